What follows belongs to an exercise in optimizing a design on an open flow for small area and a short achievable clock period; a production flow would make more cautious choices.
Function was checked by simulation only, so behaviour that the tests miss may differ from the original.
Runs are listed by start time; runs that overlapped did not see each other's results, and the first one shown may already differ from the original design.
Not every run is shown, and edits may drop behaviour that the tests do not exercise.
Power figures rest on the tool's default switching activity, not on a simulated workload.

--- flow/constraint.sdc ---
create_clock -name core_clock -period 14.0 [get_ports {clk}]
set_input_delay 2.8000 -clock core_clock [delete_from_list [all_inputs] [get_ports {clk}]]
set_output_delay 2.8000 -clock core_clock [all_outputs]
set_load 0.01 [all_outputs]
--- flow/run.sh ---
#!/bin/bash
# synth_recipe.tcl (not shown) runs the flow's synth.tcl, then flattens the netlist and writes it again
# the make line also repeats each setting of config.mk as NAME=value (left out here)
make -C /OpenROAD-flow-scripts/flow DESIGN_CONFIG=/design/flow/config.mk WORK_HOME=/design/flow/orfs CLKGATE_MAP_FILE= SYNTH_SCRIPT=/design/flow/synth_recipe.tcl finish
--- flow/config.mk ---
export PLATFORM = sky130hd
export DESIGN_NAME = singlecycle
export DESIGN_NICKNAME = singlecycle
export VERILOG_FILES = /design/flow/design.v
export SDC_FILE = /design/flow/constraint.sdc
export NUM_CORES = 4
export LEC_CHECK = 0
export CAP_MARGIN = 20
export CORE_MARGIN = 2
export CORE_UTILIZATION = 45
export PLACE_DENSITY = 0.6
export SETUP_SLACK_MARGIN = 0.7
export SLEW_MARGIN = 20
--- flow/design.v ---
module alu (
  input  logic [31:0] a, b,
  input  logic [3:0]  op,
  output logic [31:0] res
);
  always_comb begin
    logic [31:0] tmp;
    res = '0;
    tmp = '0;
    case (op)
      4'b0000: res = a + b;
      4'b1000: res = a + (~b + 1);
      4'b0010: {res[0], tmp} = {a[31], a} + (~{b[31], b} + 1);
      4'b0011: {res[0], tmp} = {1'b0, a} + (~{1'b0, b} + 1);
      4'b0100: res = a ^ b;
      4'b0110: res = a | b;	
      4'b0111: res = a & b;
      4'b0001: begin
        res = a;
        res = b[0] ? {res[30:0], 1'b0} : res;
        res = b[1] ? {res[29:0], 2'b0} : res;
        res = b[2] ? {res[27:0], 4'b0} : res;
        res = b[3] ? {res[23:0], 8'b0} : res;
        res = b[4] ? {res[15:0], 16'b0} : res;
      end
      4'b0101,
      4'b1101: begin
        res = a;
        if (op[3] && a[31]) tmp = '1;
        else tmp = '0;
        res = b[0] ? {tmp[0:0], res[31:1]} : res;
        res = b[1] ? {tmp[1:0], res[31:2]} : res;
        res = b[2] ? {tmp[3:0], res[31:4]} : res;
        res = b[3] ? {tmp[7:0], res[31:8]} : res;
        res = b[4] ? {tmp[15:0], res[31:16]} : res;
      end
      4'b1001: res = b;
      default: res = '0;
    endcase
  end
endmodule
module brcmp (
  input [31:0] a, b,
  input        brun,
  output       brlt,
  output       breq
);
  logic signed [31:0] tmp;
  assign {brlt, tmp} = brun ? {1'b0, a} + (~{1'b0, b} + 1) : {a[31], a} + (~{b[31], b} + 1);
  assign breq = ~(|tmp);
endmodule
module ctrlunit (
  input  logic [31:0] instr,
  input  logic        brlt, breq,
  output logic        pcsel, asel, bsel, brun, regwen, wren,
  output logic [4:0]  immsel,
  output logic [3:0]  op,
  output logic [2:0]  rwsel,
  output logic [1:0]  wbsel
);
  logic [4:0] opcode;
  logic [2:0] funct3;
  logic       funct7, brTrue;
  assign opcode = instr[6:2];
  assign funct3 = instr[14:12];
  assign funct7 = instr[30];
  assign brTrue = (funct3 == 3'b000 & breq) |                          
                  (funct3 == 3'b001 & ~breq) |                         
                  ({funct3[2], funct3[0]} == 2'b10 & brlt) |           
                  ({funct3[2], funct3[0]} == 2'b11 & (breq | ~brlt));  
  logic Rtype, Itype, Stype, Btype, Jtype, JItype, Utype, Ltype;
  assign Rtype  = (opcode == 5'b01100);
  assign Itype  = ({opcode[4:3], opcode[1:0]} == 4'b0000);
  assign Stype  = (opcode == 5'b01000);
  assign Btype  = (opcode == 5'b11000);
  assign Jtype  = (opcode == 5'b11011);                      
  assign Utype  = ({opcode[4], opcode[2:0]} == 4'b0101);     
  assign JItype = (opcode == 5'b11001);                      
  assign Ltype  = ~(|opcode);                                
  assign pcsel  = Jtype | JItype | (Btype & brTrue);
  assign immsel = {Jtype, Utype, Btype, Stype, Itype | JItype};
  assign brun   = funct3[1];
  assign asel   = Btype | Jtype | Utype;
  assign bsel   = ~Rtype;
  assign wren   = Stype;
  assign regwen = ~Btype & ~Stype;
  assign wbsel  = Ltype ? 2'b00 : (Jtype | JItype) ? 2'b10 : 2'b01;
  assign rwsel  = funct3;
  assign op     = (Rtype) ? {funct7, funct3} :
                  ((Itype & ~Ltype) ? ((funct3 == 3'b101) ? {funct7, funct3} : {1'b0, funct3}) :
                  ((opcode == 5'b01101) ? 4'b1001 : 4'b0000));
endmodule
module immgen (
  input  [31:7] instr,
  input  [4:0]	immsel,
  output logic [31:0] imm
);
  logic [31:11] sign;
  always_comb begin
    if (instr[31]) sign = '1; else sign = '0;
         if (immsel[0])	imm = {sign[31:11], instr[30:20]};                                 
    else if (immsel[1])	imm = {sign[31:11], instr[30:25], instr[11:7]};                    
    else if (immsel[2])	imm = {sign[31:12], instr[7], instr[30:25], instr[11:8], 1'b0};    
    else if (immsel[3])	imm = {instr[31:12], 12'b0};                                       
    else if (immsel[4])	imm = {sign[31:20], instr[19:12], instr[20], instr[30:21], 1'b0};  
    else								imm = '0;
  end
endmodule
module outperiph (
  input  logic        clk,
  input  logic        rst,
  input  logic [7:0]  addr,
  input  logic [31:0] sdata,
  input  logic        wren,
  output logic [31:0] ldata,
  output logic [31:0] hex0, hex1, hex2, hex3, hex4, hex5, hex6, hex7, ledr, ledg, lcd
);
  always_ff @(posedge clk or negedge rst) begin
    if (~rst) begin
      hex0 <= 32'b0;
      hex1 <= 32'b0;
      hex2 <= 32'b0;
      hex3 <= 32'b0;
      hex4 <= 32'b0;
      hex5 <= 32'b0;
      hex6 <= 32'b0;
      hex7 <= 32'b0;
      ledr <= 32'b0;
      ledg <= 32'b0;
      lcd  <= 32'b0;
    end else if (wren) begin
      case (addr)
        8'h00: hex0 <= sdata;
        8'h10: hex1 <= sdata;
        8'h20: hex2 <= sdata;
        8'h30: hex3 <= sdata;
        8'h40: hex4 <= sdata;
        8'h50: hex5 <= sdata;
        8'h60: hex6 <= sdata;
        8'h70: hex7 <= sdata;
        8'h80: ledr <= sdata;
        8'h90: ledg <= sdata;
        8'hA0: lcd  <= sdata;
        default: begin
          hex0 <= hex0;
          hex1 <= hex1;
          hex2 <= hex2;
          hex3 <= hex3;
          hex4 <= hex4;
          hex5 <= hex5;
          hex6 <= hex6;
          hex7 <= hex7;
          ledr <= ledr;
          ledg <= ledg;
          lcd  <= lcd;
        end
      endcase
    end
  end
  always_comb begin
    case (addr)
      8'h00: ldata = hex0;
      8'h10: ldata = hex1;
      8'h20: ldata = hex2;
      8'h30: ldata = hex3;
      8'h40: ldata = hex4;
      8'h50: ldata = hex5;
      8'h60: ldata = hex6;
      8'h70: ldata = hex7;
      8'h80: ldata = ledr;
      8'h90: ldata = ledg;
      8'hA0: ldata = lcd;
      default: ldata = 32'd0;
    endcase
  end
endmodule
module regfile (
  input  logic        clk, rst,
  input  logic [4:0]  addr1, addr2, waddr,
  input  logic [31:0] wdata,
  input  logic        regwen,
  output logic [31:0] reg1, reg2
);
  logic [31:0] rs [31:0];
  always_ff @(posedge clk or negedge rst) begin
    if (~rst) for (int i = 0; i < 32; i++) rs[i] <= '0;
    else if (regwen & (|waddr)) rs[waddr] <= wdata;
  end
  always_comb begin
    reg1 = |addr1 ? rs[addr1] : '0;
    reg2 = |addr2 ? rs[addr2] : '0;
  end
endmodule
module lsu (
  input  logic        clk,
  input  logic        rst,
  input  logic [11:0] addr,
  input  logic [31:0] sdata,
  input  logic        wren,
  input  logic [31:0] sw, btn,
  input  logic [31:0] dmem_rdata,
  output logic [8:0]  dmem_addr,
  output logic [31:0] dmem_wdata,
  output logic        dmem_we,
  input  logic [2:0]  rwsel,
  output logic [31:0] ldata,
  output logic [31:0] hex0, hex1, hex2, hex3, hex4, hex5, hex6, hex7, ledr, ledg, lcd
);
  logic mwren, periphen;
  logic [31:0] idata, odata, newdata, mrdata, periphrdata;
  assign mwren = ~addr[11] & wren;
  assign periphen = (addr[11:8] == 4'b1000) & wren;
  assign idata = (addr[7:0] == 8'h00) ? sw : (addr[7:0] == 8'h10) ? btn : 32'd0;
  always_comb begin
    casez(rwsel)
      3'b000  : newdata = {odata[31:8], sdata[7:0]};     
      3'b001  : newdata = {odata[31:16], sdata[15:0]};   
      3'b010  : newdata = sdata;                         
      default : newdata = 32'd0;
    endcase
  end
  assign dmem_addr  = addr[10:2];
  assign dmem_wdata = newdata;
  assign dmem_we    = mwren;
  assign mrdata     = dmem_rdata;
  outperiph output_peripherals (
    .clk  (clk),
    .rst  (rst),
    .addr (addr[7:0]),
    .sdata(newdata),
    .wren (periphen),
    .ldata(periphrdata),
    .hex0 (hex0),
    .hex1 (hex1),
    .hex2 (hex2),
    .hex3 (hex3),
    .hex4 (hex4),
    .hex5 (hex5),
    .hex6 (hex6),
    .hex7 (hex7),
    .ledr (ledr),
    .ledg (ledg),
    .lcd  (lcd)
  );
  assign odata = (~addr[11]) ? mrdata :
                 (addr[10:8] == 3'b000) ? periphrdata :
                 (addr[10:8] == 3'b001) ? idata : 32'd0;
  always_comb begin
    casez(rwsel)
      3'b000 : ldata = {{24{odata[7]}}, odata[7:0]};     
      3'b001 : ldata = {{16{odata[15]}}, odata[15:0]};   
      3'b010 : ldata = odata;                            
      3'b100 : ldata = {24'd0, odata[7:0]};              
      3'b101 : ldata = {16'd0, odata[15:0]};             
      default: ldata = 32'd0;
    endcase
  end
endmodule
module singlecycle (
  input  logic  clk, rst,
  input  logic [31:0] sw, btn,
  input  logic [31:0] instr,
  input  logic [31:0] dmem_rdata,
  output logic [8:0]  dmem_addr,
  output logic [31:0] dmem_wdata,
  output logic        dmem_we,
  output logic [31:0] hex0, hex1, hex2, hex3, hex4, hex5, hex6, hex7, ledr, ledg, lcd,
  output logic [31:0] pcdebug
);
  logic        pcsel, asel, bsel, brun, brlt, breq, regwen, wren;
  logic [4:0]  immsel;
  logic [3:0]  op;
  logic [2:0]  rwsel;
  logic [1:0]  wbsel;
  logic [31:0] pc, reg1, reg2, imm, a, b, res, ldata, wdata;
  assign wdata = (wbsel == 2'b01) ? res : (wbsel == 2'b10) ? pc + 32'd4 : ldata;
  assign a = asel ? pc : reg1;
  assign b = bsel ? imm : reg2;
  assign pcdebug = pc;
  regfile reg_file (
    .clk   (clk),
    .rst   (rst),
    .addr1 (instr[19:15]),
    .addr2 (instr[24:20]),
    .waddr (instr[11:7]),
    .wdata (wdata),
    .regwen(regwen),
    .reg1  (reg1),
    .reg2  (reg2)
  );
  brcmp branch_comp (
    .a   (reg1),
    .b   (reg2),
    .brun(brun),
    .brlt(brlt),
    .breq(breq)
  );
  ctrlunit control_unit (
    .instr (instr),
    .brlt  (brlt),
    .breq  (breq),
    .immsel(immsel),
    .op    (op),
    .pcsel (pcsel),
    .regwen(regwen),
    .brun  (brun),
    .asel  (asel),
    .bsel  (bsel),
    .wren  (wren),
    .wbsel (wbsel),
    .rwsel (rwsel)
  );
  immgen imm_gen (
    .instr (instr[31:7]),
    .immsel(immsel),
    .imm   (imm)
  );
  alu alu (
    .a  (a),
    .b  (b),
    .op (op),
    .res(res)
  );
  lsu lsu (
    .clk  (clk),
    .rst  (rst),
    .addr (res[11:0]),
    .sdata(reg2),
    .wren (wren),
    .sw   (sw),
    .btn  (btn),
    .dmem_rdata(dmem_rdata),
    .dmem_addr (dmem_addr),
    .dmem_wdata(dmem_wdata),
    .dmem_we   (dmem_we),
    .rwsel(rwsel),
    .ldata(ldata),
    .hex0 (hex0),
    .hex1 (hex1),
    .hex2 (hex2),
    .hex3 (hex3),
    .hex4 (hex4),
    .hex5 (hex5),
    .hex6 (hex6),
    .hex7 (hex7),
    .ledr (ledr),
    .ledg (ledg),
    .lcd  (lcd)
  );
  always_ff @(posedge clk or negedge rst) begin
    if(~rst) pc <= 32'd0; else pc <= pcsel ? res : pc + 32'd4;
  end
endmodule
==> notes.md, run 1 <==
- Outcome: finished clean
- Synthesized flop and latch total: 1376
- Drt via density: around 7.2
- GRT Overall Usage: 0.545
- Met2 usage: 0.761
- Multi-input logic area: 0.0441 mm²
- Top Usage Layer GRT: met2
- Avg Cell Area, Syn: slightly below 9 µm²
- TritonRoute pass-1 iters: 10
- Clock skew: 0.0663 ns
- Final core occ: 0.569
- Worst path cell trace: buf_6 -> buf_4 -> nor2_4 -> buf_12 -> buf_4 -> and3_1 -> a2111oi_0 -> nand4_1 -> o31a_1 -> nand3_1 -> nand2_1 -> o21ai_1 -> o221ai_2 -> a211oi_4 -> o2111ai_4 -> or2_1 -> nor3_2 -> buf_4 -> a221oi_1 -> a41o_1 -> o31ai_2 -> nand2_2 -> inv_1 -> clkdlybuf4s50_1
- Cell family with most CP delay: compound AO/OA/AOI/OAI gates
- Grt met1 use: 0.640
- Buffers on Ports: 553
- CTS Root Cell: clkbuf_16
- Total Power: 18500 µW
- Initial antenna violation count: 50
- CTS sink cnt: 1376
- Hold Worst Slack: 0.495 ns
- Critical path's slowest cell: o31a_1
- CP endpoint kind: output pin
- Pleak: 0.0470 µW
- Most frequent CP cell: buf_4
- Core box area: 0.180 mm²
- Netlist Area Pre-Place: 0.0815 mm²
- Critical path start-end classification: primary input to output pin
- Unrepaired setup endpoints after global routing: true
- Ports: 556
- # DRC: 0
- Worst-Skew Late Latency: 0.88 ns
- Layout cell share with drive strength beyond 1: 0.188
- Global route overflow: 0
- Syn_nets: 9602
- Most used DFF post-synth: dfrtp_1
- Final estimated routing congestion in global placement: 1.08
- Min-delay worst type: register to register
- Yosys warnings: 7
- Rows: 156
- Initial Utilization: 0.452
- Final setup viols: 0
- GR Util met3: 0.224
- First-pass GRT wire length: 703 mm
- Fraction of registers with async set/reset: 1.00
- Worst slew margin: 0.260
- Endpoints failing hold: 0
- Worst path buffer plus inverter count: 7
- Clock slew at reported path FFs: 0.06 ns
- Htree depth: 4
- # fillers: 16400
- CTS tree: yes
- Cts-stage hold buffer count: 0
- Syn-to-layout area delta: 25.9%
- Routed Wire Length: between 500 and 600 mm
- 1st-iter DRT viols: 16700
- Worst ir drop on vdd: 0.000161 V
- Worst slew pin tran: about 1.1 ns
- Minimum clock period: between 10 and 15 ns
- Final net count: 10500
- Max-cap violations: 0
- Largest net degree at the start of global routing: 177
- Fmax: ~74 MHz
- Crit-path max FO: 88
- Synth unique cells: 121
- Register area: 0.0344 mm²
- Max Slew Vio Count: 0
- CP arrival: between 10 and 15 ns
- Final HPWL DP: 368 mm
- Setup crit start: instr[19]
- Hold Startpoint: reg_file.rs[6][4]$_DFFE_PN0P_
- DRT antenna net count: 0
- Seq/Total Area, Yosys: 0.422
- Die area: 0.185 mm²
- Crit share post-route: 0.963
- Wire length per cell: 40.7 µm
- CTS buffer count: 156
- PD cells: 180 mW/mm²
- Biggest cell delay along the critical path: 0.67 ns
- EDFF count, synth: 0
- CP Launch Type: primary input
- Die height: 430 µm
- Die W: 430 µm
- Via count: 91800
- Vias in the first global route: roughly 85000
- Worst Path Required: roughly 11 ns
- Bufs on Longest Clock Path: 3
- Mapped Cells: between 9000 and 10000
- Worst R2R Start: reg_file.rs[9][0]$_DFFE_PN0P_
## layout make-up
cell class	instances	share of cell area
Antenna cell	55	0.00134
Clock buffer	209	0.0435
Clock inverter	74	0.00931
Inverter	179	0.00659
Multi-Input combinational cell	6925	0.430
Sequential cell	1376	0.336
Tap cell	2370	0.0289
Timing Repair Buffer	1600	0.145
## per-stage QoR
step	setup slack, ns	setup TNS (ns)	std cells	instance area (µm²)
floorplan	1.38	0	9339	81500
finish	0.516	0	12800	103000
global placement	-0.331	-3.13	12300	95100
global route	0.476	0	12700	102000
detailed placement	-0.179	-0.782	12300	95200
CTS	0.644	0	12700	101000
## synth_stat cells (133+ instances only)
cell type / number / share of area
a2111oi_0: 164 / 0.018
a21oi_1: 383 / 0.024
a22oi_1: 437 / 0.040
and3_1: 681 / 0.052
buf_2: 157 / 0.0096
clkbuf_1: 608 / 0.028
dfrtp_1: 1376 / 0.42
inv_1: 170 / 0.0078
mux2_2: 262 / 0.036
nand2_1: 1409 / 0.065
nand3_1: 182 / 0.011
nand4_1: 133 / 0.010
nor2_1: 555 / 0.026
o21ai_0: 847 / 0.052
o21ai_1: 188 / 0.012
## cells by family after synthesis
family,count (synthesis),synth area share
AND/OR/NAND/NOR,3447,0.208
AO/OA/AOI/OAI,2902,0.237
flip-flops,1376,0.422
buffers and inverters,1039,0.0533
multiplexers,372,0.0511
adder cells (fa/ha/maj),133,0.0207
XOR/XNOR,70,0.00752
## state kept, by name (all words and copies together), names as in the netlist
register,cells
lsu.output_peripherals.hex5,32
lsu.output_peripherals.hex2,32
pc,32
lsu.output_peripherals.ledg,32
lsu.output_peripherals.hex6,32
lsu.output_peripherals.ledr,32
lsu.output_peripherals.lcd,32
lsu.output_peripherals.hex7,32
lsu.output_peripherals.hex1,32
lsu.output_peripherals.hex4,32
reg_file.rs,992
lsu.output_peripherals.hex3,32
lsu.output_peripherals.hex0,32
## layer usage
metal | wire length, µm | up-vias | share of wire
met5 | 265 | - | 0.00051
met4 | 59900 | 32 | 0.12
met3 | 75100 | 2657 | 0.14
met2 | 208000 | 8470 | 0.40
met1 | 176000 | 44300 | 0.34
li1 | - | 36300 | -
## cell usage in the layout, fill, tap and decap left out, types with 34 or more instances in the layout
| cell | count |
|---|---|
| and3_1 | 677 |
| xnor2_1 | 41 |
| nor2_1 | 500 |
| and2_1 | 34 |
| o21ai_0 | 833 |
| nand2_2 | 38 |
| nand2_1 | 1364 |
| mux2_2 | 262 |
| a211oi_1 | 48 |
| inv_1 | 169 |
| dfrtp_1 | 1376 |
| o31ai_1 | 100 |
| and4_1 | 42 |
| a2111o_1 | 41 |
| nor2_4 | 38 |
| buf_4 | 923 |
| nor3_1 | 68 |
| nand3_1 | 180 |
| o211ai_1 | 35 |
| nand3b_1 | 34 |
| nor4_1 | 49 |
| o21ai_1 | 190 |
| clkbuf_16 | 161 |
| a2111oi_0 | 145 |
| nand2b_1 | 41 |
| nand4_1 | 133 |
| buf_12 | 96 |
| diode_2 | 55 |
| clkdlybuf4s50_1 | 534 |
| a22o_1 | 56 |
| a21oi_1 | 374 |
| a221oi_1 | 121 |
| ha_1 | 127 |
| a22oi_1 | 427 |
| a31oi_1 | 86 |
| clkinv_2 | 36 |
| mux2i_1 | 100 |
## power by group
part	switching, µW	internal [µW]	leakage, µW
Sequential	1330	5200	0.0179
Clock	1900	2520	0.00267
Combinational	4870	2690	0.0264
## final timing paths
path / endpoint / slack, ns / depth (start not counted)
min in group asynchronous: pc[30]$_DFF_PN0_ / 1.90 / 1
setup / recovery: dmem_wdata[13] / 0.52 / 24
hold reg to reg: reg_file.rs[6][4]$_DFFE_PN0P_ / 0.49 / 2
max in group asynchronous: reg_file.rs[4][3]$_DFFE_PN0P_ / 8.93 / 4
hold / removal: reg_file.rs[6][4]$_DFFE_PN0P_ / 0.49 / 2
setup reg to reg: pc[7]$_DFF_PN0_ / 4.82 / 30
## worst min-delay path: cells and delay by family (launching register included)
| kind | cells | cell delay [ns] |
|---|---|---|
| AOI/OAI and AO/OA | 1 | 0.06 |
| and+or+nand+nor | 1 | 0.05 |
| DFF | 1 | 0.35 |
## timing repair
| item | 4_1_cts | 5_1_grt |
|---|---|---|
| pin swaps | 24 | 44 |
| endpoints found under the setup margin | 24 | 23 |
| buffers inserted | 46 | 54 |
| cloned | 5 | 3 |
| resized for setup | 92 | 106 |
==> run 2: changes to the inputs <==
==> flow/design.v (replaced) <==
module alu (
  input  logic [31:0] a, b,
  input  logic        sub,      
  input  logic        unsgn,    
  input  logic        arith,    
  input  logic [2:0]  funct3,
  output logic [31:0] res,
  output logic        lt, eq
);
  logic [32:0] diff;
  logic [31:0] sum, shin, shr, rev;
  logic        fill;
  assign diff = {1'b0, a} + {1'b0, b ^ {32{sub}}} + 33'(sub);
  assign sum  = diff[31:0];
  assign lt   = unsgn ? ~diff[32] : ((a[31] ^ b[31]) ? a[31] : diff[31]);
  assign eq   = (a == b);
  always_comb
    for (int i = 0; i < 32; i++) rev[i] = a[31 - i];
  assign shin = (funct3[2]) ? a : rev;
  assign fill = arith & a[31] & funct3[2];
  always_comb begin
    shr = shin;
    shr = b[0] ? {{ 1{fill}}, shr[31:1]}  : shr;
    shr = b[1] ? {{ 2{fill}}, shr[31:2]}  : shr;
    shr = b[2] ? {{ 4{fill}}, shr[31:4]}  : shr;
    shr = b[3] ? {{ 8{fill}}, shr[31:8]}  : shr;
    shr = b[4] ? {{16{fill}}, shr[31:16]} : shr;
  end
  always_comb begin
    case (funct3)
      3'b000: res = sum;
      3'b001: for (int i = 0; i < 32; i++) res[i] = shr[31 - i];
      3'b010: res = {31'd0, lt};
      3'b011: res = {31'd0, lt};
      3'b100: res = a ^ b;
      3'b101: res = shr;
      3'b110: res = a | b;
      default: res = a & b;
    endcase
  end
endmodule
module brcmp (
  input  logic [2:0] funct3,
  input  logic       lt, eq,
  output logic       taken
);
  always_comb
    case (funct3[2:1])
      2'b00:   taken = eq ^ funct3[0];    
      default: taken = lt ^ funct3[0];    
    endcase
endmodule
module ctrlunit (
  input  logic [31:0] instr,
  output logic        load, store, branch, jal, jalr, lui, auipc, opimm, op,
  output logic        regwen, sub, unsgn, arith, bsel
);
  logic [4:0] opc;
  logic [2:0] f3;
  assign opc = instr[6:2];
  assign f3  = instr[14:12];
  assign load   = (opc == 5'b00000);
  assign store  = (opc == 5'b01000);
  assign branch = (opc == 5'b11000);
  assign jal    = (opc == 5'b11011);
  assign jalr   = (opc == 5'b11001);
  assign lui    = (opc == 5'b01101);
  assign auipc  = (opc == 5'b00101);
  assign opimm  = (opc == 5'b00100);
  assign op     = (opc == 5'b01100);
  assign regwen = ~branch & ~store;
  assign bsel   = op | branch;
  assign sub    = branch | ((op | opimm) & (f3 == 3'b010 | f3 == 3'b011)) |
                  (op & f3 == 3'b000 & instr[30]);
  assign unsgn  = branch ? f3[1] : f3[0];
  assign arith  = instr[30];
endmodule
module immgen (
  input  logic [31:0] instr,
  input  logic        store, branch, jal,
  output logic [31:0] imm_alu,
  output logic [31:0] imm_pc
);
  logic [31:0] immI, immS, immB, immJ, immU;
  assign immI = {{21{instr[31]}}, instr[30:20]};
  assign immS = {{21{instr[31]}}, instr[30:25], instr[11:7]};
  assign immB = {{20{instr[31]}}, instr[7], instr[30:25], instr[11:8], 1'b0};
  assign immJ = {{12{instr[31]}}, instr[19:12], instr[20], instr[30:21], 1'b0};
  assign immU = {instr[31:12], 12'b0};
  assign imm_alu = store ? immS : immI;
  assign imm_pc  = branch ? immB : jal ? immJ : immU;
endmodule
module outperiph (
  input  logic        clk,
  input  logic        rst,
  input  logic [7:0]  addr,
  input  logic [31:0] sdata,
  input  logic [3:0]  lanes,
  input  logic        wren,
  output logic [31:0] ldata,
  output logic [31:0] hex0, hex1, hex2, hex3, hex4, hex5, hex6, hex7, ledr, ledg, lcd
);
  logic [10:0][31:0] r;
  logic [10:0] sel;
  always_comb
    for (int i = 0; i < 11; i++) sel[i] = (addr == 8'(i * 16));
  for (genvar i = 0; i < 11; i++) begin : g_reg
    for (genvar l = 0; l < 4; l++) begin : g_lane
      always_ff @(posedge clk or negedge rst) begin
        if (~rst) r[i][8*l +: 8] <= '0;
        else if (wren & sel[i] & lanes[l]) r[i][8*l +: 8] <= sdata[8*l +: 8];
      end
    end
  end
  always_comb begin
    ldata = '0;
    for (int i = 0; i < 11; i++) ldata = ldata | ({32{sel[i]}} & r[i]);
  end
  assign hex0 = r[0];
  assign hex1 = r[1];
  assign hex2 = r[2];
  assign hex3 = r[3];
  assign hex4 = r[4];
  assign hex5 = r[5];
  assign hex6 = r[6];
  assign hex7 = r[7];
  assign ledr = r[8];
  assign ledg = r[9];
  assign lcd  = r[10];
endmodule
module regfile (
  input  logic        clk, rst,
  input  logic [4:0]  addr1, addr2, waddr,
  input  logic [31:0] wdata,
  input  logic        regwen,
  output logic [31:0] reg1, reg2
);
  logic [31:0] rs [1:31];
  logic [31:1] vld;
  logic [31:1] we;
  always_comb
    for (int i = 1; i < 32; i++) we[i] = regwen & (waddr == 5'(i));
  always_ff @(posedge clk or negedge rst) begin
    if (~rst) vld <= '0;
    else vld <= vld | we;
  end
  always_ff @(posedge clk)
    for (int i = 1; i < 32; i++) if (we[i]) rs[i] <= wdata;
  always_comb begin
    reg1 = '0;
    reg2 = '0;
    for (int i = 1; i < 32; i++) begin
      reg1 = reg1 | ({32{vld[i] & (addr1 == 5'(i))}} & rs[i]);
      reg2 = reg2 | ({32{vld[i] & (addr2 == 5'(i))}} & rs[i]);
    end
  end
endmodule
module lsu (
  input  logic        clk,
  input  logic        rst,
  input  logic [11:0] addr,
  input  logic [31:0] sdata,
  input  logic        store,
  input  logic [31:0] sw, btn,
  input  logic [31:0] dmem_rdata,
  output logic [8:0]  dmem_addr,
  output logic [31:0] dmem_wdata,
  output logic        dmem_we,
  input  logic [2:0]  rwsel,
  output logic [31:0] ldata,
  output logic [31:0] hex0, hex1, hex2, hex3, hex4, hex5, hex6, hex7, ledr, ledg, lcd
);
  logic [31:0] idata, odata, periphrdata, wword;
  logic [3:0]  lanes;
  always_comb begin
    case (rwsel)
      3'b000:  begin lanes = 4'b0001; wword = sdata; end
      3'b001:  begin lanes = 4'b0011; wword = sdata; end
      3'b010:  begin lanes = 4'b1111; wword = sdata; end
      default: begin lanes = 4'b1111; wword = '0; end
    endcase
  end
  assign dmem_addr = addr[10:2];
  assign dmem_we   = store & ~addr[11];
  always_comb
    for (int l = 0; l < 4; l++)
      dmem_wdata[8*l +: 8] = lanes[l] ? wword[8*l +: 8] : dmem_rdata[8*l +: 8];
  outperiph output_peripherals (
    .clk  (clk),
    .rst  (rst),
    .addr (addr[7:0]),
    .sdata(wword),
    .lanes(lanes),
    .wren (store & (addr[11:8] == 4'b1000)),
    .ldata(periphrdata),
    .hex0 (hex0),
    .hex1 (hex1),
    .hex2 (hex2),
    .hex3 (hex3),
    .hex4 (hex4),
    .hex5 (hex5),
    .hex6 (hex6),
    .hex7 (hex7),
    .ledr (ledr),
    .ledg (ledg),
    .lcd  (lcd)
  );
  assign idata = (addr[7:0] == 8'h00) ? sw : (addr[7:0] == 8'h10) ? btn : 32'd0;
  assign odata = (~addr[11]) ? dmem_rdata :
                 (addr[10:8] == 3'b000) ? periphrdata :
                 (addr[10:8] == 3'b001) ? idata : 32'd0;
  always_comb begin
    case (rwsel)
      3'b000 : ldata = {{24{odata[7]}}, odata[7:0]};     
      3'b001 : ldata = {{16{odata[15]}}, odata[15:0]};   
      3'b010 : ldata = odata;                            
      3'b100 : ldata = {24'd0, odata[7:0]};              
      3'b101 : ldata = {16'd0, odata[15:0]};             
      default: ldata = 32'd0;
    endcase
  end
endmodule
module singlecycle (
  input  logic  clk, rst,
  input  logic [31:0] sw, btn,
  input  logic [31:0] instr,
  input  logic [31:0] dmem_rdata,
  output logic [8:0]  dmem_addr,
  output logic [31:0] dmem_wdata,
  output logic        dmem_we,
  output logic [31:0] hex0, hex1, hex2, hex3, hex4, hex5, hex6, hex7, ledr, ledg, lcd,
  output logic [31:0] pcdebug
);
  logic        load, store, branch, jal, jalr, lui, auipc, opimm, op;
  logic        regwen, sub, unsgn, arith, bsel, lt, eq, taken;
  logic [2:0]  funct3;
  logic [31:0] pc, pc4, pcimm, reg1, reg2, imm_alu, imm_pc, b, res, ldata, wdata;
  logic [11:0] addr;
  assign funct3  = instr[14:12];
  assign pcdebug = pc;
  ctrlunit control_unit (
    .instr (instr),
    .load  (load),
    .store (store),
    .branch(branch),
    .jal   (jal),
    .jalr  (jalr),
    .lui   (lui),
    .auipc (auipc),
    .opimm (opimm),
    .op    (op),
    .regwen(regwen),
    .sub   (sub),
    .unsgn (unsgn),
    .arith (arith),
    .bsel  (bsel)
  );
  immgen imm_gen (
    .instr  (instr),
    .store  (store),
    .branch (branch),
    .jal    (jal),
    .imm_alu(imm_alu),
    .imm_pc (imm_pc)
  );
  regfile reg_file (
    .clk   (clk),
    .rst   (rst),
    .addr1 (instr[19:15]),
    .addr2 (instr[24:20]),
    .waddr (instr[11:7]),
    .wdata (wdata),
    .regwen(regwen),
    .reg1  (reg1),
    .reg2  (reg2)
  );
  assign b = bsel ? reg2 : imm_alu;
  alu alu (
    .a     (reg1),
    .b     (b),
    .sub   (sub),
    .unsgn (unsgn),
    .arith (arith),
    .funct3((op | opimm) ? funct3 : 3'b000),
    .res   (res),
    .lt    (lt),
    .eq    (eq)
  );
  brcmp branch_comp (
    .funct3(funct3),
    .lt    (lt),
    .eq    (eq),
    .taken (taken)
  );
  assign pc4   = pc + 32'd4;
  assign pcimm = pc + imm_pc;
  assign addr  = reg1[11:0] + imm_alu[11:0];
  lsu lsu (
    .clk  (clk),
    .rst  (rst),
    .addr (addr),
    .sdata(reg2),
    .store(store),
    .sw   (sw),
    .btn  (btn),
    .dmem_rdata(dmem_rdata),
    .dmem_addr (dmem_addr),
    .dmem_wdata(dmem_wdata),
    .dmem_we   (dmem_we),
    .rwsel(funct3),
    .ldata(ldata),
    .hex0 (hex0),
    .hex1 (hex1),
    .hex2 (hex2),
    .hex3 (hex3),
    .hex4 (hex4),
    .hex5 (hex5),
    .hex6 (hex6),
    .hex7 (hex7),
    .ledr (ledr),
    .ledg (ledg),
    .lcd  (lcd)
  );
  always_comb begin
    if (load)             wdata = ldata;
    else if (jal | jalr)  wdata = pc4;
    else if (lui)         wdata = imm_pc;
    else if (auipc)       wdata = pcimm;
    else                  wdata = res;
  end
  always_ff @(posedge clk or negedge rst) begin
    if (~rst)                    pc <= 32'd0;
    else if (jal | (branch & taken)) pc <= pcimm;
    else if (jalr)               pc <= res;
    else                         pc <= pc4;
  end
endmodule
==> run 2 against run 1 <==
Still clean on timing, DRC and antenna. Design area fell by 11%. Synthesized cell count shrank 25%. Via count is 14% lower. Global-route usage is 0.090 points lower. Clock skew fell by 0.0065 ns. Hold slack lost 0.020 ns. Register-to-register slack lost 0.06 ns. Highest routed layer unchanged.
==> notes.md, run 2 <==
- Bufs on Longest Clock Path: 3
- Clock skew: 0.0598 ns
- Routed Wire Length: 492 mm
- Layout cell share with drive strength beyond 1: 0.164
- CTS tree: yes
- Wire length per cell: 49.4 µm
- Global route overflow: 0
- Top cells by area, synth: edfxtp_1, dfrtp_1, mux2_2, nand2_1, nor3_1
- 1st-iter DRT viols: 16500
- Die height: around 420 µm
- # fillers: 15200
- Buffers on Ports: 553
- Fraction of registers with async set/reset: 0.295
- Worst path cell trace: clkdlybuf4s50_1 -> and3b_1 -> buf_4 -> nand4_1 -> o2111ai_1 -> or4_1 -> nor2_1 -> inv_1 -> ha_1 -> a211oi_1 -> buf_4 -> o21bai_1 -> a2111oi_0 -> o31ai_1 -> a21o_1 -> a21oi_1 -> xnor2_2 -> nor2b_1 -> clkdlybuf4s50_1
- Vias in the first global route: 71300
- Reg with most FFs: reg_file.rs
- CTS buffer count: between 150 and 200
- Max-cap violations: 0
- Die W: ~420 µm
- Yosys warnings: 7
- Crit share post-route: 0.887
- Critical path start-end classification: primary input to output pin
- Clock slew at reported path FFs: 0.05 ns
- PD cells: 149 mW/mm²
- Multi-input logic area: 0.0346 mm²
- Avg Cell Area, Syn: between 10 and 15 µm²
- Worst-Skew Late Latency: around 0.9 ns
- Critical path's slowest cell: clkdlybuf4s50_1
- Leading cell types in the layout, fill and taps excluded: edfxtp_1, nand2_1, clkdlybuf4s50_1
- Outcome: finished clean
- Worst slew margin: 0.138
- # DRC: 0
- Final net count: just under 8000
- Max Slew Vio Count: 0
- Register area: between 0.04 and 0.05 mm²
- CP arrival: slightly below 10 ns
- Initial antenna violation count: 55
- Htree depth: 4
- Largest regs: reg_file.rs (992), lsu.output_peripherals.r (352), pc (32)
- Die area: 0.176 mm²
- Biggest cell delay along the critical path: 0.81 ns
- Syn-to-layout area delta: 18.3%
- Cts-stage hold buffer count: 0
- Initial Utilization: 0.452
- Unrepaired setup endpoints after global routing: false
- Dpl cell area: 0.0861 mm²
- CP endpoint kind: output pin
- Worst Setup Slack, final: 1.58 ns
- Crit-path max FO: 16
- Setup WS pre-CTS: 1.86 ns
- Ports: 556
- Via count: 78800
- First-pass GRT wire length: about 640 mm
- Min-delay worst type: register to register
- Core box area: 0.171 mm²
- Seq/Total Area, Yosys: 0.518
- Worst slew pin tran: approximately 1.3 ns
- Syn_nets: roughly 7300
- Hold Crit Depth: 1
- Most used DFF post-synth: edfxtp_1
- Final HPWL DP: 325 mm
- Endpoints failing hold: 0
- Minimum clock period: 12.42 ns
- Total Power: between 10000 and 15000 µW
- Post-CTS sizing: 0
- Commonest cells post-synth: edfxtp_1, nand2_1, nor3_1, dfrtp_1, mux2_2
- Most common cell after layout, fill and taps aside: edfxtp_1
- Design area: 0.0917 mm²
- # Post-CTS Setup Buffers: 0
- Final setup viols: 0
- Worst Path Required: 11.20 ns
- Fmax: 80.5 MHz
- GRT Overall Usage: 0.545
- EDFF count, synth: 992
- DRT antenna net count: 0
- Drt via density: 7.90
- Final setup TNS: 0 ns
- Largest net degree at the start of global routing: 144
- CTS Root Cell: clkbuf_16
- Synth unique cells: 124
- Yosys top cell area share: 0.384
- CTS sink cnt: 1407
- Pleak: 0.0347 µW
- Final estimated routing congestion in global placement: between 1 and 1.5
- Worst ir drop on vdd: 0.000147 V
- CP Launch Type: primary input
- Synthesized flop and latch total: 1407
- Synth area leader: edfxtp_1
- Mapped Cells: 7017
- Rows: 152
- Worst R2R Path Depth: 19
- Largest register FFs: 992
- Netlist Area Pre-Place: 0.0775 mm²
- TritonRoute pass-1 iters: 13
- Count leader, synth: edfxtp_1
[run 2: changes by cell type after synthesis, sizes merged, moves of 253 or more]
cell / change
clkbuf: -253
nand2: -656
o21ai: -886
edfxtp: +992
nor2: -316
dfrtp: -961
nor3: +357
and3: -545
[run 2: final timing paths]
kind	slack, ns	endpoint	startpoint
max in group asynchronous	9.61	lsu.output_peripherals.r[201]$_DFFE_PN0P_	rst
setup reg to reg	4.76	reg_file.rs[12][19]$_DFFE_PP_	reg_file.vld[12]$_DFF_PN0_
hold / removal	0.47	reg_file.vld[3]$_DFF_PN0_	reg_file.vld[3]$_DFF_PN0_
min in group asynchronous	1.96	pc[3]$_DFF_PN0_	rst
hold reg to reg	0.47	reg_file.vld[3]$_DFF_PN0_	reg_file.vld[3]$_DFF_PN0_
setup / recovery	1.58	dmem_we	instr[19]
[run 2: routing by layer]
layer / vias to the layer above / part of all wire / global-route usage
li1: 28700 / - / -
met1: 38200 / 0.32 / 0.623
met2: 8878 / 0.40 / 0.748
met4: 26 / 0.12 / 0.489
met3: 2981 / 0.16 / 0.259
met5: - / 0.0013 / 0.0345
[run 2: power breakdown]
part / total (µW) / internal [µW] / switching, µW
sequential: 5210 / 5020 / 190
clock: 4350 / 2480 / 1870
combinational: 4110 / 1060 / 3060
[run 2: cell families after synthesis]
logic type               Yosys count  synth area share
XOR/XNOR                         122            0.0138
flip-flops                      1407             0.518
adder cells (fa/ha/maj)          140            0.0229
AO/OA/AOI/OAI                   1752             0.173
multiplexers                     452            0.0655
AND/OR/NAND/NOR                 2428             0.162
buffers and inverters            716            0.0436
[run 2: stage by stage]
| step | hold slack, ns | std cells | utilization |
|---|---|---|---|
| final | 0.475 | 9968 | 0.535 |
| after floorplan | 0.534 | 7017 | - |
| after global routing | 0.506 | 9914 | 0.534 |
| after CTS | 0.472 | 9893 | 0.533 |
| after detailed placement | 0.458 | 9606 | 0.503 |
| after global placement | 0.454 | 9606 | 0.503 |
[run 2: worst max-delay path, delay by kind of cell]
| kind | cells | cell delay [ns] |
|---|---|---|
| simple gates | 5 | 1.98 |
| buf+inv | 5 | 2.17 |
| xor+xnor | 1 | 0.17 |
| fa+ha+maj | 1 | 0.37 |
| compound gates | 7 | 2.10 |
[run 2: area by class of cell]
type | count | share of cell area
multi-input cells | 4894 | 0.377
clock buffers | 211 | 0.0474
repair buffers | 900 | 0.0899
inverters | 101 | 0.00419
clock inverters | 76 | 0.0100
diodes | 69 | 0.00188
well taps | 2310 | 0.0315
flip-flops and latches | 1407 | 0.438
==> run 3: changes to the inputs <==
--- a/flow/design.v
+++ b/flow/design.v
@@ -20,10 +20,5 @@
   assign fill = arith & a[31] & funct3[2];
-  always_comb begin
-    shr = shin;
-    shr = b[0] ? {{ 1{fill}}, shr[31:1]}  : shr;
-    shr = b[1] ? {{ 2{fill}}, shr[31:2]}  : shr;
-    shr = b[2] ? {{ 4{fill}}, shr[31:4]}  : shr;
-    shr = b[3] ? {{ 8{fill}}, shr[31:8]}  : shr;
-    shr = b[4] ? {{16{fill}}, shr[31:16]} : shr;
-  end
+  logic [63:0] shx;
+  assign shx = {{32{fill}}, shin} >> b[4:0];
+  assign shr = shx[31:0];
   always_comb begin
@@ -148,10 +143,18 @@
     for (int i = 1; i < 32; i++) if (we[i]) rs[i] <= wdata;
-  always_comb begin
-    reg1 = '0;
-    reg2 = '0;
-    for (int i = 1; i < 32; i++) begin
-      reg1 = reg1 | ({32{vld[i] & (addr1 == 5'(i))}} & rs[i]);
-      reg2 = reg2 | ({32{vld[i] & (addr2 == 5'(i))}} & rs[i]);
+  function automatic logic [31:0] rdport(input logic [4:0] a,
+                                         input logic [31:1] v,
+                                         input logic [31:1][31:0] d);
+    logic [3:0][31:0] g;
+    for (int j = 0; j < 4; j++) begin
+      g[j] = '0;
+      for (int k = 0; k < 8; k++)
+        if (8*j+k != 0) g[j] = g[j] | ({32{v[8*j+k] & (a[2:0] == 3'(k))}} & d[8*j+k]);
     end
-  end
+    rdport = g[a[4:3]];
+  endfunction
+  logic [31:1][31:0] rsp;
+  always_comb
+    for (int i = 1; i < 32; i++) rsp[i] = rs[i];
+  assign reg1 = rdport(addr1, vld, rsp);
+  assign reg2 = rdport(addr2, vld, rsp);
 endmodule
--- a/flow/config.mk
+++ b/flow/config.mk
@@ -10,4 +10,5 @@
 export CORE_UTILIZATION = 45
+export CTS_BUF_LIST = sky130_fd_sc_hd__clkbuf_8
 export PLACE_DENSITY = 0.6
-export SETUP_SLACK_MARGIN = 0.7
+export SETUP_SLACK_MARGIN = 5
 export SLEW_MARGIN = 20
==> run 3 against run 2 <==
Still clean. Count of clock-buffer cells in the layout rose by 38. Sequential share of layout area grew 1.4 points. Clock power fell by 15%. Die area shrank 7.1%. Via count is 15% lower. Combinational power shrank 14%. Utilization increased by 2.5 points. Final cell count is 7.2% lower. Synthesized area is 7.2% lower. Hold slack gained 0.019 ns. First-iteration DRC count decreased by 26%. Design area shrank 3.1%. Critical path type unchanged.
==> notes.md, run 3 <==
- Outcome: finished clean
- CP Launch Type: primary input
- CP endpoint kind: output pin
- Largest regs: reg_file.rs (992), lsu.output_peripherals.r (352), pc (32)
- Worst slew margin: 0.169
- Setup crit start: instr[15]
- Ports: ~560
- DRT antenna net count: 0
- 1st-iter DRT viols: 12300
- Total Power: about 12000 µW
- Die W: 404 µm
- Most used DFF post-synth: edfxtp_1
- Final net count: 7222
- CTS buffer count: 229
- Final setup TNS: 0 ns
- Crit-path max FO: 24
- CTS tree: yes
- Cell family with most CP delay: compound AO/OA/AOI/OAI gates
- Core box area: 0.159 mm²
- Via count: 67300
- Fraction of registers with async set/reset: 0.295
- Design area: just under 0.09 mm²
- Largest register FFs: 992
- Worst R2R Start: reg_file.vld[14]$_DFF_PN0_
- Worst path cell trace: buf_12 -> bufbuf_16 -> and4b_4 -> buf_6 -> a22o_1 -> a221oi_1 -> nand4_1 -> a32o_2 -> ha_1 -> inv_1 -> a21o_1 -> buf_4 -> a311oi_4 -> buf_12 -> inv_1 -> buf_6
- Final HPWL DP: 260 mm
- Htree depth: 4
- Rows: 146
- Seq/Total Area, Yosys: 0.559
- CTS Root Cell: clkbuf_8
- Critical path's slowest cell: nand4_1
- Worst path buffer plus inverter count: 8
- Final core occ: 0.560
- Layout cell share with drive strength beyond 1: 0.181
- Yosys warnings: 7
- Wire length per cell: 41.7 µm
- TritonRoute pass-1 iters: 11
- Worst-Skew Late Latency: 1.03 ns
- Count leader, synth: edfxtp_1
- Final setup viols: 0
- Netlist Area Pre-Place: around 0.072 mm²
- Pleak: 0.0328 µW
- Unrepaired setup endpoints after global routing: true
- Clock skew: 0.0781 ns
- Vias in the first global route: 61700
- Endpoints failing hold: 0
- Commonest cells post-synth: edfxtp_1, nand2_1, a22oi_1, dfrtp_1, o21ai_0
- Max-cap violations: 0
- Synth area leader: edfxtp_1
- Most common cell after layout, fill and taps aside: edfxtp_1
- Mapped Cells: 6257
- Syn_nets: 6527
- Hold Worst Slack: 0.494 ns
- # DRC: 0
- Worst ir drop on vdd: 0.000104 V
- Syn-to-layout area delta: 23.5%
- Clock slew at reported path FFs: roughly 0.06 ns
- Global route overflow: 0
- Fmax: ~100 MHz
- Crit share post-route: 0.691
- Final estimated routing congestion in global placement: 1.06
- First-pass GRT wire length: 518 mm
- Min-delay worst type: register to register
- Leading cell types in the layout, fill and taps excluded: edfxtp_1, nand2_1, clkdlybuf4s50_1
- Top cells by area, synth: edfxtp_1, dfrtp_1, a22oi_1, nand2_1, a221oi_1
- GRT Overall Usage: 0.459
- Reg with most FFs: reg_file.rs
- Drt via density: 7.28
- Worst Path Required: between 10 and 15 ns
- CP arrival: 6.88 ns
- Avg Cell Area, Syn: roughly 11 µm²
- Hold Startpoint: reg_file.vld[6]$_DFF_PN0_
- Buffers on Ports: 553
- Routed Wire Length: 386 mm
- Dpl cell area: 0.0807 mm²
- Die area: between 0.15 and 0.2 mm²
- Die height: approximately 400 µm
- Synthesized flop and latch total: 1407
- EDFF count, synth: 992
- Bufs on Longest Clock Path: 3
- Biggest cell delay along the critical path: 0.65 ns
- Max Slew Vio Count: 0
- Synth unique cells: 100
- Minimum clock period: 9.68 ns
- Largest net degree at the start of global routing: 165
- Initial antenna violation count: 40
- Yosys top cell area share: 0.414
- Worst slew pin tran: 1.23 ns
- CTS sink cnt: about 1400
- Critical path start-end classification: primary input to output pin
- PD cells: 139 mW/mm²
- Initial Utilization: 0.454
run 3: changes by cell type after synthesis, sizes merged, moves of 55 or more:
cell     previous run  this run
a222oi             56       179
and3              136        40
a2111oi           156        16
a22oi             273       418
buf               257       163
nor3              440        44
mux2              378       152
nand2             755       658
o21ai             150       401
nand4             334        67
a221oi            152       272
a31oi              30        85
run 3: cell type report:
class | instances | area [µm²]
timing repair buffer | 999 | 10100
tap | 2072 | 2590
inverter | 140 | 551
antenna | 28 | 70.1
sequential | 1407 | 40200
fill | 13500 | 69700
clock buffer | 249 | 3430
multi-input combinational | 4175 | 30700
clock inverter | 178 | 1220
run 3: metal layers:
metal | global-route usage | vias up | routed length [µm]
met5 | 0.00268 | - | 188
met4 | 0.359 | 28 | 38000
met3 | 0.162 | 1349 | 57100
met2 | 0.647 | 6236 | 159000
met1 | 0.573 | 33300 | 132000
li1 | - | 26500 | -
run 3: metrics by stage:
| stage | worst slack (ns) | instances |
|---|---|---|
| floorplan | 4.66 | 6257 |
| global placement | 2.24 | 8638 |
| detailed placement | 2.17 | 8640 |
| CTS | 4.49 | 9184 |
| global route | 4.34 | 9226 |
| finish | 4.32 | 9248 |
run 3: worst paths after layout:
check                                                       endpoint  slack (ns)  depth (start not counted)
max in group asynchronous  lsu.output_peripherals.r[226]$_DFFE_PN0P_        9.72                          3
max                                                     dmem_addr[8]        4.32                         16
max reg2reg                             reg_file.rs[19][2]$_DFFE_PP_        6.55                         28
min reg2reg                                reg_file.vld[6]$_DFF_PN0_        0.49                          1
min in group asynchronous                            pc[9]$_DFF_PN0_        1.83                          1
min                                        reg_file.vld[6]$_DFF_PN0_        0.49                          1
run 3: cells by family after synthesis:
group,count (synthesis),synth area share
compound gates,2197,0.225
simple gates,1450,0.0971
flops,1407,0.559
buf+inv,675,0.0384
mux,269,0.0413
fa+ha+maj,140,0.0247
xor+xnor,119,0.0146
run 3: worst reg2reg max path: cells and delay by family (launching register included):
family,cells,cell delay [ns]
simple gates,6,0.97
flops,1,0.42
fa+ha+maj,1,0.21
compound gates,11,3.78
buf+inv,10,1.71
run 3: what timing repair did:
action / CTS / global route
hold buffers: 0 / 0
endpoints found under the setup margin: 1418 / 796
gates resized for setup: 400 / 94
pin swaps: 76 / 50
cloned: 18 / 1
buffers inserted: 99 / 33
run 3: where the power goes:
part | internal [µW] | total [µW] | switching [µW]
sequential | 4940 | 5090 | 144
clock | 1900 | 3700 | 1810
combinational | 1060 | 3520 | 2460
==> run 4: changes to the inputs <==
==> flow/flow/run.sh (new file) <==
#!/bin/bash
# The standard layout (standard.sh, all ORFS steps unchanged) with one
# difference: the buffers that buffer_ports puts on every input and output
# port are buf_1 cells (resized later by repair where timing needs it)
# instead of the default clkdlybuf4s50_1 delay cells.
set -euo pipefail
bash standard.sh 'BUFFER_PORTS_ARGS=-buffer_cell sky130_fd_sc_hd__buf_1' finish > standard.log 2>&1
==> flow/standard.sh (new file) <==
#!/bin/bash
# synth_recipe.tcl (not shown) runs the flow's synth.tcl, then flattens the netlist and writes it again
# the make line also repeats each setting of config.mk as NAME=value (left out here)
make -C /OpenROAD-flow-scripts/flow DESIGN_CONFIG=/design/flow/config.mk WORK_HOME=/design/flow/orfs CLKGATE_MAP_FILE= SYNTH_SCRIPT=/design/flow/synth_recipe.tcl "${@:-finish}"
removed: flow/run.sh
==> run 4 against run 3 <==
Global-route usage down 0.83 points. Non-clock buffer count up 20. Via count up 0.58%. Largest power group unchanged. Maximum frequency down 0.15%. Highest routed layer unchanged. Sequential share of layout area up 1.6 points. Final cell count up 0.18%. Critical path type unchanged.
==> notes.md, run 4 <==
- Outcome: finished clean
- Seq/Total Area, Yosys: 0.559
- Reg with most FFs: reg_file.rs
- CP arrival: roughly 6.9 ns
- Hold Worst Slack: between 0.4 and 0.5 ns
- Syn_nets: about 6500
- Rows: 146
- Crit share post-route: 0.692
- Drt via density: 7.31
- PD cells: 143 mW/mm²
- Global route overflow: 0
- Comb pwr share: 0.278
- Top cells by area, synth: edfxtp_1, dfrtp_1, a22oi_1, nand2_1, a221oi_1
- Max Slew Vio Count: 0
- TritonRoute pass-1 iters: 10
- Die W: 404 µm
- Worst slew pin tran: 1.28 ns
- Largest regs: reg_file.rs (992), lsu.output_peripherals.r (352), pc (32)
- # DRC: 0
- First-pass GRT wire length: approximately 510 mm
- Final setup TNS: 0 ns
- CTS buffer count: 228
- Synth unique cells: 100
- Die height: 404 µm
- Synth area leader: edfxtp_1
- EDFF count, synth: 992
- CTS Root Cell: clkbuf_8
- Sw Pwr: 4390 µW
- Final core occ: 0.541
- Int Pwr: 7840 µW
- Wire length per cell: between 40 and 50 µm
- DRT antenna net count: 0
- Minimum clock period: 9.69 ns
- Via count: 67700
- Largest register FFs: ~990
- Final estimated routing congestion in global placement: ~1.1
- Avg Cell Area, Syn: 11.5 µm²
- Crit-path max FO: 7
- Most common cell after layout, fill and taps aside: edfxtp_1
- CTS sink cnt: 1407
- CP endpoint kind: output pin
- Yosys warnings: 7
- Net Sw Frac: 0.359
- Most used DFF post-synth: edfxtp_1
- Max-cap violations: 0
- Vias in the first global route: 61300
- Initial Utilization: 0.454
- Ports: 556
- Clock skew: 0.0971 ns
- Routed Wire Length: 381 mm
- Endpoints failing hold: 0
- Final setup viols: 0
- Initial antenna violation count: 30
- Fmax: 103 MHz
- Critical path start-end classification: primary input to output pin
- Leading cell types in the layout, fill and taps excluded: edfxtp_1, nand2_1, buf_1
- Flop pwr share: 0.417
- Min-delay worst type: register to register
- Buffers on Ports: 553
- Synthesized flop and latch total: 1407
- Yosys top cell area share: 0.414
- Worst ir drop on vdd: 0.000119 V
- Final HPWL DP: approximately 260 mm
- Clock share of power: 0.305
- 1st-iter DRT viols: ~13000
- Commonest cells post-synth: edfxtp_1, nand2_1, a22oi_1, dfrtp_1, o21ai_0
- Count leader, synth: edfxtp_1
- Total Power: 12200 µW
- CP Launch Type: primary input
- Syn-to-layout area delta: 19.2%
- Clock slew at reported path FFs: 0.07 ns
- Pleak: 0.0316 µW
- Worst-Skew Late Latency: approximately 1.1 ns
- Core box area: 0.159 mm²
- Unrepaired setup endpoints after global routing: true
- CTS tree: yes
- Cts-stage hold buffer count: 0
- Htree depth: 4
- Fraction of registers with async set/reset: 0.295
- Die area: 0.163 mm²
- Worst slew margin: 0.138
- Worst Path Required: 11.20 ns
- Netlist Area Pre-Place: 0.0719 mm²
- Bufs on Longest Clock Path: 3
- Largest net degree at the start of global routing: about 170
- Final net count: 7242
- Mapped Cells: between 6000 and 7000
- Layout cell share with drive strength beyond 1: 0.182
- GRT Overall Usage: 0.451
-- run 4: final cells by class --
class	count	area (µm²)
fillers	13800	72800
multi-input cells	4176	30800
clock buffers	267	3670
repair buffers	1019	6790
well taps	2072	2590
flip-flops and latches	1407	40200
diodes	25	62.6
clock inverters	159	1070
inverters	140	557
-- run 4: logic make-up (layout without fill, tap and decap cells) --
logic type                 Yosys count  after routing  synth area share
AOI/OAI and AO/OA                 2197           2197             0.225
and+or+nand+nor                   1450           1451            0.0971
DFF                               1407           1407             0.559
buffers and inverters              675           1585            0.0384
muxes                              269            269            0.0413
adders and majority gates          140            140            0.0247
xor gates and xnor gates           119            119            0.0146
other                                0             25                 0
-- run 4: critical path, stage by stage --
cell,delay [ns]
clkbuf_16,0.19
buf_16,0.16
and4b_2,0.25
buf_6,0.12
a222oi_1,0.36
nand4_1,0.23
o22ai_4,0.33
mux2i_1,0.14
buf_4,0.20
ha_4,0.16
a21o_1,0.16
a21o_1,0.19
a211o_1,0.31
a211oi_4,0.28
o31ai_2,0.10
a21oi_2,0.18
o2bb2ai_2,0.14
xnor2_2,0.16
buf_12,0.15
nor2b_4,0.15
buf_6,0.12
-- run 4: path summary, 6_finish.rpt --
check	slack, ns	startpoint	endpoint	cells after the start
max in group asynchronous	10.62	rst	lsu.output_peripherals.r[188]$_DFFE_PN0P_	2
min in group asynchronous	1.83	rst	pc[28]$_DFF_PN0_	1
setup / recovery	4.31	instr[16]	dmem_we	21
hold / removal	0.50	reg_file.vld[31]$_DFF_PN0_	reg_file.vld[31]$_DFF_PN0_	1
hold reg to reg	0.50	reg_file.vld[31]$_DFF_PN0_	reg_file.vld[31]$_DFF_PN0_	1
setup reg to reg	6.06	reg_file.vld[5]$_DFF_PN0_	reg_file.rs[30][23]$_DFFE_PP_	22
-- run 4: stage by stage --
| step | area, µm² | setup WS, ns | std cells |
|---|---|---|---|
| 2_1_floorplan | 72100 | 4.66 | 6257 |
| 3_3_place_gp | 77400 | 2.36 | 8651 |
| 3_5_place_dp | 77500 | 2.39 | 8654 |
| 4_1_cts | 84900 | 4.42 | 9207 |
| 5_1_grt | 85700 | 4.21 | 9247 |
| 6_report | 85700 | 4.31 | 9265 |
-- run 4: what timing repair did --
item,in CTS,in global routing
endpoints found under the setup margin,1418,947
pin swaps,53,35
resized for setup,298,104
setup buffers,107,28
cloned,20,2
-- run 4: routing by layer --
layer  routed length [µm]  part of all wire  GRT usage
met1               130000              0.34      0.562
met2               152000              0.40      0.618
met3                63000              0.17      0.193
met4                36200             0.095      0.335
met5                  242           0.00063    0.00416
-- run 4: power by group through the flow --
stage | Clock, µW | Sequential (µW) | Combinational, µW
after floorplan | 0 | 5140 | 1520
after global placement | 0 | 5170 | 2890
after detailed placement | 0 | 5170 | 2940
after CTS | 3720 | 5080 | 3130
after global routing | 3920 | 5100 | 3440
final | 3730 | 5100 | 3400
==> run 5: changes to the inputs <==
--- a/flow/config.mk
+++ b/flow/config.mk
@@ -10,3 +10,3 @@
 export CORE_UTILIZATION = 45
-export CTS_BUF_LIST = sky130_fd_sc_hd__clkbuf_8
+export CTS_BUF_LIST = sky130_fd_sc_hd__clkbuf_4
 export PLACE_DENSITY = 0.6
==> run 5 against run 4 <==
Still clean on timing, DRC and antenna. Worst setup slack worse by 0.0066 ns. Flip-flop and latch count stayed put. First-iteration DRC count is 6.1% higher. Sequential power hardly changed. Clock skew is 0.057 ns higher. Critical endpoint is now dmem_addr[7]. Largest cell class unchanged.
==> notes.md, run 5 <==
- Outcome: finished clean
- Ports: 556
- Buffers on Ports: 553
- Via count: 68600
- Clock share of power: 0.303
- Flop pwr share: 0.420
- Die area: 0.163 mm²
- Worst-Skew Late Latency: approximately 1.4 ns
- Core box area: 0.159 mm²
- Worst slew margin: 0.0405
- Most common cell after layout, fill and taps aside: edfxtp_1
- Biggest cell delay along the critical path: approximately 0.47 ns
- Yosys warnings: 7
- Layout cell share with drive strength beyond 1: 0.204
- Crit share post-route: 0.693
- Bufs on Longest Clock Path: 4
- Routed Wire Length: 381 mm
- Worst R2R End: reg_file.rs[27][22]$_DFFE_PP_
- Net Sw Frac: 0.359
- Design area: 0.0850 mm²
- Syn_nets: 6527
- Dpl cell area: 0.0775 mm²
- Global route overflow: 0
- Initial Utilization: 0.454
- Critical path's slowest cell: ha_1
- Hold Worst Slack: 0.505 ns
- Critical path start-end classification: primary input to output pin
- Unrepaired setup endpoints after global routing: true
- Avg Cell Area, Syn: 11.5 µm²
- CP arrival: about 7 ns
- Final HPWL DP: 255 mm
- Seq/Total Area, Yosys: 0.559
- Synthesized flop and latch total: 1407
- Final estimated routing congestion in global placement: 1.08
- CP Launch Type: primary input
- Top cells by area, synth: edfxtp_1, dfrtp_1, a22oi_1, nand2_1, a221oi_1
- Rows: 146
- Worst R2R Path Depth: 20
- WHS Endpoint: reg_file.vld[29]$_DFF_PN0_
- Commonest cells post-synth: edfxtp_1, nand2_1, a22oi_1, dfrtp_1, o21ai_0
- # DRC: 0
- Htree depth: 5
- Int Pwr: 7780 µW
- Most frequent CP cell: buf_4
- Pleak: ~0.031 µW
- R2r setup slk: roughly 5.7 ns
- Initial antenna violation count: 44
- Hold Crit Depth: 1
- Final net count: 7362
- Wire length per cell: 40.3 µm
- Mapped Cells: 6257
- Reg with most FFs: reg_file.rs
- DRT antenna net count: 0
- Yosys top cell area share: 0.414
- CP endpoint kind: output pin
- Crit-path max FO: 18
- Leading cell types in the layout, fill and taps excluded: edfxtp_1, nand2_1, clkbuf_4
- Largest net degree at the start of global routing: 173
- Endpoints failing hold: 0
- Worst R2R Start: reg_file.vld[5]$_DFF_PN0_
- Clock skew: 0.154 ns
- # fillers: 14100
- Synth unique cells: 100
- GRT Overall Usage: 0.452
- Max Slew Vio Count: 0
- Final setup TNS: 0 ns
- First-pass GRT wire length: 513 mm
- Largest register FFs: 992
- Largest regs: reg_file.rs (992), lsu.output_peripherals.r (352), pc (32)
- Worst path cell trace: clkbuf_16 -> buf_16 -> buf_4 -> and4bb_4 -> buf_4 -> a22o_1 -> a221oi_1 -> nand3_1 -> a32o_4 -> ha_1 -> o21a_1 -> a211oi_4 -> o31ai_2 -> a21oi_2 -> buf_4 -> buf_6 -> xnor2_4 -> inv_1 -> buf_2
- Synth area leader: edfxtp_1
- Worst ir drop on vdd: 0.0000947 V
- Max-cap violations: 0
- TritonRoute pass-1 iters: 9
- Comb pwr share: 0.277
- Hold Startpoint: reg_file.vld[29]$_DFF_PN0_
- Final setup viols: 0
- CTS sink cnt: ~1400
- Count leader, synth: edfxtp_1
- Drt via density: 7.25
- Sw Pwr: 4360 µW
- Fmax: 103 MHz
- Fraction of registers with async set/reset: 0.295
- PD cells: ~140 mW/mm²
- Minimum clock period: 9.70 ns
- Die W: ~400 µm
- Worst Path Required: 11.20 ns
- CTS Root Cell: clkbuf_4
- Most used DFF post-synth: edfxtp_1
- CTS tree: yes
- EDFF count, synth: around 990
- Min-delay worst type: register to register
- Netlist Area Pre-Place: 0.0719 mm²
- Die height: approximately 400 µm
- 1st-iter DRT viols: approximately 14000
- Worst slew pin tran: between 1 and 1.5 ns
- Vias in the first global route: 62200
- CTS buffer count: 381
- Clock slew at reported path FFs: 0.07 ns
- Syn-to-layout area delta: 18.2%
## run 5: cell counts after synthesis
Identical to the previous run, type by type.
## run 5: critical path: cells and delay by family
kind                       cells  cell delay (ns)
xor gates and xnor gates       1             0.29
adders and majority gates      1             0.47
AOI/OAI and AO/OA              7             1.62
and+or+nand+nor                2             0.47
buffers and inverters          8             1.20
## run 5: layout make-up
class	instances	area, µm²	share of cell area
antenna	24	60.1	0.000707
timing repair buffer	986	6370	0.0750
clock inverter	92	472	0.00555
sequential	1407	40200	0.473
multi-input combinational	4176	30600	0.360
inverter	140	548	0.00645
tap	2072	2590	0.0305
clock buffer	558	4190	0.0493
## run 5: through the flow
| stage | cells | setup WS, ns | utilization | total power [µW] |
|---|---|---|---|---|
| 2_1_floorplan | 6257 | 4.66 | - | 6660 |
| 3_3_place_gp | 8651 | 2.36 | 0.488 | 8050 |
| 3_5_place_dp | 8654 | 2.39 | 0.489 | 8100 |
| 4_1_cts | 9402 | 4.43 | 0.532 | 11900 |
| 5_1_grt | 9442 | 4.26 | 0.536 | 12400 |
| 6_report | 9455 | 4.30 | 0.536 | 12100 |
## run 5: worst max-delay path by stage
stage	slack, ns	endpoint	start	cells past startpoint
6_report	4.30	dmem_addr[7]	instr[16]	19
5_1_grt	4.26	dmem_we	instr[16]	19
4_1_cts	4.43	dmem_we	instr[15]	20
3_5_place_dp	2.39	reg_file.rs[25][20]$_DFFE_PP_	instr[16]	24
3_3_place_gp	2.36	reg_file.rs[21][25]$_DFFE_PP_	instr[16]	23
2_1_floorplan	4.66	dmem_we	instr[16]	20
## run 5: per-layer routing
metal	routed length (µm)	track usage	up-vias	share of wire
met5	575	0	-	0.0015
met4	35100	0.334	38	0.092
met3	62700	0.199	1491	0.16
met2	152000	0.618	6543	0.40
met1	131000	0.562	33600	0.34
li1	-	-	26900	-
## run 5: cells by family after synthesis
logic type,after synthesis,share of synthesized area
xor+xnor,119,0.0146
fa+ha+maj,140,0.0247
buf+inv,675,0.0384
simple gates,1450,0.0971
flops,1407,0.559
compound gates,2197,0.225
mux,269,0.0413
## run 5: power by group through the flow
stage / registers [µW] / clock network, µW / logic [µW]
2_1_floorplan: 5140 / 0 / 1520
3_3_place_gp: 5170 / 0 / 2890
3_5_place_dp: 5170 / 0 / 2940
4_1_cts: 5080 / 3680 / 3100
5_1_grt: 5100 / 3900 / 3410
6_report: 5100 / 3680 / 3360
## run 5: repair_timing
item,CTS,global route
buffers inserted,80,28
resized for setup,262,75
endpoints found under the setup margin,1401,748
cloned,18,0
pin swaps,46,32
hold buffers,0,0
==> run 6: changes to the inputs <==
--- a/flow/config.mk
+++ b/flow/config.mk
@@ -14 +14,3 @@
 export SLEW_MARGIN = 20
+export SYNTH_HIERARCHICAL = 1
+export SYNTH_MINIMUM_KEEP_SIZE = 3000
==> run 6 against run 5 <==
Highest routed layer unchanged. Clock skew increased by 0.041 ns. Maximum frequency grew 1.4%. Count of clock-buffer cells in the layout shrank 9. Sequential power about the same. Worst setup slack improved by 0.14 ns. Combinational power up 4%.
==> notes.md, run 6 <==
- Outcome: finished clean
- Pleak: 0.0321 µW
- Synth unique cells: 101
- Vias in the first global route: 64600
- CP endpoint kind: output pin
- Mapped Cells: roughly 6400
- CTS sink cnt: 1407
- Max-cap violations: 0
- Crit share post-route: 0.683
- Most common cell after layout, fill and taps aside: edfxtp_1
- Minimum clock period: 9.56 ns
- Yosys top cell area share: 0.404
- Placed cells: 8841
- First-pass GRT wire length: slightly above 500 mm
- Buffers on Ports: 553
- Yosys warnings: 13
- Crit-path max FO: 8
- 1st-iter DRT viols: 14400
- Worst Setup Slack, final: roughly 4.4 ns
- Leading cell types in the layout, fill and taps excluded: edfxtp_1, nand2_1, clkbuf_4
- # DRC: 0
- Core box area: 0.163 mm²
- Hold Worst Slack: a little under 0.5 ns
- GRT Overall Usage: 0.444
- Bufs on Longest Clock Path: 4
- PD cells: 140 mW/mm²
- Final net count: 7488
- Layout cell share with drive strength beyond 1: 0.219
- CTS tree: yes
- Endpoints failing hold: 0
- Syn_nets: 6641
- Rows: 148
- Synthesized flop and latch total: 1407
- Worst ir drop on vdd: 0.000103 V
- CP arrival: 6.76 ns
- Largest regs: reg_file.rs (992), lsu.output_peripherals.r (352), pc (32)
- TritonRoute pass-1 iters: 10
- Initial antenna violation count: 33
- Commonest cells post-synth: edfxtp_1, nand2_1, dfrtp_1, a21oi_1, a22oi_1
- Wire length per cell: 39.8 µm
- Max Slew Vio Count: 0
- Routed Wire Length: 384 mm
- Via count: 69700
- Clock skew: 0.195 ns
- CP Launch Type: primary input
- Synth area leader: edfxtp_1
- Worst Path Required: roughly 11 ns
- Ports: 556
- Seq/Total Area, Yosys: 0.544
- Avg Cell Area, Syn: 11.6 µm²
- DRT antenna net count: 0
- Fin cells: 9660
- Clock slew at reported path FFs: roughly 0.070 ns
- Unrepaired setup endpoints after global routing: true
- Htree depth: 5
- Fmax: 105 MHz
- Die area: between 0.15 and 0.2 mm²
- Reg with most FFs: reg_file.rs
- Count leader, synth: edfxtp_1
- Syn-to-layout area delta: 17.7%
- CTS buffer count: 386
- Final HPWL DP: 254 mm
- Global route overflow: 0
- Final setup TNS: 0 ns
- Largest register FFs: 992
- Die height: 409 µm
- Final setup viols: 0
- Drt via density: 7.22
- Worst slew margin: 0.125
- Netlist Area Pre-Place: ~0.074 mm²
- Most used DFF post-synth: edfxtp_1
- EDFF count, synth: 992
- Top cells by area, synth: edfxtp_1, dfrtp_1, a22oi_1, mux2_2, nand2_1
- Worst-Skew Late Latency: 1.52 ns
- Final core occ: 0.533
- Setup WS pre-CTS: ~2.2 ns
- Largest net degree at the start of global routing: 87
- Cts-stage hold buffer count: 0
- Initial Utilization: 0.453
- CTS Root Cell: clkbuf_4
- Final estimated routing congestion in global placement: ~1.1
- Worst slew pin tran: 1.31 ns
- Critical path start-end classification: primary input to output pin
- Die W: between 400 and 500 µm
- Fraction of registers with async set/reset: 0.295
- Min-delay worst type: register to register
run 6: logic make-up (layout without fill, tap and decap cells):
family,Yosys count,after routing,share of synthesized area
other cells,0,26,0
fa+ha+maj,141,141,0.0242
compound gates,2247,2247,0.222
buf+inv,644,1732,0.0387
flops,1407,1407,0.544
simple gates,1435,1436,0.101
mux,374,374,0.0553
xor+xnor,122,122,0.0145
run 6: timing repair:
action                                  4_1_cts  5_1_grt
buffers inserted                            116       24
gates cloned                                 20        0
pin swaps                                    65       41
gates resized for setup                     314       51
endpoints found under the setup margin     1308      667
run 6: final timing paths:
path | start | endpoint | slack (ns) | depth (start not counted)
min in group asynchronous | rst | lsu.output_peripherals.r[247]$_DFFE_PN0P_ | 1.48 | 1
worst max register to register | reg_file.vld[15]$_DFF_PN0_ | reg_file.rs[22][31]$_DFFE_PP_ | 6.32 | 24
worst max-delay path | instr[15] | dmem_we | 4.44 | 16
worst min register to register | reg_file.vld[13]$_DFF_PN0_ | reg_file.vld[13]$_DFF_PN0_ | 0.50 | 1
max in group asynchronous | rst | lsu.output_peripherals.r[54]$_DFFE_PN0P_ | 10.22 | 3
worst min-delay path | reg_file.vld[13]$_DFF_PN0_ | reg_file.vld[13]$_DFF_PN0_ | 0.50 | 1
run 6: per-module statistics from Yosys, one instance, submodules excluded:
module	copies in the design	cells inside	flops+latches
regfile	1	2988	1023
singlecycle	1	3382	384
run 6: critical path, stage by stage:
cell and delay, ns:
clkbuf_16 0.18, buf_12 0.16, and4bb_4 0.42, buf_12 0.17
buf_12 0.13, a22oi_1 0.09, and4_1 0.25, a211oi_4 0.48
a31o_2 0.44, ha_1 0.25, inv_1 0.08, a311o_1 0.32
mux2i_1 0.15, and2_4 0.16, nor3_4 0.42, buf_2 0.22
run 6: metrics by stage:
step | area (µm²) | total power [µW]
final | 86800 | 12200
after global routing | 86800 | 12400
after CTS | 86300 | 11900
after detailed placement | 79000 | 8230
after global placement | 79000 | 8200
after floorplan | 73900 | 6780
run 6: final cells by class:
| type | count | area [µm²] |
|---|---|---|
| Multi-Input combinational cell | 4320 | 32400 |
| Clock buffer | 549 | 4120 |
| Inverter | 111 | 445 |
| Timing Repair Buffer | 991 | 6520 |
| Sequential cell | 1407 | 40200 |
| Clock inverter | 81 | 382 |
| Fill cell | 14500 | 75900 |
| Tap cell | 2175 | 2720 |
| Antenna cell | 26 | 65.1 |
run 6: power breakdown:
group | switching (µW) | leakage [µW] | internal [µW]
combinational | 2480 | 0.0148 | 993
sequential | 155 | 0.0146 | 4940
clock | 1790 | 0.00271 | 1820
run 6: metal layers:
layer | GRT usage | up-vias | wire, µm
li1 | - | 27300 | -
met5 | 0 | - | 188
met1 | 0.553 | 34200 | 133000
met4 | 0.337 | 20 | 36600
met3 | 0.176 | 1558 | 59300
met2 | 0.615 | 6618 | 155000
==> run 7: changes to the inputs <==
--- a/flow/design.v
+++ b/flow/design.v
@@ -130,3 +130,5 @@
   input  logic        regwen,
-  output logic [31:0] reg1, reg2
+  output logic [31:0] reg1, reg2,
+  input  logic [11:0] offs,         
+  output logic [11:0] addr          
 );
@@ -159,2 +161,3 @@
   assign reg2 = rdport(addr2, vld, rsp);
+  assign addr = reg1[11:0] + offs;
 endmodule
@@ -277,3 +280,5 @@
     .reg1  (reg1),
-    .reg2  (reg2)
+    .reg2  (reg2),
+    .offs  (imm_alu[11:0]),
+    .addr  (addr)
   );
@@ -299,3 +304,2 @@
   assign pcimm = pc + imm_pc;
-  assign addr  = reg1[11:0] + imm_alu[11:0];
   lsu lsu (
==> run 7 against run 6 <==
Combinational power decreased by 6.3%. Largest power group unchanged. Synthesized cell count increased by 2.7%. First-iteration DRC count decreased by 21%. Flip-flop and latch count unchanged. Clock skew decreased by 0.025 ns. Die area decreased by 1.7%. Sequential power about the same. Largest cell class unchanged. Power decreased by 0.81%. Hold slack got worse by 0.0040 ns. Sequential share of layout area increased by 0.63 points.
==> notes.md, run 7 <==
- Outcome: finished clean
- Hold Worst Slack: 0.492 ns
- Drt via density: 6.94
- Final setup viols: 0
- First-pass GRT wire length: just under 500 mm
- Worst-Skew Late Latency: 1.43 ns
- WHS Endpoint: reg_file.vld[27]$_DFF_PN0_
- Layout cell share with drive strength beyond 1: 0.186
- Fraction of registers with async set/reset: 0.295
- Setup WS pre-CTS: 2.25 ns
- Yosys warnings: 13
- Commonest cells post-synth: edfxtp_1, nand2_1, o21ai_0, dfrtp_1, clkbuf_1
- Top cells by area, synth: edfxtp_1, dfrtp_1, nand2_1, o21ai_0, a22o_1
- Syn-to-layout area delta: 18.2%
- CTS buffer count: 384
- Wire length per cell: 36.6 µm
- Global route overflow: 0
- Worst slew pin tran: ~1.2 ns
- CTS Root Cell: clkbuf_4
- Max Slew Vio Count: 0
- Rows: 147
- Largest register FFs: 992
- Clock slew at reported path FFs: ~0.060 ns
- Most common cell after layout, fill and taps aside: edfxtp_1
- CTS sink cnt: about 1400
- Minimum clock period: approximately 9.5 ns
- Count leader, synth: edfxtp_1
- Synth area leader: edfxtp_1
- Worst ir drop on vdd: slightly above 0.0001 V
- Crit-path max FO: 9
- Initial Utilization: 0.453
- Netlist Area Pre-Place: 0.0725 mm²
- Worst slew margin: 0.183
- Mapped Cells: 6544
- Reg with most FFs: reg_file.rs
- Worst R2R Path Depth: 29
- Most used DFF post-synth: edfxtp_1
- CP arrival: 6.65 ns
- Largest net degree at the start of global routing: 164
- Final estimated routing congestion in global placement: approximately 1
- Critical path start-end classification: primary input to output pin
- Bufs on Longest Clock Path: 4
- Synthesized flop and latch total: 1407
- Vias in the first global route: 63400
- TritonRoute pass-1 iters: 13
- Unrepaired setup endpoints after global routing: true
- Worst R2R Start: reg_file.vld[9]$_DFF_PN0_
- Final HPWL DP: 233 mm
- Largest regs: reg_file.rs (992), lsu.output_peripherals.r (352), pc (32)
- Seq/Total Area, Yosys: 0.554
- # DRC: 0
- Worst Setup Slack, final: between 4 and 5 ns
- Total Power: 12100 µW
- Max-cap violations: 0
- Die height: between 400 and 500 µm
- Pleak: 0.0315 µW
- Final setup TNS: 0 ns
- Synth unique cells: 99
- Buffers on Ports: 553
- Final net count: 7591
- GRT Overall Usage: 0.423
- Core box area: 0.160 mm²
- Setup crit start: instr[16]
- Hold Crit Depth: 1
- Dpl cell area: approximately 0.078 mm²
- Fmax: 106 MHz
- Die W: 405 µm
- EDFF count, synth: around 990
- Endpoints failing hold: 0
- Htree depth: 5
- Cts-stage hold buffer count: 0
- Die area: 0.164 mm²
- 1st-iter DRT viols: about 11000
- Leading cell types in the layout, fill and taps excluded: edfxtp_1, nand2_1, clkbuf_4
- CP Launch Type: primary input
- Design area: ~0.086 mm²
- Initial antenna violation count: 36
- CTS tree: yes
- Hold Startpoint: reg_file.vld[27]$_DFF_PN0_
- R2r setup slk: 6.28 ns
- DRT antenna net count: 0
- Worst Path Required: around 11 ns
- Crit share post-route: 0.675
- CP endpoint kind: output pin
- Clock skew: about 0.17 ns
- Min-delay worst type: register to register
- Worst R2R End: reg_file.rs[31][19]$_DFFE_PP_
- # fillers: 14300
- Avg Cell Area, Syn: 11.1 µm²
- Routed Wire Length: 357 mm
- Yosys top cell area share: 0.411
- Ports: approximately 560
- Via count: 67800
- PD cells: 141 mW/mm²
- Syn_nets: a little under 7000
==> run 7: how the worst max path moves through the flow <==
stage / end / slack, ns / depth (start not counted)
floorplan: dmem_we / 4.50 / 21
global placement: reg_file.rs[21][23]$_DFFE_PP_ / 2.26 / 30
detailed placement: reg_file.rs[21][23]$_DFFE_PP_ / 2.25 / 30
CTS: dmem_we / 4.78 / 20
global route: dmem_we / 4.55 / 20
finish: dmem_we / 4.55 / 20
==> run 7: per-module statistics from Yosys (local to each module, per instance) <==
module,times used,flops+latches,cells inside
regfile,1,1023,3016
singlecycle,1,384,3528
==> run 7: kinds of logic after synthesis <==
| group | Yosys count | synth area share |
|---|---|---|
| compound gates | 2428 | 0.242 |
| xor+xnor | 117 | 0.0141 |
| fa+ha+maj | 140 | 0.0245 |
| buf+inv | 707 | 0.0413 |
| flops | 1407 | 0.554 |
| mux | 126 | 0.0206 |
| simple gates | 1619 | 0.104 |
==> run 7: area by class of cell <==
cell class	count	area, µm²	area share
Sequential cell	1407	40200	0.469
Multi-Input combinational cell	4431	31000	0.362
Timing Repair Buffer	984	6520	0.0761
Clock buffer	571	4290	0.0500
Tap cell	2160	2700	0.0316
Clock inverter	82	454	0.00530
Inverter	113	424	0.00495
Antenna cell	23	57.6	0.000672
==> run 7: routing by layer <==
layer	track usage	share of wire
met1	0.503	0.34
met2	0.628	0.43
met3	0.144	0.14
met4	0.331	0.092
met5	0	0.00027
==> run 7: what timing repair did <==
action,CTS,global route
gates cloned,23,0
pin swaps,72,15
gates resized for setup,307,54
setup endpoints to repair,1139,424
buffers inserted,105,16
==> run 7: report_power, final <==
| part | switching (µW) | internal, µW |
|---|---|---|
| clock | 1790 | 1940 |
| sequential | 149 | 4930 |
| combinational | 2310 | 951 |
| total | 4250 | 7820 |
==> run 7: per-stage QoR <==
| step | instances | utilization |
|---|---|---|
| after floorplan | 6544 | - |
| after global placement | 8945 | 0.485 |
| after detailed placement | 8946 | 0.485 |
| after CTS | 9727 | 0.531 |
| after global routing | 9760 | 0.535 |
| final | 9771 | 0.535 |
==> run 7: critical path, cell delays in order <==
cell and delay, ns:
clkbuf_16 0.15, buf_16 0.16, and4_4 0.20, buf_12 0.15
a221o_1 0.34, a221oi_2 0.21, nand2_2 0.16, nand2_4 0.22
mux2i_4 0.11, buf_6 0.17, ha_4 0.23, a211oi_4 0.28
o21ai_2 0.09, nor3_2 0.25, o31ai_2 0.13, a21o_1 0.18
a21oi_2 0.21, xnor2_2 0.12, nor3_4 0.26, buf_2 0.20
==> run 8: changes to the inputs <==
--- a/flow/config.mk
+++ b/flow/config.mk
@@ -16 +16,2 @@
 export SYNTH_MINIMUM_KEEP_SIZE = 3000
+export TNS_END_PERCENT = 10
==> run 8 against run 7 <==
Design area shrank 0.39%. Global-route usage shrank 0.78 points. Power shrank 1.1%. Combinational power is essentially flat. Clock power shrank 3%. Worst setup slack gained 0.00069 ns. Sequential share of layout area grew 0.18 points. Hold slack lost 0.0048 ns. Synthesized cell count is the same.
==> notes.md, run 8 <==
- Worst R2R End: reg_file.rs[21][21]$_DFFE_PP_
- EDFF count, synth: 992
- Rows: 147
- Yosys top cell area share: 0.411
- Leading cell types in the layout, fill and taps excluded: edfxtp_1, nand2_1, clkbuf_4
- Ports: 556
- Top sig layer: met5
- Endpoints failing hold: 0
- Most common cell after layout, fill and taps aside: edfxtp_1
- Final estimated routing congestion in global placement: 1.05
- Worst slew margin: 0.147
- CP arrival: 6.65 ns
- CP endpoint: dmem_we
- Wire length on met2: 150 mm
- Yosys warnings: 13
- Minimum clock period: 9.45 ns
- Crit-path max FO: 8
- CTS tree: yes
- Syn_nets: 6814
- Syn-to-layout area delta: 17.7%
- Largest net degree at the start of global routing: 136
- Drt via density: between 6 and 7
- # DRC: 0
- Most frequent CP cell: buf_4
- Synth unique cells: between 90 and 100
- Synthesized flop and latch total: 1407
- Final setup TNS: 0 ns
- Clock slew at reported path FFs: 0.07 ns
- Worst path cell trace: clkbuf_16 -> buf_12 -> nor4bb_4 -> buf_4 -> buf_4 -> a22o_1 -> a221oi_1 -> nand4_1 -> a21oi_4 -> a21oi_1 -> buf_4 -> ha_4 -> nand2_1 -> o31ai_4 -> a21o_1 -> a21oi_2 -> xnor2_2 -> nor3_4 -> buf_2
- Seq/Total Area, Yosys: 0.554
- First-pass GRT wire length: 481 mm
- # fillers: 14200
- Initial antenna violation count: 28
- Synth area leader: edfxtp_1
- Htree depth: 5
- Hold Worst Slack: approximately 0.5 ns
- Max-cap violations: 0
- Register area: between 0.04 and 0.05 mm²
- Via count: 67600
- Worst slew pin tran: 1.27 ns
- Max Slew Vio Count: 0
- Routed Wire Length: 352 mm
- Worst R2R Path Depth: 31
- Core box area: 0.160 mm²
- Critical path start-end classification: primary input to output pin
- Die W: 405 µm
- CP Launch Type: primary input
- Reg with most FFs: reg_file.rs
- Bufs on Longest Clock Path: 4
- Die area: 0.164 mm²
- Worst Path Required: approximately 11 ns
- Count leader, synth: edfxtp_1
- Area share of fa/ha/maj cells after synthesis: 0.0245
- Fmax: 106 MHz
- Fraction of registers with async set/reset: 0.295
- CP endpoint kind: output pin
- Mapped Cells: 6544
- CTS buffer count: 377
- Final net count: approximately 7600
- Final HPWL DP: between 200 and 250 mm
- Top cells by area, synth: edfxtp_1, dfrtp_1, nand2_1, o21ai_0, a22o_1
- GRT Overall Usage: 0.415
- Largest register FFs: 992
- Initial Utilization: 0.453
- Layout cell share with drive strength beyond 1: 0.185
- Multi-input logic area: 0.0310 mm²
- Largest regs: reg_file.rs (992), lsu.output_peripherals.r (352), pc (32)
- PD cells: about 140 mW/mm²
- Vias in the first global route: between 60000 and 70000
- Setup crit start: instr[17]
- Die height: 405 µm
- DRT antenna net count: 0
- R2r setup slk: 5.91 ns
- Simple-gate share of the synthesized area: 0.104
- Buffers on Ports: 553
- Synth Area in XOR/XNOR: 0.0141
- Worst-Skew Late Latency: 1.46 ns
- Worst path buffer plus inverter count: 6
- CTS Root Cell: clkbuf_4
- Global route overflow: 0
- Unrepaired setup endpoints after global routing: true
- Met3 WL: 49.3 mm
- Avg Cell Area, Syn: approximately 11 µm²
- Clock skew: approximately 0.16 ns
- Netlist Area Pre-Place: approximately 0.072 mm²
- Pleak: about 0.031 µW
- Crit share post-route: 0.675
- Min-delay worst type: register to register
- Synth Area in Compound Gates: 0.242
- Largest family of logic cells by synthesized area: compound AO/OA/AOI/OAI gates
- CP Depth: 19
- Cell family with most CP delay: compound AO/OA/AOI/OAI gates
- CTS sink cnt: ~1400
- Commonest cells post-synth: edfxtp_1, nand2_1, o21ai_0, dfrtp_1, clkbuf_1
- Metal-1 WL: 120 mm
- Worst R2R Start: reg_file.vld[8]$_DFF_PN0_
- Most used DFF post-synth: edfxtp_1
- 1st-iter DRT viols: about 12000
- Final setup viols: 0
- Mux contribution to synthesized area: 0.0206
- Critical path's slowest cell: nand4_1
- Cts-stage hold buffer count: 0
- Wire length per cell: between 30 and 40 µm
- Outcome: finished clean
- TritonRoute pass-1 iters: 10
- Worst ir drop on vdd: roughly 0.00011 V
- Biggest cell delay along the critical path: 0.39 ns
## run 8: worst min path at each step
stage,end,from,cells after the start,slack (ns)
5_1_grt,reg_file.vld[31]$_DFF_PN0_,reg_file.vld[31]$_DFF_PN0_,1,0.51
2_1_floorplan,reg_file.vld[10]$_DFF_PN0_,reg_file.vld[10]$_DFF_PN0_,1,0.44
6_report,reg_file.vld[31]$_DFF_PN0_,reg_file.vld[31]$_DFF_PN0_,1,0.49
3_5_place_dp,reg_file.vld[30]$_DFF_PN0_,reg_file.vld[30]$_DFF_PN0_,1,0.46
4_1_cts,reg_file.vld[30]$_DFF_PN0_,reg_file.vld[30]$_DFF_PN0_,1,0.48
3_3_place_gp,reg_file.vld[7]$_DFF_PN0_,reg_file.vld[7]$_DFF_PN0_,1,0.46
## run 8: kinds of logic (layout without fill, tap and decap cells)
logic type / count (synthesis) / after routing
XOR/XNOR: 117 / 117
buffers and inverters: 707 / 1734
flip-flops: 1407 / 1407
AND/OR/NAND/NOR: 1619 / 1619
multiplexers: 126 / 126
adder cells (fa/ha/maj): 140 / 140
AO/OA/AOI/OAI: 2428 / 2429
other: 0 / 30
## run 8: layout make-up
cell class / instances / share of cell area
inverter: 113 / 0.00497
timing repair buffer: 985 / 0.0745
antenna: 30 / 0.000880
sequential: 1407 / 0.471
clock buffer: 544 / 0.0479
clock inverter: 92 / 0.00595
tap: 2160 / 0.0317
multi-input combinational: 4431 / 0.363
## run 8: where the power goes
group          internal [µW]  switching (µW)
clock                   1860            1750
sequential              4930             147
combinational            952            2290
total                   7750            4190
## run 8: repair_timing
action / CTS / global route
setup endpoints to repair: 1189 / 777
buffers inserted: 112 / 16
pin swaps: 61 / 18
cloned: 14 / 0
gates resized for setup: 286 / 68
## run 8: Yosys stat by module (local to each module, per instance)
module / times used / cells / flops+latches
regfile: 1 / 3016 / 1023
singlecycle: 1 / 3528 / 384
## run 8: stage by stage
stage                     setup WS (ns)  std cells   util  power [µW]  area (µm²)
after global placement             1.33       8948  0.485        8010       77600
final                              4.55       9762  0.533       11900       85300
after CTS                          4.75       9713  0.529       11700       84700
after global routing               4.56       9747  0.532       12300       85300
after floorplan                    4.50       6544      -        6660       72500
after detailed placement           1.66       8951  0.485        8040       77700
## run 8: layer usage
| layer | GRT usage | vias up |
|---|---|---|
| met3 | 0.135 | 1234 |
| met1 | 0.507 | 32900 |
| li1 | - | 27700 |
| met2 | 0.607 | 5748 |
| met4 | 0.322 | 22 |
| met5 | 0 | - |
==> run 9: changes to the inputs <==
--- a/flow/config.mk
+++ b/flow/config.mk
@@ -7,3 +7,3 @@
 export LEC_CHECK = 0
-export CAP_MARGIN = 20
+export CAP_MARGIN = 10
 export CORE_MARGIN = 2
@@ -13,3 +13,3 @@
 export SETUP_SLACK_MARGIN = 5
-export SLEW_MARGIN = 20
+export SLEW_MARGIN = 10
 export SYNTH_HIERARCHICAL = 1
==> run 9 against run 8 <==
Count of clock-buffer cells in the layout fell by 11. First-iteration DRC count rose by 1.9%. Hold slack improved by 0.0010 ns. Via count fell by 0.13%. Clock skew rose by 0.016 ns. Synthesized area did not move. Non-clock buffer count fell by 7. Critical path type is now primary input to register.
==> notes.md, run 9 <==
- Worst R2R Start: reg_file.vld[8]$_DFF_PN0_
- Reg with most FFs: reg_file.rs
- # DRC: 0
- CTS sink cnt: between 1000 and 1500
- Initial Utilization: 0.453
- Flop pwr share: 0.426
- Critical path's slowest cell: o21ai_0
- Total Power: 11900 µW
- Worst slew margin: 0.112
- EDFF count, synth: 992
- Sw Pwr: 4210 µW
- Worst Setup Slack, final: ~4.4 ns
- CTS buffer count: 379
- Leading cell types in the layout, fill and taps excluded: edfxtp_1, nand2_1, buf_1
- Fraction of registers with async set/reset: 0.295
- TritonRoute pass-1 iters: 10
- Unrepaired setup endpoints after global routing: true
- Ports: 556
- Syn_nets: 6814
- Core box area: 0.160 mm²
- CP arrival: 10.62 ns
- GRT Overall Usage: 0.414
- 1st-iter DRT viols: 12400
- Netlist Area Pre-Place: between 0.07 and 0.08 mm²
- CTS Root Cell: clkbuf_4
- Placed cells: 8949
- Clock slew at reported path FFs: 0.06 ns
- Pleak: 0.0313 µW
- Layout cell share with drive strength beyond 1: 0.180
- Cell family with most CP delay: compound AO/OA/AOI/OAI gates
- Via count: 67500
- Initial antenna violation count: 33
- Most used DFF post-synth: edfxtp_1
- Worst Path Required: 15.02 ns
- First-pass GRT wire length: 481 mm
- Count leader, synth: edfxtp_1
- Min-delay worst type: register to register
- Rows: around 150
- Die area: 0.164 mm²
- Setup WS pre-CTS: between 1.5 and 2 ns
- Buffers on Ports: about 550
- Endpoints failing hold: 0
- Net Sw Frac: 0.353
- Top cells by area, synth: edfxtp_1, dfrtp_1, nand2_1, o21ai_0, a22o_1
- Largest net degree at the start of global routing: 136
- Wire length per cell: 36.2 µm
- Int Pwr: 7710 µW
- Worst slew pin tran: 1.33 ns
- Vias in the first global route: 62100
- Comb pwr share: 0.273
- Hold Startpoint: reg_file.vld[6]$_DFF_PN0_
- Final setup viols: 0
- Worst-Skew Late Latency: 1.42 ns
- Worst ir drop on vdd: between 0.00009 and 0.0001 V
- Hold Crit Depth: 1
- Largest regs: reg_file.rs (992), lsu.output_peripherals.r (352), pc (32)
- Die W: between 400 and 500 µm
- Outcome: finished clean
- Final estimated routing congestion in global placement: 1.05
- Largest register FFs: 992
- Worst R2R Path Depth: 30
- Clock share of power: 0.301
- Yosys top cell area share: 0.411
- Mapped Cells: 6544
- Max Slew Vio Count: 0
- Minimum clock period: 9.61 ns
- Biggest cell delay along the critical path: 0.99 ns
- Synth unique cells: 99
- CP endpoint kind: register
- Htree depth: 5
- Crit-path max FO: 34
- Final setup TNS: 0 ns
- Synth area leader: edfxtp_1
- CP Launch Type: primary input
- CTS tree: yes
- Fin cells: 9747
- DRT antenna net count: 0
- PD cells: 140 mW/mm²
- Synthesized flop and latch total: 1407
- Drt via density: 6.92
- Routed Wire Length: 353 mm
- R2r setup slk: 5.60 ns
- Critical path start-end classification: primary input to register
- Fmax: 104 MHz
- Global route overflow: 0
- Avg Cell Area, Syn: 11.1 µm²
- Final HPWL DP: 231 mm
- Worst R2R End: reg_file.rs[19][27]$_DFFE_PP_
- Syn-to-layout area delta: 17.5%
- Worst path buffer plus inverter count: 15
- Seq/Total Area, Yosys: 0.554
- Final net count: around 7600
- Crit share post-route: 0.686
- Die height: 405 µm
- Setup crit start: instr[17]
- WHS Endpoint: reg_file.vld[6]$_DFF_PN0_
- Bufs on Longest Clock Path: 4
- Max-cap violations: 0
- Clock skew: 0.173 ns
- Yosys warnings: 13
- Commonest cells post-synth: edfxtp_1, nand2_1, o21ai_0, dfrtp_1, clkbuf_1
- Most common cell after layout, fill and taps aside: edfxtp_1
## run 9: cell counts after synthesis
No cell type changed its count.
## run 9: per-module statistics from Yosys (local to each module, per instance)
module       area, µm²  flops+latches  cells  times used
regfile          44100           1023   3016           1
singlecycle      28400            384   3528           1
## run 9: layout make-up
type	instances	area [µm²]
well taps	2160	2700
flip-flops and latches	1407	40200
inverters	113	424
clock inverters	100	526
multi-input cells	4432	31000
fillers	14200	75000
diodes	24	60.1
repair buffers	978	6320
clock buffers	533	4000
## run 9: routing by layer
layer / wire, µm / global-route usage / vias up
met3: 50000 / 0.140 / 1281
li1: - / - / 27700
met5: 69 / 0 / -
met4: 33300 / 0.326 / 12
met2: 149000 / 0.601 / 5777
met1: 120000 / 0.506 / 32800
## run 9: metrics by stage
step | utilization | area (µm²) | hold slack [ns]
2_1_floorplan | - | 72500 | 0.445
3_3_place_gp | 0.485 | 77600 | 0.460
3_5_place_dp | 0.485 | 77700 | 0.464
4_1_cts | 0.527 | 84500 | 0.479
5_1_grt | 0.531 | 85100 | 0.506
6_report | 0.532 | 85200 | 0.488
## run 9: timing repair
action	4_1_cts	5_1_grt
endpoints found under the hold margin	0	0
pin swaps	66	21
resized for setup	287	66
cloned	15	2
setup buffers	94	29
hold buffers	0	0
endpoints found under the setup margin	1198	838
## run 9: kinds of logic after synthesis
logic type               after synthesis  synth area share
AND/OR/NAND/NOR                     1619             0.104
XOR/XNOR                             117            0.0141
multiplexers                         126            0.0206
buffers and inverters                707            0.0413
flip-flops                          1407             0.554
adder cells (fa/ha/maj)              140            0.0245
AO/OA/AOI/OAI                       2428             0.242
## run 9: power by group through the flow
stage / logic [µW] / clock network (µW) / registers [µW]
3_5_place_dp: 2880 / 0 / 5150
5_1_grt: 3340 / 3820 / 5080
6_report: 3260 / 3590 / 5080
3_3_place_gp: 2860 / 0 / 5150
4_1_cts: 3030 / 3610 / 5070
2_1_floorplan: 1530 / 0 / 5130
## run 9: how the worst max path moves through the flow
stage	end	depth (start not counted)	slack (ns)
after floorplan	dmem_we	21	4.50
after global placement	pc[27]$_DFF_PN0_	24	1.33
after detailed placement	reg_file.rs[18][27]$_DFFE_PP_	30	1.68
after CTS	dmem_we	20	4.77
after global routing	dmem_addr[8]	20	4.50
final	reg_file.rs[19][27]$_DFFE_PP_	35	4.39
## run 9: worst reg2reg max path, delay by kind of cell, from the launching register on
family | cells | cell delay [ns]
XOR/XNOR | 1 | 0.22
flip-flops | 1 | 0.44
AND/OR/NAND/NOR | 7 | 1.53
buffers and inverters | 8 | 1.52
AO/OA/AOI/OAI | 13 | 4.13
adder cells (fa/ha/maj) | 1 | 0.18
==> run 10: changes to the inputs <==
==> flow/flow/run.sh (replaced) <==
#!/bin/bash
# The standard layout (standard.sh, all ORFS steps) with two changes:
# - synthesis runs flow/synth.tcl: the standard flow's synthesis script with a different
#   ABC script (flow/abc.script) for mapping the logic;
# - the buffers that buffer_ports puts on every input and output port are
#   buf_1 cells (resized later by repair where timing needs it) instead of the
#   default clkdlybuf4s50_1 delay cells.
# make's and the tools' full output goes to standard.log; ORFS keeps each
# step's log under orfs/logs.
set -euo pipefail
export FLOW_ABC_SCRIPT="$PWD/flow/abc.script"
bash standard.sh "SYNTH_SCRIPT=$PWD/flow/synth.tcl" \
  'BUFFER_PORTS_ARGS=-buffer_cell sky130_fd_sc_hd__buf_1' finish > standard.log 2>&1
==> flow/flow/abc.script (new file) <==
&get -n
&st
&dch
&nf
&st
&syn2
&if -g -K 6
&synch2
&nf
&st
&syn2
&if -g -K 6
&synch2
&nf -R 1000
&put
buffer -c
topo
stime -c
upsize -c
dnsize -c
==> flow/flow/synth.tcl (new file) <==
# The standard flow's synthesis script (synth_recipe.tcl), unchanged except that the ABC
# run that maps the logic to cells uses flow/abc.script: ORFS's speed script
# with two rounds of restructuring instead of five and more area-recovery
# rounds in the last mapping. Flip-flops are mapped before ABC, so the
# registers, their names and their cells are the standard synthesis's.
proc synth {args} { yosys synth -nofsm -noshare {*}$args }
proc abc {args} {
  set i [lsearch -exact $args -script]
  if {$i >= 0} { lset args [expr {$i + 1}] $::env(FLOW_ABC_SCRIPT) }
  yosys abc {*}$args
}
source $::env(SCRIPTS_DIR)/synth.tcl
# left out here: clear keep_hierarchy, flatten, clean up, hide names made inside functions, write 1_2_yosys.v
==> run 10 against run 9 <==
Via count shrank 1.3%. Non-clock buffer count decreased by 91. Global-route usage is 1.4 points higher. Count of clock-buffer cells in the layout increased by 9. Routed wire length rose by 0.74%. Maximum frequency up 3.2%. Utilization down 0.78 points. Die area is 2.4% lower. First-iteration DRC count grew 3.9%. Hold slack lost 0.0020 ns. Largest cell class unchanged. Largest power group unchanged. Highest routed layer unchanged.
==> notes.md, run 10 <==
- Outcome: finished clean
- Max Slew Vio Count: 0
- Final estimated routing congestion in global placement: 1.07
- Largest regs: reg_file.rs (992), lsu.output_peripherals.r (352), pc (32)
- CTS tree: yes
- Net Sw Frac: 0.347
- Pleak: 0.0297 µW
- GRT Overall Usage: 0.428
- Unrepaired setup endpoints after global routing: true
- Hold Startpoint: reg_file.vld[21]$_DFF_PN0_
- Total Power: between 10000 and 15000 µW
- 1st-iter DRT viols: 12900
- Yosys warnings: 13
- Worst ir drop on vdd: 0.000119 V
- R2r setup slk: about 6.3 ns
- Crit-path max FO: 8
- Fmax: 107 MHz
- Yosys top cell area share: 0.421
- Final net count: 7494
- Seq/Total Area, Yosys: 0.568
- DRT antenna net count: 0
- Clock share of power: 0.313
- Synth unique cells: 90
- Critical path start-end classification: primary input to output pin
- Initial Utilization: 0.453
- WHS Endpoint: reg_file.vld[21]$_DFF_PN0_
- Syn_nets: around 6800
- Largest register FFs: 992
- Avg Cell Area, Syn: 10.9 µm²
- Minimum clock period: about 9.3 ns
- PD cells: 143 mW/mm²
- Syn-to-layout area delta: 15.6%
- Vias in the first global route: between 60000 and 70000
- Worst slew pin tran: 1.40 ns
- Final setup TNS: 0 ns
- Hold Worst Slack: 0.486 ns
- Die height: 401 µm
- Most common cell after layout, fill and taps aside: edfxtp_1
- Clock slew at reported path FFs: 0.07 ns
- Final setup viols: 0
- Synth area leader: edfxtp_1
- Clock skew: 0.168 ns
- Routed Wire Length: 355 mm
- Crit share post-route: 0.665
- Min-delay worst type: register to register
- Via count: 66600
- CP Launch Type: primary input
- Worst Path Required: 11.20 ns
- Endpoints failing hold: 0
- Largest net degree at the start of global routing: 130
- CTS Root Cell: clkbuf_4
- Worst R2R End: reg_file.rs[28][1]$_DFFE_PP_
- Leading cell types in the layout, fill and taps excluded: edfxtp_1, nand2_1, o21ai_0
- Initial antenna violation count: 36
- CP endpoint kind: output pin
- Placed cells: approximately 8800
- First-pass GRT wire length: 488 mm
- Buffers on Ports: 553
- Most used DFF post-synth: edfxtp_1
- Biggest cell delay along the critical path: 0.38 ns
- TritonRoute pass-1 iters: 13
- Die area: 0.160 mm²
- Worst slew margin: 0.0602
- Worst R2R Start: reg_file.vld[27]$_DFF_PN0_
- Cts-stage hold buffer count: 0
- Core box area: approximately 0.16 mm²
- Bufs on Longest Clock Path: 4
- Global route overflow: 0
- Wire length per cell: 37.1 µm
- Synthesized flop and latch total: 1407
- Drt via density: approximately 7.0
- Worst path cell trace: buf_8 -> buf_12 -> and3_4 -> and2_4 -> buf_12 -> a22o_1 -> a221oi_2 -> nand4_1 -> nand2_2 -> o21ai_4 -> ha_4 -> a21o_1 -> a21oi_4 -> nor2b_2 -> nor4_2 -> a21oi_1 -> nand4_1 -> nand2_2 -> o21ai_2 -> nand2b_1 -> a21oi_2 -> xnor2_2 -> nor2_4 -> buf_6
- Critical path's slowest cell: o21ai_4
- Sw Pwr: just over 4000 µW
- EDFF count, synth: 992
- Count leader, synth: nand2_1
- Top cells by area, synth: edfxtp_1, dfrtp_1, nand2_1, o21ai_0, a221oi_1
- Fraction of registers with async set/reset: 0.295
- Worst R2R Path Depth: 27
- Flop pwr share: 0.435
- Hold Crit Depth: 1
- Max-cap violations: 0
- Ports: 556
- Final HPWL DP: between 200 and 250 mm
- CTS buffer count: about 380
- Comb pwr share: 0.252
- Layout cell share with drive strength beyond 1: 0.160
- Netlist Area Pre-Place: between 0.07 and 0.08 mm²
- CP arrival: roughly 6.5 ns
- Final core occ: 0.524
- Reg with most FFs: reg_file.rs
- # DRC: 0
- Die W: 401 µm
- Mapped Cells: 6514
- Htree depth: 5
- Worst-Skew Late Latency: 1.39 ns
- Rows: roughly 150
- CTS sink cnt: ~1400
- Fin cells: 9568
- Commonest cells post-synth: nand2_1, edfxtp_1, o21ai_0, dfrtp_1, clkbuf_1
- Int Pwr: 7620 µW
run 10: modules after synthesis (local to each module, per instance):
module,flops+latches,cell area [µm²]
singlecycle,384,27100
regfile,1023,43600
run 10: area by class of cell:
cell class	instances	area (µm²)
fill	14100	74400
antenna	26	65.1
inverter	110	417
tap	2058	2570
timing repair inverter	1	5.00
timing repair buffer	887	5180
multi-input combinational	4436	28800
clock inverter	101	558
sequential	1407	40200
clock buffer	542	4070
run 10: what timing repair did:
item,CTS,global route
setup buffers,49,4
endpoints found under the setup margin,1418,524
gates cloned,6,1
pin swaps,40,22
resized for setup,224,26
run 10: per-stage QoR:
stage | instance area (µm²) | setup WS (ns)
after floorplan | 70800 | 4.74
after global placement | 75700 | 1.91
after detailed placement | 75700 | 1.87
after CTS | 81600 | 4.75
after global routing | 81800 | 4.53
final | 81800 | 4.69
run 10: worst max-delay path: cells and delay by family:
| kind | cells | cell delay (ns) |
|---|---|---|
| AND/OR/NAND/NOR | 10 | 1.39 |
| AO/OA/AOI/OAI | 8 | 1.34 |
| buffers and inverters | 4 | 0.56 |
| adder cells (fa/ha/maj) | 1 | 0.27 |
| XOR/XNOR | 1 | 0.12 |
run 10: power groups by stage:
stage / clock [µW] / sequential, µW / combinational [µW]
after floorplan: 0 / 5140 / 1440
after global placement: 0 / 5150 / 2660
after detailed placement: 0 / 5150 / 2680
after CTS: 3670 / 5070 / 2760
after global routing: 3900 / 5080 / 3010
final: 3650 / 5080 / 2930
run 10: worst max path at each step:
stage	from	endpoint	slack (ns)	cells past startpoint
floorplan	instr[17]	reg_file.rs[10][8]$_DFFE_PP_	4.74	24
detailed placement	instr[17]	reg_file.rs[6][23]$_DFFE_PP_	1.87	26
global route	instr[17]	dmem_we	4.53	24
CTS	instr[15]	dmem_addr[8]	4.75	23
global placement	instr[17]	reg_file.rs[6][23]$_DFFE_PP_	1.91	26
finish	instr[16]	dmem_we	4.69	24
run 10: kinds of logic after synthesis:
family / after synthesis / share of synthesized area
buffers and inverters: 673 / 0.0395
multiplexers: 86 / 0.0127
XOR/XNOR: 133 / 0.0166
AO/OA/AOI/OAI: 2261 / 0.224
flip-flops: 1407 / 0.568
adder cells (fa/ha/maj): 140 / 0.0251
AND/OR/NAND/NOR: 1814 / 0.115
run 10: layer usage:
metal / track usage / up-vias / routed length (µm)
met5: 0 / - / 293
met4: 0.329 / 24 / 32500
met3: 0.135 / 1327 / 48400
met2: 0.626 / 5900 / 152000
met1: 0.528 / 32300 / 123000
li1: - / 27000 / -
==> run 11: changes to the inputs <==
==> flow/flow/abc.script (replaced) <==
&get -n
&st
&dch
&nf
&st
&syn2
&if -g -K 6
&synch2
&nf
&st
&syn2
&if -g -K 6
&synch2
&nf -R 1000
&put
topo
stime -c
dnsize -c
--- a/flow/flow/synth.tcl
+++ b/flow/flow/synth.tcl
@@ -2,4 +2,5 @@
 # run that maps the logic to cells uses flow/abc.script: ORFS's speed script
-# with two rounds of restructuring instead of five and more area-recovery
-# rounds in the last mapping. Flip-flops are mapped before ABC, so the
+# with two rounds of restructuring instead of five, more area-recovery rounds
+# in the last mapping, and no buffering or upsizing in ABC (the layout's
+# repair buffers and sizes with the real constraints and wires). Flip-flops are mapped before ABC, so the
 # registers, their names and their cells are the standard synthesis's.
==> run 11 against run 10 <==
Sequential share of layout area down 0.15 points. Clock power down 1%. Synthesized area is 3.6% lower. Global-route usage fell by 0.58 points. First-iteration DRC count fell by 10%. Register-to-register slack improved by 0.19 ns. Hold slack improved by 0.0072 ns. Design area rose by 0.30%. Via count shrank 0.63%.
==> notes.md, run 11 <==
- Outcome: finished clean
- Leading cell types in the layout, fill and taps excluded: edfxtp_1, nand2_1, o21ai_0
- Fraction of registers with async set/reset: 0.295
- Routed Wire Length: 341 mm
- Synth unique cells: 59
- CP Launch Type: primary input
- Synthesized flop and latch total: 1407
- Worst Setup Slack, final: 4.58 ns
- Die W: 393 µm
- Total Power: 11500 µW
- EDFF count, synth: around 1000
- Die area: ~0.15 mm²
- CP endpoint kind: output pin
- Hold Startpoint: reg_file.vld[31]$_DFF_PN0_
- Syn-to-layout area delta: 20.3%
- Rows: 142
- Top cells by area, synth: edfxtp_1, dfrtp_1, nand2_1, o21ai_0, a221oi_1
- Final estimated routing congestion in global placement: ~1.0
- Minimum clock period: between 9 and 10 ns
- Via count: between 60000 and 70000
- # DRC: 0
- Reg with most FFs: reg_file.rs
- Met3 WL: about 43 mm
- CTS Root Cell: clkbuf_4
- Fmax: 106 MHz
- 1st-iter DRT viols: 11600
- Clock slew at reported path FFs: ~0.060 ns
- Top sig layer: met5
- Unrepaired setup endpoints after global routing: true
- CTS tree: yes
- Final setup TNS: 0 ns
- Largest net degree at the start of global routing: 147
- CTS buffer count: 384
- Die height: between 300 and 400 µm
- Most used DFF post-synth: edfxtp_1
- Min-delay worst type: register to register
- Max Slew Vio Count: 0
- Worst Path Required: ~11 ns
- Bufs on Longest Clock Path: 4
- R2r setup slk: 6.45 ns
- Syn_nets: around 6200
- Metal-1 WL: between 100 and 150 mm
- Global route overflow: 0
- Endpoints failing hold: 0
- Commonest cells post-synth: nand2_1, edfxtp_1, o21ai_0, dfrtp_1, a21oi_1
- Wire length on met2: 148 mm
- Worst slew margin: 0.124
- Setup crit start: instr[15]
- Netlist Area Pre-Place: 0.0682 mm²
- Wire length per cell: about 36 µm
- Most common cell after layout, fill and taps aside: edfxtp_1
- # fillers: 13400
- GRT Overall Usage: 0.423
- Worst R2R Start: reg_file.vld[6]$_DFF_PN0_
- Final setup viols: 0
- Crit-path max FO: 8
- Worst ir drop on vdd: 0.0000788 V
- Setup WS pre-CTS: 1.99 ns
- Mapped Cells: 5959
- TritonRoute pass-1 iters: 12
- Vias in the first global route: 61900
- Seq/Total Area, Yosys: 0.589
- Drt via density: 6.91
- Worst-Skew Late Latency: 1.41 ns
- Final core occ: 0.547
- Largest regs: reg_file.rs (992), lsu.output_peripherals.r (352), pc (32)
- Avg Cell Area, Syn: between 10 and 15 µm²
- Final HPWL DP: 222 mm
- Cts-stage hold buffer count: 0
- Yosys top cell area share: 0.437
- Max-cap violations: 0
- Count leader, synth: nand2_1
- Clock skew: 0.147 ns
- Critical path start-end classification: primary input to output pin
- First-pass GRT wire length: 470 mm
- Largest register FFs: approximately 1000
- Layout cell share with drive strength beyond 1: 0.164
- CTS sink cnt: 1407
- Pleak: roughly 0.03 µW
- Htree depth: 5
- Ports: 556
- Buffers on Ports: 553
- PD cells: 140 mW/mm²
- Synth area leader: edfxtp_1
- DRT antenna net count: 0
- Yosys warnings: 13
- Worst slew pin tran: 1.30 ns
- CP arrival: between 6 and 7 ns
- Crit share post-route: 0.673
- Initial antenna violation count: 38
- Final net count: 7565
- Core box area: 0.150 mm²
- Initial Utilization: 0.454
[run 11: changes by cell type after synthesis, sizes merged]
cell / previous run / this run
clkinv: 1 / 110
clkbuf: 382 / 0
buf: 181 / 8
nor2b: 27 / 29
and2b: 2 / 0
inv: 109 / 0
[run 11: area by class of cell]
type,instances,area [µm²],area share
Clock inverter,68,408,0.00497
Multi-Input combinational cell,4456,29000,0.353
Antenna cell,29,72.6,0.000884
Clock buffer,548,4110,0.0501
Timing Repair inverter,1,8.76,0.000107
Tap cell,2016,2520,0.0307
Timing Repair Buffer,935,5320,0.0648
Inverter,110,442,0.00538
Sequential cell,1407,40200,0.490
[run 11: power by group]
part           switching, µW  internal (µW)
Sequential               147           4940
Combinational           2030            799
Clock                   1740           1860
[run 11: final timing paths]
kind                                                              to  depth (start not counted)
setup / recovery                                             dmem_we                         22
hold / removal                            reg_file.vld[31]$_DFF_PN0_                          1
setup reg to reg                        reg_file.rs[4][27]$_DFFE_PP_                         25
hold reg to reg                           reg_file.vld[31]$_DFF_PN0_                          1
max in group asynchronous  lsu.output_peripherals.r[220]$_DFFE_PN0P_                          3
min in group asynchronous   lsu.output_peripherals.r[42]$_DFFE_PN0P_                          1
[run 11: through the flow]
stage | hold WS (ns) | cells | instance area (µm²)
2_1_floorplan | 0.448 | 5959 | 68700
3_3_place_gp | 0.465 | 8763 | 75400
3_5_place_dp | 0.472 | 8763 | 75400
4_1_cts | 0.493 | 9513 | 81600
5_1_grt | 0.524 | 9561 | 82000
6_report | 0.493 | 9570 | 82100
[run 11: critical path, stage by stage]
cell and delay [ns]:
buf_12 0.14, nor2b_4 0.25, nor2b_4 0.25, and2_4 0.24
buf_4 0.14, buf_4 0.18, a221oi_1 0.10, nand3_1 0.17
nand2_1 0.18, o21ai_0 0.25, buf_4 0.25, ha_2 0.35
a21o_1 0.22, nand2_1 0.07, nand2_1 0.09, o21ai_1 0.13
nand2b_1 0.10, a21oi_4 0.19, xnor2_4 0.09, buf_12 0.15
nor2_4 0.12, buf_6 0.12
[run 11: repair_timing]
item | CTS | global route
hold endpoints to repair | 0 | 0
pin swaps | 53 | 14
gates resized for setup | 169 | 45
gates cloned | 23 | 3
endpoints found under the setup margin | 1113 | 505
buffers inserted | 111 | 24
[run 11: Yosys stat by module (local to each module, per instance)]
module,cell area [µm²],copies in the design,flip-flops and latches,cells
singlecycle,25900,1,384,3151
regfile,42300,1,1023,2808
[run 11: logic make-up (layout without fill, tap and decap cells)]
| logic type | count (synthesis) | count (layout) | share of synthesized area |
|---|---|---|---|
| adders and majority gates | 140 | 140 | 0.0260 |
| muxes | 86 | 86 | 0.0131 |
| DFF | 1407 | 1407 | 0.589 |
| AOI/OAI and AO/OA | 2261 | 2261 | 0.231 |
| xor gates and xnor gates | 133 | 133 | 0.0171 |
| and+or+nand+nor | 1814 | 1836 | 0.117 |
| buffers and inverters | 118 | 1662 | 0.00693 |
| other | 0 | 29 | 0 |
[run 11: per-layer routing]
layer,track usage,vias to the layer above
met2,0.636,5667
met1,0.531,32100
met3,0.107,1273
met4,0.305,18
li1,-,27100
met5,0,-
==> run 12: changes to the inputs <==
--- a/flow/flow/abc.script
+++ b/flow/flow/abc.script
@@ -15,4 +15,6 @@
 &put
+buffer -c
 topo
 stime -c
+upsize -c
 dnsize -c
--- a/flow/flow/synth.tcl
+++ b/flow/flow/synth.tcl
@@ -2,5 +2,4 @@
 # run that maps the logic to cells uses flow/abc.script: ORFS's speed script
-# with two rounds of restructuring instead of five, more area-recovery rounds
-# in the last mapping, and no buffering or upsizing in ABC (the layout's
-# repair buffers and sizes with the real constraints and wires). Flip-flops are mapped before ABC, so the
+# with two rounds of restructuring instead of five and more area-recovery
+# rounds in the last mapping. Flip-flops are mapped before ABC, so the
 # registers, their names and their cells are the standard synthesis's.
--- a/flow/config.mk
+++ b/flow/config.mk
@@ -11,3 +11,3 @@
 export CTS_BUF_LIST = sky130_fd_sc_hd__clkbuf_4
-export PLACE_DENSITY = 0.6
+export PLACE_DENSITY = 0.65
 export SETUP_SLACK_MARGIN = 5
==> run 12 against run 11 <==
Final cell count up 0.13%. Die area up 3.7%. Register-to-register slack worse by 0.44 ns. Synthesized cell count up 9.3%. Hold slack worse by 0.011 ns. Clock skew up 0.016 ns. Sequential power about the same. Clock power down 3%. Worst setup slack worse by 0.10 ns. Count of clock-buffer cells in the layout down 13. Flip-flop and latch count unchanged. Via count up 0.74%. Critical endpoint is now reg_file.rs[25][31]$_DFFE_PP_. Largest cell class unchanged.
==> notes.md, run 12 <==
- CTS sink cnt: 1407
- Seq/Total Area, Yosys: 0.568
- Clock slew at reported path FFs: roughly 0.07 ns
- Final net count: between 7000 and 8000
- GRT Overall Usage: 0.413
- Most common cell after layout, fill and taps aside: edfxtp_1
- Reg with most FFs: reg_file.rs
- Die W: 401 µm
- Endpoints failing hold: 0
- Leading cell types in the layout, fill and taps excluded: edfxtp_1, nand2_1, o21ai_0
- Unrepaired setup endpoints after global routing: true
- Drt via density: 6.96
- Worst ir drop on vdd: 0.000105 V
- Fraction of registers with async set/reset: 0.295
- Largest regs: reg_file.rs (992), lsu.output_peripherals.r (352), pc (32)
- Worst slew pin tran: 1.34 ns
- Commonest cells post-synth: nand2_1, edfxtp_1, o21ai_0, dfrtp_1, clkbuf_1
- Top cells by area, synth: edfxtp_1, dfrtp_1, nand2_1, o21ai_0, a221oi_1
- Worst R2R End: reg_file.rs[25][31]$_DFFE_PP_
- Yosys warnings: 13
- Yosys top cell area share: 0.421
- DRT antenna net count: 0
- Rows: 145
- Avg Cell Area, Syn: 10.9 µm²
- Initial antenna violation count: 44
- Core box area: approximately 0.16 mm²
- Synthesized flop and latch total: between 1000 and 1500
- Routed Wire Length: 345 mm
- Synth area leader: edfxtp_1
- R2r setup slk: 6.01 ns
- Synth Area in XOR/XNOR: 0.0166
- Final HPWL DP: 238 mm
- Min-delay worst type: register to register
- Syn-to-layout area delta: 15.7%
- Netlist Area Pre-Place: 0.0708 mm²
- Synth Area in Compound Gates: 0.224
- TritonRoute pass-1 iters: 11
- Largest family of logic cells by synthesized area: compound AO/OA/AOI/OAI gates
- Layout cell share with drive strength beyond 1: 0.164
- Total Power: 11500 µW
- Max Slew Vio Count: 0
- Htree depth: 5
- Worst Path Required: 15.00 ns
- Simple-gate share of the synthesized area: 0.115
- 1st-iter DRT viols: 12700
- Ports: between 500 and 600
- Worst R2R Path Depth: 23
- Buffers on Ports: 553
- Outcome: finished clean
- Most used DFF post-synth: edfxtp_1
- Bufs on Longest Clock Path: 4
- Hold Crit Depth: 1
- Pleak: 0.0298 µW
- Count leader, synth: nand2_1
- CP endpoint kind: register
- Max-cap violations: 0
- Crit-path max FO: 31
- Register area: 0.0402 mm²
- CTS buffer count: 372
- EDFF count, synth: 992
- Crit share post-route: 0.680
- CP Launch Type: primary input
- Synth unique cells: 90
- Fmax: 105 MHz
- Vias in the first global route: between 60000 and 70000
- Worst R2R Start: reg_file.vld[22]$_DFF_PN0_
- PD cells: 141 mW/mm²
- # fillers: approximately 14000
- CTS tree: yes
- Via count: approximately 67000
- Largest register FFs: around 990
- Worst slew margin: 0.100
- Worst Setup Slack, final: 4.47 ns
- Critical path start-end classification: primary input to register
- CTS Root Cell: clkbuf_4
- # DRC: 0
- Initial Utilization: 0.453
- CP arrival: 10.53 ns
- Final setup TNS: 0 ns
- Final setup viols: 0
- Global route overflow: 0
- Hold Startpoint: reg_file.vld[28]$_DFF_PN0_
- Worst-Skew Late Latency: about 1.5 ns
- Cts-stage hold buffer count: 0
- Syn_nets: about 6800
- Minimum clock period: 9.53 ns
- Mux contribution to synthesized area: 0.0127
- Multi-input logic area: 0.0289 mm²
- Die area: roughly 0.16 mm²
- WHS Endpoint: reg_file.vld[28]$_DFF_PN0_
- Setup WS pre-CTS: 2.15 ns
- Mapped Cells: 6514
- Wire length per cell: about 36 µm
- Largest net degree at the start of global routing: 148
- Final estimated routing congestion in global placement: 1.05
- Clock skew: approximately 0.16 ns
- First-pass GRT wire length: 474 mm
- Die height: 401 µm
- Area share of fa/ha/maj cells after synthesis: 0.0251
run 12: changes by cell type after synthesis, moves of 35 or more:
cell	delta
or2_0	-35
clkinv_1	-109
buf_2	+127
clkbuf_1	+382
and2_0	-41
inv_1	+107
or2_2	+35
and2_1	+39
run 12: how the worst max path moves through the flow:
stage          startpoint                            end
6_report        instr[16]  reg_file.rs[25][31]$_DFFE_PP_
4_1_cts         instr[16]                        dmem_we
2_1_floorplan   instr[17]   reg_file.rs[10][8]$_DFFE_PP_
5_1_grt         instr[16]                        dmem_we
3_5_place_dp    instr[15]   reg_file.rs[4][23]$_DFFE_PP_
3_3_place_gp    instr[20]  reg_file.rs[15][24]$_DFFE_PP_
run 12: through the flow:
stage	hold slack [ns]	area, µm²	cells	utilization
6_report	0.482	81900	9582	0.524
5_1_grt	0.493	81800	9573	0.524
4_1_cts	0.479	81200	9528	0.520
3_5_place_dp	0.462	75800	8855	0.485
3_3_place_gp	0.458	75800	8855	0.485
2_1_floorplan	0.445	70800	6514	-
run 12: cell type report:
cell class,count,area share
Antenna cell,33,0.00101
Tap cell,2058,0.0315
Multi-Input combinational cell,4437,0.354
Clock buffer,535,0.0491
Sequential cell,1407,0.491
Inverter,110,0.00504
Clock inverter,89,0.00469
Timing Repair Buffer,913,0.0643
run 12: power by group:
group          switching (µW)  total, µW  leakage (µW)  internal [µW]
clock network            1750       3510       0.00266           1760
registers                 132       5080        0.0146           4950
logic                    2140       2940        0.0125            804
total                    4020      11500        0.0298           7510
run 12: repair_timing:
item                       in CTS  in global routing
pin swaps                      31                 33
setup buffers                  46                 18
setup endpoints to repair    1117                749
resized for setup             174                 90
gates cloned                    3                  3
run 12: cells by family (layout without fill, tap and decap cells):
| group | after synthesis | in the layout |
|---|---|---|
| buf+inv | 673 | 1647 |
| simple gates | 1814 | 1817 |
| fa+ha+maj | 140 | 140 |
| mux | 86 | 86 |
| other cells | 0 | 33 |
| xor+xnor | 133 | 133 |
| compound gates | 2261 | 2261 |
| flops | 1407 | 1407 |
run 12: worst max-delay path: stages:
cell	delay [ns]
buf_6	0.10
buf_12	0.13
buf_4	0.14
buf_4	0.14
and3_2	0.35
buf_4	0.35
a222oi_1	0.31
nand3_1	0.13
a211oi_1	0.66
a21oi_1	0.08
nand2_1	0.10
o21ai_1	0.41
inv_1	0.32
o21ai_0	0.19
o21ai_0	0.66
nor2_1	0.09
a21oi_1	0.38
mux2i_1	0.26
a21oi_1	0.60
a21oi_1	0.26
a21oi_1	0.21
o21ai_0	0.09
o21ai_0	0.46
o21ai_0	0.19
a31oi_1	0.68
o21ai_2	0.08
buf_4	0.28
run 12: per-module statistics from Yosys, one instance, submodules excluded:
module / flops+latches / cells / copies in the design / cell area (µm²)
singlecycle: 384 / 3415 / 1 / 27100
regfile: 1023 / 3099 / 1 / 43600
run 12: per-layer routing:
layer / GRT usage / wire length [µm]
met1: 0.495 / 115000
met2: 0.628 / 151000
met3: 0.134 / 48900
met4: 0.291 / 30100
met5: 0 / 175
==> run 13: changes to the inputs <==
--- a/flow/config.mk
+++ b/flow/config.mk
@@ -9,5 +9,5 @@
 export CORE_MARGIN = 2
-export CORE_UTILIZATION = 45
+export CORE_UTILIZATION = 50
 export CTS_BUF_LIST = sky130_fd_sc_hd__clkbuf_4
-export PLACE_DENSITY = 0.65
+export PLACE_DENSITY = 0.6
 export SETUP_SLACK_MARGIN = 5
==> run 13 against run 12 <==
The layout now fails its checks (max-capacitance violations, max-slew violations). Worst setup slack lost 0.027 ns. Final cell count shrank 1.5%. Sequential share of layout area shrank 0.20 points. Combinational power grew 4%. Count of clock-buffer cells in the layout grew 28. Global-route usage grew 6.8 points. Critical path type is now primary input to output pin. Largest power group unchanged.
==> notes.md, run 13 <==
- Mapped Cells: 6514
- Most common cell after layout, fill and taps aside: edfxtp_1
- Initial Utilization: 0.502
- Max Slew Vio Count: 1
- Minimum clock period: 9.55 ns
- Worst slew pin tran: 1.48 ns
- Vias in the first global route: 61500
- Crit-path max FO: 6
- Largest regs: reg_file.rs (992), lsu.output_peripherals.r (352), pc (32)
- Seq/Total Area, Yosys: 0.568
- Bufs on Longest Clock Path: 4
- Core box area: 0.141 mm²
- Worst slew margin: -0.0121
- Reg with most FFs: reg_file.rs
- Syn_nets: 6784
- Cts-stage hold buffer count: 0
- Flop pwr share: 0.432
- Hold Worst Slack: slightly below 0.5 ns
- Wire length per cell: roughly 38 µm
- Top cells by area, synth: edfxtp_1, dfrtp_1, nand2_1, o21ai_0, a221oi_1
- Most used DFF post-synth: edfxtp_1
- CP arrival: 6.75 ns
- Critical path's slowest cell: nand4_1
- Worst path buffer plus inverter count: 4
- Int Pwr: about 7600 µW
- Final estimated routing congestion in global placement: 1.08
- CTS tree: yes
- DRT antenna net count: 0
- Worst Setup Slack, final: 4.45 ns
- Comb pwr share: 0.261
- Layout Check Fails: max-capacitance violations, max-slew violations
- Die height: 380 µm
- Avg Cell Area, Syn: 10.9 µm²
- Die W: 380 µm
- Netlist Area Pre-Place: between 0.07 and 0.08 mm²
- Worst-Skew Late Latency: 1.43 ns
- Crit share post-route: 0.682
- GRT Overall Usage: 0.481
- Worst R2R Start: reg_file.vld[27]$_DFF_PN0_
- Worst ir drop on vdd: ~0.000093 V
- CP endpoint kind: output pin
- Layout cell share with drive strength beyond 1: 0.168
- Sw Pwr: about 4200 µW
- Synth unique cells: 90
- Hold Startpoint: reg_file.vld[26]$_DFF_PN0_
- Die area: 0.145 mm²
- Syn-to-layout area delta: 16.2%
- CTS buffer count: 380
- CTS Root Cell: clkbuf_4
- Fraction of registers with async set/reset: 0.295
- Htree depth: 5
- Critical path start-end classification: primary input to output pin
- Cell family with most CP delay: simple AND/OR/NAND/NOR gates
- Synthesized flop and latch total: between 1000 and 1500
- Outcome: failed layout checks
- Final core occ: 0.583
- Drt via density: between 7 and 8
- Unrepaired setup endpoints after global routing: true
- Buffers on Ports: approximately 550
- Clock share of power: 0.308
- Biggest cell delay along the critical path: 0.40 ns
- Largest register FFs: 992
- Endpoints failing hold: 0
- Clock skew: between 0.1 and 0.15 ns
- Net Sw Frac: 0.354
- Leading cell types in the layout, fill and taps excluded: edfxtp_1, nand2_1, o21ai_0
- Final HPWL DP: 238 mm
- # fillers: 12300
- Max-cap violations: 1
- # DRC: 0
- Global route overflow: 0
- Min-delay worst type: register to register
- Worst path cell trace: buf_12 -> buf_12 -> nor3_4 -> buf_4 -> and2_4 -> a22o_1 -> a221oi_4 -> nand4_1 -> nand3_4 -> o21ai_4 -> ha_4 -> a21o_1 -> a21oi_2 -> nor2b_2 -> nor4_2 -> a21oi_1 -> nand4_1 -> nand2_1 -> o21ai_1 -> nand2b_1 -> a21oi_2 -> xnor2_2 -> nor2_4 -> buf_6
- Dpl cell area: 0.0755 mm²
- Largest net degree at the start of global routing: 166
- 1st-iter DRT viols: 13700
- CTS sink cnt: 1407
- Final setup TNS: 0 ns
- Final net count: 7528
- Ports: 556
- Initial antenna violation count: 36
- PD cells: between 100 and 150 mW/mm²
- Synth area leader: edfxtp_1
- Commonest cells post-synth: nand2_1, edfxtp_1, o21ai_0, dfrtp_1, clkbuf_1
- Setup WS pre-CTS: 2.04 ns
- First-pass GRT wire length: 488 mm
- Fmax: 105 MHz
- Count leader, synth: nand2_1
- Final setup viols: 0
- Routed Wire Length: 359 mm
- Yosys top cell area share: 0.421
- Yosys warnings: 13
- Via count: 67000
- Setup crit start: instr[16]
- Design area: 0.0822 mm²
- TritonRoute pass-1 iters: 13
- CP Launch Type: primary input
- Clock slew at reported path FFs: 0.07 ns
- EDFF count, synth: 992
- Rows: 138
- Worst Path Required: 11.20 ns
- Pleak: 0.0301 µW
-- run 13: per-module statistics from Yosys, one instance, submodules excluded --
module / cells inside / flip-flops and latches
regfile: 3099 / 1023
singlecycle: 3415 / 384
-- run 13: cell families after synthesis --
group                    Yosys count  share of synthesized area
adder cells (fa/ha/maj)          140                     0.0251
AND/OR/NAND/NOR                 1814                      0.115
XOR/XNOR                         133                     0.0166
multiplexers                      86                     0.0127
flip-flops                      1407                      0.568
AO/OA/AOI/OAI                   2261                      0.224
buffers and inverters            673                     0.0395
-- run 13: final timing paths --
| check | slack [ns] | endpoint | cells after the start |
|---|---|---|---|
| max in group asynchronous | 9.44 | pc[20]$_DFF_PN0_ | 4 |
| min in group asynchronous | 1.47 | lsu.output_peripherals.r[306]$_DFFE_PN0P_ | 1 |
| hold / removal | 0.49 | reg_file.vld[26]$_DFF_PN0_ | 1 |
| hold reg to reg | 0.49 | reg_file.vld[26]$_DFF_PN0_ | 1 |
| setup / recovery | 4.45 | dmem_we | 24 |
| setup reg to reg | 6.00 | reg_file.rs[29][6]$_DFFE_PP_ | 25 |
-- run 13: worst reg2reg max path, stage by stage, from the launching register on --
cell,delay (ns)
dfrtp_1,0.40
and3_4,0.23
buf_6,0.13
a22o_1,0.26
a221oi_4,0.20
nand4_1,0.41
nand3_4,0.32
o21ai_4,0.16
ha_4,0.27
a21o_1,0.17
a21oi_2,0.19
nor2b_2,0.08
nor4_2,0.16
a21oi_1,0.10
a21oi_1,0.26
xnor2_2,0.12
buf_4,0.16
or3_1,0.53
nor2_4,0.54
buf_4,0.49
a22oi_1,0.16
and3_1,0.21
a21oi_1,0.60
o22ai_1,0.21
o22ai_2,1.04
buf_4,0.43
-- run 13: layout make-up --
cell class	instances	area (µm²)	area share
clock inverter	87	398	0.00484
timing repair buffer	923	5590	0.0680
antenna	19	47.5	0.000578
inverter	110	413	0.00502
multi-input combinational	4436	29000	0.353
tap	1890	2360	0.0288
sequential	1407	40200	0.489
clock buffer	563	4230	0.0514
-- run 13: timing repair --
item | in CTS | in global routing
resized for setup | 273 | 46
cloned | 8 | 0
pin swaps | 61 | 27
setup endpoints to repair | 1090 | 788
buffers inserted | 82 | 5
-- run 13: through the flow --
stage | total power [µW] | instances
CTS | 11600 | 9411
finish | 11800 | 9435
global placement | 7890 | 8671
detailed placement | 7920 | 8671
global route | 12100 | 9424
floorplan | 6580 | 6514
-- run 13: routing by layer --
metal | wire (µm) | GRT usage | share of wire | vias to the layer above
met1 | 119000 | 0.587 | 0.33 | 32300
met5 | 234 | 0 | 0.00065 | -
met3 | 55000 | 0.178 | 0.15 | 1362
li1 | - | - | - | 27100
met2 | 148000 | 0.683 | 0.41 | 6241
met4 | 36000 | 0.389 | 0.10 | 34
-- run 13: power groups by stage --
stage	clock (µW)	sequential, µW	combinational [µW]
after floorplan	0	5140	1440
after global placement	0	5150	2750
after detailed placement	0	5150	2770
after CTS	3630	5070	2870
after global routing	3860	5090	3130
final	3620	5080	3070

port drivers added, routing unchanged:
Ports are ideal in the flow. The routed layouts listed here were re-timed in OpenROAD. Step 1: set_driving_cell puts a clkbuf_16 on clk and a buf_2 on each other input, an assumption about the parent block. Step 2, shift: input delay + t, output delay - t, t = (earliest + latest rising clock arrival at the registers) / 2. This alone moves slack from input paths to output paths. a / b / c = ideal / step 1 / step 2; a / b = the first two.
run | t (ns) | setup WS [ns] | worst setup path at the end
run 1 | 0.947 | 0.516 / 0.467 / 0.467 | input to output
run 2 | 0.943 | 1.577 / 1.550 / 1.387 | input to register
run 3 | 1.076 | 4.322 / 4.276 / 3.777 | input to register
run 4 | 1.103 | 4.308 / 4.072 / 3.235 | input to register
run 5 | 1.441 | 4.301 / 4.046 / 2.810 | input to register
run 6 | 1.502 | 4.437 / 4.104 / 3.371 | input to register
run 7 | 1.424 | 4.547 / 4.351 / 3.414 | input to register
run 8 | 1.470 | 4.547 / 4.296 / 3.006 | input to register
run 9 | 1.409 | 4.392 / 4.204 / 2.795 | input to register
run 10 | 1.384 | 4.694 / 4.593 / 3.272 | input to register
run 11 | 1.406 | 4.578 / 4.403 / 3.551 | input to register
run 12 | 1.439 | 4.474 / 4.417 / 3.025 | input to register
run 13 | 1.428 | 4.447 / 4.372 / 3.156 | input to register
The setup slack of run 9, which loses most, moves by -0.188 ns with the drivers and by -1.597 ns with both steps.
